Source: an optimization exercise on an open RTL-to-GDS flow (aim: small area). Production flows keep margins and buffers that such runs may drop. Only simulation tests tie the RTL to the original design; equivalence was not proved. The runs stand in the order in which they began. Some may have run side by side, so a run need not build on the results above it, and the first need not be the original design. Not every run is shown, and edits may drop behaviour that the tests do not exercise. The flow treats the clock pin as an ideal source, which a real chip does not have. Power is estimated from default activity; no workload was simulated.

<file path="flow/config.mk">
export PLATFORM = sky130hd
export DESIGN_NAME = wb_drv_config
export DESIGN_NICKNAME = wb_drv_config
export VERILOG_FILES = /design/flow/design.v
export SDC_FILE = /design/flow/constraint.sdc
export NUM_CORES = 4
export LEC_CHECK = 0
export CAP_MARGIN = 20
export CORE_MARGIN = 2
export CORE_UTILIZATION = 40
export SLEW_MARGIN = 20
</file>
<file path="flow/constraint.sdc">
create_clock -name core_clock -period 10.0 [get_ports {clk}]
set_input_delay 2.0000 -clock core_clock [delete_from_list [all_inputs] [get_ports {clk}]]
set_output_delay 2.0000 -clock core_clock [all_outputs]
set_load 0.01 [all_outputs]
</file>
<file path="flow/design.v">
`default_nettype none
`timescale 1ns/1ns
module wb_drv_config #(
        parameter [31:0]    BASE_ADDRESS        = 32'h0300_0000,
        parameter [31:0]    DELAY_SYNC_ADDRESS  = BASE_ADDRESS,
        parameter [31:0]    DELAY_P_ADDRESS     = BASE_ADDRESS+1,
        parameter [31:0]    DELAY_N_ADDRESS     = BASE_ADDRESS+2,
        parameter [31:0]    DRV_CURRENT         = BASE_ADDRESS+3
    ) (
        input wire      clk,
        input wire      reset,
        input wire          i_wb_cyc,        
        input wire          i_wb_stb,        
        input wire          i_wb_we,         
        input wire [31:0]   i_wb_addr,       
        input wire [31:0]   i_wb_data,       
        output reg          o_wb_ack,        
        output wire          o_wb_stall,      
        output reg [31:0]   o_wb_data,       
        output reg [15:0]   o_del_sync,      
        output reg [15:0]   o_del_sync_inv,  
        output reg [15:0]   o_del_p,         
        output reg [15:0]   o_del_p_inv,     
        output reg [15:0]   o_del_n,         
        output reg [15:0]   o_del_n_inv,     
        output reg [31:0]   o_current       
    );
    assign o_wb_stall = 0;
    always @(posedge clk) begin
        if(reset) begin
            o_del_sync      <=  'hffff_0000;
            o_del_sync_inv  <=  'h0000_ffff;
            o_del_p         <=  'hffff_0000;
            o_del_p_inv     <=  'h0000_ffff;
            o_del_n         <=  'hffff_0000;
            o_del_n_inv     <=  'h0000_ffff;
            o_current      <=  1;
        end else if(i_wb_stb && i_wb_cyc && i_wb_we && !o_wb_stall) begin
            if(i_wb_addr == DELAY_SYNC_ADDRESS) begin
                o_del_sync      <=  i_wb_data[15:0];
                o_del_sync_inv  <=  ~i_wb_data[31:16];
            end
            if(i_wb_addr == DELAY_P_ADDRESS) begin
                o_del_p         <=  i_wb_data[15:0];
                o_del_p_inv     <=  ~i_wb_data[31:16];
            end
            if(i_wb_addr == DELAY_N_ADDRESS) begin
                o_del_n         <=  i_wb_data[15:0];
                o_del_n_inv     <=  ~i_wb_data[31:16];
            end
            if(i_wb_addr == DRV_CURRENT) begin
                o_current      <=  i_wb_data;
            end
        end
    end
    always @(posedge clk) begin
        if(reset) begin
            o_wb_data   <= 0;
        end else if (i_wb_stb && i_wb_cyc && !i_wb_we && !o_wb_stall) begin
            if(i_wb_addr == DELAY_SYNC_ADDRESS) begin
                o_wb_data <= {o_del_sync, o_del_sync_inv};
            end
            if(i_wb_addr == DELAY_P_ADDRESS) begin
                o_wb_data <= {o_del_p, o_del_p_inv};
            end
            if(i_wb_addr == DELAY_N_ADDRESS) begin
                o_wb_data <= {o_del_n, o_del_n_inv};
            end
            if(i_wb_addr == DRV_CURRENT) begin
                o_wb_data <= o_current;
            end
        end
    end
    always @(posedge clk) begin
        if(reset)
            o_wb_ack <= 0;
        else
            o_wb_ack <= (i_wb_stb && !o_wb_stall && (i_wb_addr == DELAY_SYNC_ADDRESS || i_wb_addr == DELAY_P_ADDRESS || i_wb_addr == DELAY_N_ADDRESS || i_wb_addr == DRV_CURRENT));
    end
endmodule
</file>
<file path="flow/run.sh">
#!/bin/bash
# synth_recipe.tcl (not shown) runs the flow's synth.tcl, then flattens the netlist and writes it again
# the make line also repeats each setting of config.mk as NAME=value (left out here)
make -C /OpenROAD-flow-scripts/flow DESIGN_CONFIG=/design/flow/config.mk WORK_HOME=/design/flow/orfs CLKGATE_MAP_FILE= SYNTH_SCRIPT=/design/flow/synth_recipe.tcl finish
</file>
==> flow_summary.json, run 1 <==
{
  "fin_hold_ws_ps": 478.5,
  "maxSlewHeadroom_pct": 41.37,
  "setup_tns_ps": 0,
  "cts_tree": "built",
  "io_pins": 231,
  "port_buffers": 229,
  "viasPerCell": 5.717,
  "total_power_mw": 1.378,
  "min_period_over_period_pct": 49.73,
  "path_max_fanout": 69,
  "routed_wl_um": 26550,
  "worstPathCellList": "clkdlybuf4s50_1, or4b_1, or4_4, or4_2, o31ai_1",
  "n_antenna_cell": 0,
  "clockBufferDepth": 2,
  "drive_gt1_share_pct": 9.862,
  "synth_nets": 822,
  "yosys_warnings": 1,
  "min_path_type": "flop to flop",
  "area_growth_pct": 39.54,
  "post_drt_wl_per_cell_um": 22.65,
  "worstPathArrival_ps": 5310,
  "max_stage_delay_ps": 1060,
  "grt_pass1_wl_um": 39810,
  "syn_area_um2": 7208,
  "hpwl_um": 18040,
  "ys_seq_elements": 161,
  "cts_resized": 0,
  "layout_min_cycle_time_ps": 4973,
  "syn_inst": 753,
  "yosysSeqAreaShare_pct": 44.71,
  "yosysTopAreaCell": "dfxtp_1",
  "vdd_drop_max_mv": 0.1310,
  "slew_viol_final": 0,
  "htreeDepth": 4,
  "antenna_found_initial": 0,
  "cts_inserted_buffers": 17,
  "layout_commonest_cell": "clkdlybuf4s50_1",
  "grt_max_degree": 84,
  "post_cts_buffers": 0,
  "clock.fmax_mhz": 201.1,
  "drc_errors": 0,
  "vias": 6700,
  "yosys-top-cells-area": "dfxtp_1, mux2i_1, nand2_1",
  "start_kind": "input pin",
  "rsz0062_at_grt": "false",
  "overflow": 0,
  "grt_use_total_pct": 26.79,
  "crit_type": "input pin to flop",
  "crit_slowest_cell": "or4_2",
  "drt-initial-drc-count": 490,
  "num-fill-cells": 1597,
  "firstDrtPassIters": 5,
  "avgSynthCellArea_um2": 9.573,
  "utilization_pct": 56.38,
  "end_kind": "flop",
  "synth.distinct_cells": 34,
  "clkTransAtPathRegs_ps": 60,
  "worst_pin_slew_ps": 879.4,
  "start_util_pct": 40.40,
  "cp.required_ps": 10340,
  "clk_latency_ps": 430,
  "synth_top_area_share_pct": 44.71,
  "hold_viol": 0,
  "layout.nets": 999,
  "chipWidth_um": 138.2,
  "die-height_um": 138.2,
  "hold_buffers": 0,
  "powerDensity_nw_per_um2": 137.0,
  "skew_ps": 6.864,
  "layout_common_cells": "clkdlybuf4s50_1, dfxtp_1, mux2i_1",
  "worst-path-buf-inv": 1,
  "core.rowCount": 49,
  "drtAntennaViolNets": 0,
  "crit_family": "simple AND/OR/NAND/NOR gates",
  "grt_pass1_vias": 6415,
  "status": "complete, no violations",
  "dieArea_um2": 19110,
  "coreArea_um2": 17840,
  "finalWeightedCongestion": 0.8525,
  "power.leakage_nw": 4.018,
  "root_buffer": "clkbuf_16",
  "setup_violations": 0,
  "cap_violations": 0,
  "cts_sinks": 161
}
power by group:
group	total, mW	switching [mW]	internal [mW]	leakage, nW
clock network	0.650	0.265	0.386	0.286
logic	0.0862	0.0513	0.0349	2.43
registers	0.641	0.0000000000401	0.641	1.30
cell usage after synthesis:
cell	number
mux2_4	10
buf_6	11
nand4_1	1
or3_1	2
or4_4	2
nor4_1	37
o311ai_0	32
or4_1	4
or2_2	1
nand2_1	80
o21ai_0	32
inv_1	2
o31ai_1	32
nor2b_1	32
nand3b_1	1
nand3_1	1
clkbuf_1	61
nand4b_1	1
mux2_1	4
conb_1	1
nand2b_1	2
clkbuf_2	1
and4_1	2
buf_1	3
buf_4	2
nor2_1	50
a31o_1	2
or4b_1	1
mux2i_1	113
a31oi_1	32
buf_2	6
dfxtp_1	161
a31o_2	29
mux2_2	2
worst paths after layout:
check	start	endpoint	slack, ps	cells after the start
min	o_del_sync[8]	o_del_sync[8]	480	2
max reg2reg	o_current[19]	o_wb_data[19]	8880	4
min reg2reg	o_del_sync[8]	o_del_sync[8]	480	2
max	i_wb_addr[27]	o_wb_data[24]	5030	5
metrics by stage:
step,setup slack (ps),area (um2),instances
after detailed placement,4627,9475,1140
after floorplan,5857,7208,753
final,5027,10060,1172
after global placement,4561,9474,1140
after global routing,4944,10060,1172
after CTS,5056,10060,1172
logic make-up after synthesis:
kind of cell           count (synthesis)  synth area share (%)
AOI/OAI and AO/OA                    159                 15.99
DFF                                  161                 44.71
and+or+nand+nor                      217                 14.69
buffers and inverters                 86                 5.850
muxes                                129                 18.71
other                                  1               0.05202
sequential cells by signal, summed over array words and instances, names as in the netlist:
| register | count |
|---|---|
| o_del_p_inv | 16 |
| o_wb_ack | 1 |
| o_del_sync | 16 |
| o_del_sync_inv | 16 |
| o_del_n | 16 |
| o_del_n_inv | 16 |
| o_wb_data | 32 |
| o_current | 32 |
| o_del_p | 16 |
area by class of cell:
type                       count  area, um2  area share (%)
clock buffer                  22      474.2           4.715
clock inverter                10      108.9           1.082
inverter                       2      8.758         0.08708
multi-input combinational    506       3577           35.56
sequential                   161       3223           32.04
tap                          229      286.5           2.849
timing repair buffer         242       2380           23.66
per-layer routing:
layer  share of wire, %  vias to the layer above  wire [um]  track usage [%]
met5                  0                        -          0                0
met4                2.4                        0        639            9.452
met3                7.1                       41       1877            5.334
met2                 47                      288      12600            44.11
met1                 43                     3248      11430            35.17
li1                   -                     3123          -                -
worst register-to-register path, stage by stage (launching register included):
cell     delay (ps)
dfxtp_1         380
mux2i_1         120
nand2_1         170
o21ai_0         150
o31ai_1         210
==> run 2: changes to the inputs <==
==> flow/design.v (replaced) <==
`default_nettype none
`timescale 1ns/1ns
module wb_drv_config #(
        parameter [31:0]    BASE_ADDRESS        = 32'h0300_0000,
        parameter [31:0]    DELAY_SYNC_ADDRESS  = BASE_ADDRESS,
        parameter [31:0]    DELAY_P_ADDRESS     = BASE_ADDRESS+1,
        parameter [31:0]    DELAY_N_ADDRESS     = BASE_ADDRESS+2,
        parameter [31:0]    DRV_CURRENT         = BASE_ADDRESS+3
    ) (
        input wire      clk,
        input wire      reset,
        input wire          i_wb_cyc,        
        input wire          i_wb_stb,        
        input wire          i_wb_we,         
        input wire [31:0]   i_wb_addr,       
        input wire [31:0]   i_wb_data,       
        output reg          o_wb_ack,        
        output wire         o_wb_stall,      
        output wire [31:0]  o_wb_data,       
        output reg [15:0]   o_del_sync,      
        output reg [15:0]   o_del_sync_inv,  
        output reg [15:0]   o_del_p,         
        output reg [15:0]   o_del_p_inv,     
        output reg [15:0]   o_del_n,         
        output reg [15:0]   o_del_n_inv,     
        output reg [31:0]   o_current       
    );
    assign o_wb_stall = 0;
    wire hit_sync = (i_wb_addr == DELAY_SYNC_ADDRESS);
    wire hit_p    = (i_wb_addr == DELAY_P_ADDRESS);
    wire hit_n    = (i_wb_addr == DELAY_N_ADDRESS);
    wire hit_cur  = (i_wb_addr == DRV_CURRENT);
    wire hit      = hit_sync | hit_p | hit_n | hit_cur;
    wire wr = i_wb_stb & i_wb_cyc & i_wb_we;
    wire w_sync = wr & hit_sync & ~reset;
    wire w_p    = wr & hit_p    & ~reset;
    wire w_n    = wr & hit_n    & ~reset;
    wire w_cur  = wr & hit_cur  & ~reset;
    wire h_sync = ~(reset | (wr & hit_sync));
    wire h_p    = ~(reset | (wr & hit_p));
    wire h_n    = ~(reset | (wr & hit_n));
    wire h_cur  = ~(reset | (wr & hit_cur));
    wire [15:0] d_inv = ~i_wb_data[31:16] | {16{reset}};
    wire        d_c0  = i_wb_data[0] | reset;
    wire [15:0] nx_sync, nx_sync_inv, nx_p, nx_p_inv, nx_n, nx_n_inv;
    wire [31:0] nx_cur;
    wire [31:0] d_cur = {i_wb_data[31:1], d_c0};
    wire [31:0] w_cur_v = {{31{w_cur}}, ~h_cur};
    genvar i;
    generate for (i = 0; i < 16; i = i + 1) begin : g_del
        wb_drv_config_ao22 u_sync     (.a1(o_del_sync[i]),     .a2(h_sync), .b1(i_wb_data[i]), .b2(w_sync),  .x(nx_sync[i]));
        wb_drv_config_ao22 u_sync_inv (.a1(o_del_sync_inv[i]), .a2(h_sync), .b1(d_inv[i]),     .b2(~h_sync), .x(nx_sync_inv[i]));
        wb_drv_config_ao22 u_p        (.a1(o_del_p[i]),        .a2(h_p),    .b1(i_wb_data[i]), .b2(w_p),     .x(nx_p[i]));
        wb_drv_config_ao22 u_p_inv    (.a1(o_del_p_inv[i]),    .a2(h_p),    .b1(d_inv[i]),     .b2(~h_p),    .x(nx_p_inv[i]));
        wb_drv_config_ao22 u_n        (.a1(o_del_n[i]),        .a2(h_n),    .b1(i_wb_data[i]), .b2(w_n),     .x(nx_n[i]));
        wb_drv_config_ao22 u_n_inv    (.a1(o_del_n_inv[i]),    .a2(h_n),    .b1(d_inv[i]),     .b2(~h_n),    .x(nx_n_inv[i]));
    end
    for (i = 0; i < 32; i = i + 1) begin : g_cur
        wb_drv_config_ao22 u_cur      (.a1(o_current[i]),      .a2(h_cur),  .b1(d_cur[i]),     .b2(w_cur_v[i]), .x(nx_cur[i]));
    end endgenerate
    always @(posedge clk) begin
        o_del_sync     <= nx_sync;
        o_del_sync_inv <= nx_sync_inv;
        o_del_p        <= nx_p;
        o_del_p_inv    <= nx_p_inv;
        o_del_n        <= nx_n;
        o_del_n_inv    <= nx_n_inv;
        o_current      <= nx_cur;
    end
    localparam CONSEC = (DELAY_SYNC_ADDRESS[1:0] == 2'd0) &&
                        (DELAY_P_ADDRESS == DELAY_SYNC_ADDRESS + 1) &&
                        (DELAY_N_ADDRESS == DELAY_SYNC_ADDRESS + 2) &&
                        (DRV_CURRENT     == DELAY_SYNC_ADDRESS + 3);
    reg [1:0] rd_sel;
    generate if (CONSEC) begin : g_sel_addr
        always @(posedge clk)
            rd_sel <= i_wb_addr[1:0];
    end else begin : g_sel_hit
        always @(posedge clk)
            rd_sel <= hit_cur ? 2'd3 : hit_n ? 2'd2 : hit_p ? 2'd1 : 2'd0;
    end endgenerate
    wire [3:0] rd_hot = 4'b0001 << rd_sel;
    wire [31:0] rd_sync = {o_del_sync, o_del_sync_inv};
    wire [31:0] rd_p    = {o_del_p, o_del_p_inv};
    wire [31:0] rd_n    = {o_del_n, o_del_n_inv};
    generate for (i = 0; i < 32; i = i + 1) begin : g_rd
        wb_drv_config_ao2222 u_rd (.s(rd_hot), .d({o_current[i], rd_n[i], rd_p[i], rd_sync[i]}), .x(o_wb_data[i]));
    end endgenerate
    always @(posedge clk) begin
        if(reset)
            o_wb_ack <= 0;
        else
            o_wb_ack <= i_wb_stb & hit;
    end
endmodule
module wb_drv_config_ao22 (
        input wire  a1,
        input wire  a2,
        input wire  b1,
        input wire  b2,
        output wire x
    );
    assign x = (a1 & a2) | (b1 & b2);
endmodule
module wb_drv_config_ao2222 (
        input wire [3:0] s,
        input wire [3:0] d,
        output wire      x
    );
    assign x = |(s & d);
endmodule
--- a/flow/config.mk
+++ b/flow/config.mk
@@ -9,3 +9,4 @@
 export CORE_MARGIN = 2
 export CORE_UTILIZATION = 40
 export SLEW_MARGIN = 20
+export SYNTH_HIERARCHICAL = 1
==> run 2 against run 1 <==
  * Still clean on timing, DRC and antenna
  * Die area decreased by 33%
  * Clock-buffer cell count is 4 lower
  * Clock power is 8.9% lower
  * Total power down 4.2%
  * Register-to-register slack gained 420 ps
  * Sequential power is 12% lower
  * Combinational power increased by 93%
  * Worst setup slack gained 240 ps
  * First-iteration DRC count down 29%
  * Cell count is 30% lower
  * Synthesized area fell by 34%
  * Non-clock buffer count fell by 9
  * Largest power group unchanged
==> flow_summary.json, run 2 <==
{
  "setup_tns_ps": 0,
  "cts_resized": 0,
  "yosysSeqAreaShare_pct": 55.38,
  "cap_violations": 0,
  "fin_hold_ws_ps": 512.4,
  "port_buffers": 229,
  "grt_max_degree": 33,
  "drc_errors": 0,
  "clkPwrFrac_pct": 44.9,
  "total_power_mw": 1.319,
  "end_kind": "primary output",
  "layout_common_cells": "clkdlybuf4s50_1, dfxtp_1, a22o_1",
  "clkTransAtPathRegs_ps": 60,
  "syn_area_um2": 4736,
  "routed_wl_um": 17930,
  "vias": 4841,
  "min_period_over_period_pct": 47.31,
  "crit_slowest_cell": "and2_1",
  "powerDensity_nw_per_um2": 167.9,
  "rsz0062_at_grt": "false",
  "cts_tree": "built",
  "status": "complete, no violations",
  "clk_latency_ps": 410,
  "firstDrtPassIters": 6,
  "grt_use_total_pct": 27.44,
  "setup_violations": 0,
  "cts_inserted_buffers": 17,
  "pwr-share-seq_pct": 42.5,
  "yosys_warnings": 7,
  "grt_pass1_vias": 4832,
  "worstPathArrival_ps": 2730,
  "clock.fmax_mhz": 211.4,
  "combPwrFrac_pct": 12.6,
  "worst-path-buf-inv": 2,
  "syn_inst": 414,
  "hpwl_um": 11440,
  "coreArea_um2": 11470,
  "max_stage_delay_ps": 660,
  "worst_pin_slew_ps": 1166,
  "intPower_mw": 0.9839,
  "post_cts_buffers": 0,
  "layout_commonest_cell": "clkdlybuf4s50_1",
  "instances_no_fill": 816,
  "num-fill-cells": 905,
  "core.rowCount": 39,
  "synthTopCellsByCount": "dfxtp_1, a22o_1, a22oi_1",
  "clockBufferDepth": 2,
  "crit_type": "flop to primary output",
  "largest_register": "o_current",
  "finalWeightedCongestion": 0.8030,
  "layout.nets": 729,
  "dp_slack_ps": 5392,
  "min_path_type": "flop to flop",
  "netSwitchingFraction_pct": 25.42,
  "power.leakage_nw": 3.074,
  "die-height_um": 112.8,
  "place_area_um2": 7286,
  "layout_min_cycle_time_ps": 4731,
  "crit_family": "buffers and inverters",
  "root_buffer": "clkbuf_16",
  "yosysTopAreaCell": "dfxtp_1",
  "drt-initial-drc-count": 349,
  "synth_top_area_share_pct": 55.38,
  "io_pins": 231,
  "viasPerCell": 5.933,
  "fin_area_um2": 7855,
  "drive_gt1_share_pct": 7.875,
  "dpl.cell_count": 784,
  "largest_reg_flops": 32,
  "yosys-top-cells-area": "dfxtp_1, a22o_1, a22oi_1",
  "grt_pass1_wl_um": 27390,
  "drtAntennaViolNets": 0,
  "ys_seq_elements": 131,
  "overflow": 0,
  "cts_sinks": 131,
  "start_kind": "flop",
  "switchingPower_mw": 0.3353,
  "post_drt_wl_per_cell_um": 21.97,
  "cp.required_ps": 8000,
  "dominantRegCellSynth": "dfxtp_1",
  "slew_viol_final": 0,
  "synth_nets": 483,
  "utilization_pct": 68.50,
  "worst_slack_ps": 5269,
  "avgSynthCellArea_um2": 11.44,
  "hold_buffers": 0,
  "start_util_pct": 41.30,
  "postSynth.asyncResetShare_pct": 0,
  "dieArea_um2": 12730,
  "maxSlewHeadroom_pct": 22.24,
  "hold_viol": 0,
  "chipWidth_um": 112.8,
  "antenna_found_initial": 0,
  "n_antenna_cell": 0,
  "htreeDepth": 4,
  "path_max_fanout": 19,
  "yosysMostFrequentCell": "dfxtp_1",
  "worstPathCellList": "and2_1, buf_4, a22oi_1, nand2_1, clkdlybuf4s50_1",
  "vdd_drop_max_mv": 0.1252,
  "synth.distinct_cells": 26,
  "skew_ps": 0,
  "synth-edff-count": 0,
  "area_growth_pct": 65.87
}
## run 2: power groups by stage
stage          registers (mW)  clock network (mW)  logic [mW]
5_1_grt                 0.563               0.620       0.175
3_5_place_dp            0.571                   0       0.166
3_3_place_gp            0.571                   0       0.164
2_1_floorplan           0.575                   0      0.0508
6_report                0.561               0.592       0.166
4_1_cts                 0.560               0.595       0.166
## run 2: logic make-up (layout without fill, tap and decap cells)
| logic type | count (synthesis) | count (layout) | share of synthesized area (%) |
|---|---|---|---|
| compound gates | 200 | 200 | 35.09 |
| flops | 131 | 131 | 55.38 |
| simple gates | 75 | 75 | 8.666 |
| buf+inv | 7 | 266 | 0.7925 |
| other cells | 1 | 1 | 0.07918 |
## run 2: worst paths after layout
check / depth (start not counted) / slack, ps / end / startpoint
worst max register to register: 1 / 9300 / o_del_p[11] / o_del_p[11]
worst min-delay path: 1 / 510 / o_del_sync_inv[4] / o_del_sync_inv[4]
worst max-delay path: 5 / 5270 / o_wb_data[11] / rd_sel[1]
worst min register to register: 1 / 510 / o_del_sync_inv[4] / o_del_sync_inv[4]
## run 2: per-module statistics from Yosys, one instance, submodules excluded
module	cells	copies in the design
wb_drv_config	190	1
wb_drv_config_ao2222	3	32
wb_drv_config_ao22	1	128
## run 2: area by class of cell
| type | count | area, um2 | area share [%] |
|---|---|---|---|
| Timing Repair Buffer | 233 | 2322 | 29.56 |
| Sequential cell | 131 | 2623 | 33.39 |
| Clock buffer | 18 | 439.2 | 5.591 |
| Inverter | 1 | 3.754 | 0.04779 |
| Clock inverter | 14 | 130.1 | 1.657 |
| Tap cell | 143 | 178.9 | 2.278 |
| Multi-Input combinational cell | 276 | 2158 | 27.48 |
## run 2: metal layers
metal,global-route usage (%),share of wire [%],vias to the layer above
met3,8.570,10,19
met1,36.63,42,2351
li1,-,-,2186
met2,43.15,46,285
met4,7.724,1.5,0
met5,0,0,-
==> run 3: changes to the inputs <==
==> flow/flow/run.sh (new file) <==
#!/bin/bash
# The standard layout, with the port buffers that buffer_ports inserts made of
# the smallest buffer cell instead of the default clkdlybuf4s50_1.
set -euo pipefail
export BUFFER_PORTS_ARGS="-buffer_cell sky130_fd_sc_hd__buf_1"
bash standard.sh > standard.log 2>&1
==> flow/standard.sh (new file) <==
#!/bin/bash
# synth_recipe.tcl (not shown) runs the flow's synth.tcl, then flattens the netlist and writes it again
# the make line also repeats each setting of config.mk as NAME=value (left out here)
make -C /OpenROAD-flow-scripts/flow DESIGN_CONFIG=/design/flow/config.mk WORK_HOME=/design/flow/orfs CLKGATE_MAP_FILE= SYNTH_SCRIPT=/design/flow/synth_recipe.tcl "${@:-finish}"
removed: flow/run.sh
==> run 3 against run 2 <==
  * Fmax up 8.0%
  * Sequential power hardly changed
  * Still clean on timing, DRC and antenna
  * First-iteration DRC count fell by 17%
  * Flip-flop and latch count did not move
  * Global-route usage fell by 2.3 points
==> flow_summary.json, run 3 <==
{
  "status": "complete, no violations",
  "hold_viol": 0,
  "coreArea_um2": 11470,
  "viasPerCell": 5.767,
  "grt_max_degree": 33,
  "io_pins": 231,
  "chipWidth_um": 112.8,
  "worst-path-stages": 5,
  "power.leakage_nw": 2.526,
  "htreeDepth": 4,
  "synth_top_area_share_pct": 55.38,
  "num-fill-cells": 1044,
  "end_kind": "primary output",
  "setup_violations": 0,
  "skew_ps": 0,
  "largest_reg_flops": 32,
  "root_buffer": "clkbuf_16",
  "hpwl_um": 10550,
  "drc_errors": 0,
  "layout_commonest_cell": "buf_1",
  "cts_inserted_buffers": 17,
  "overflow": 0,
  "firstDrtPassIters": 5,
  "synth-simple-area-share_pct": 8.666,
  "vias": 4706,
  "cts_tree": "built",
  "syn_area_um2": 4736,
  "synth-edff-count": 0,
  "cts_resized": 0,
  "clock.fmax_mhz": 228.4,
  "yosys_warnings": 7,
  "drt-initial-drc-count": 289,
  "powerDensity_nw_per_um2": 201.7,
  "grt_pass1_vias": 4451,
  "maxSlewHeadroom_pct": 26.93,
  "layout_common_cells": "buf_1, dfxtp_1, a22o_1",
  "clk_latency_ps": 400,
  "crit_family": "simple AND/OR/NAND/NOR gates",
  "layout_min_cycle_time_ps": 4379,
  "finalWeightedCongestion": 0.7937,
  "setup_tns_ps": 0,
  "start_kind": "flop",
  "die-height_um": 112.8,
  "worstPathCellList": "and2_1, buf_4, a22oi_1, nand2_1, buf_1",
  "synthTopCellsByCount": "dfxtp_1, a22o_1, a22oi_1",
  "dominantRegCellSynth": "dfxtp_1",
  "yosys-top-cells-area": "dfxtp_1, a22o_1, a22oi_1",
  "place_area_um2": 5854,
  "post_drt_wl_per_cell_um": 20.08,
  "routed_wl_um": 16390,
  "min_path_type": "flop to flop",
  "synthAdderAreaFrac_pct": 0,
  "worst-path-buf-inv": 2,
  "rsz0062_at_grt": "false",
  "vdd_drop_max_mv": 0.1155,
  "synth-compound-area-share_pct": 35.09,
  "max_stage_delay_ps": 700,
  "worstPathArrival_ps": 2380,
  "dieArea_um2": 12730,
  "cp.required_ps": 8000,
  "syn_inst": 414,
  "yosysSeqAreaShare_pct": 55.38,
  "clockBufferDepth": 2,
  "core.rowCount": 39,
  "fin_area_um2": 6460,
  "grt_pass1_wl_um": 25120,
  "ys_seq_elements": 131,
  "grt_use_total_pct": 25.13,
  "worst_pin_slew_ps": 1096,
  "n_antenna_cell": 0,
  "crit_type": "flop to primary output",
  "yosysMostFrequentCell": "dfxtp_1",
  "synth_top_family_by_area": "compound AO/OA/AOI/OAI gates",
  "avgSynthCellArea_um2": 11.44,
  "synth_xor_area_share_pct": 0,
  "postSynth.asyncResetShare_pct": 0,
  "holdPathStages": 1,
  "slew_viol_final": 0,
  "crit_slowest_cell": "and2_1",
  "hold_buffers": 0,
  "yosysTopAreaCell": "dfxtp_1",
  "synthMuxAreaShare_pct": 0,
  "reg2regPathDepth": 1,
  "synth.distinct_cells": 26,
  "drive_gt1_share_pct": 7.578,
  "layout.nets": 729,
  "cts_sinks": 131,
  "antenna_found_initial": 0,
  "synth_nets": 483,
  "port_buffers": 229,
  "drtAntennaViolNets": 0,
  "area_growth_pct": 36.41,
  "post_cts_buffers": 0,
  "cap_violations": 0,
  "path_max_fanout": 17,
  "min_period_over_period_pct": 43.79,
  "clkTransAtPathRegs_ps": 60,
  "largest_register": "o_current",
  "start_util_pct": 41.30
}
## run 3: cell counts after synthesis
No cell type changed its count.
## run 3: worst paths after layout
path | slack (ps) | from | endpoint
setup reg to reg | 9310 | o_del_n[0] | o_del_n[0]
hold / removal | 510 | o_del_sync_inv[11] | o_del_sync_inv[11]
setup / recovery | 5620 | rd_sel[0] | o_wb_data[11]
hold reg to reg | 510 | o_del_sync_inv[11] | o_del_sync_inv[11]
## run 3: cell type report
cell class / instances / area [um2] / area share (%)
repair buffers: 233 / 890.9 / 13.79
flip-flops and latches: 131 / 2623 / 40.60
clock buffers: 23 / 478.0 / 7.399
inverters: 1 / 3.754 / 0.05811
well taps: 143 / 178.9 / 2.770
multi-input cells: 276 / 2158 / 33.41
clock inverters: 9 / 127.6 / 1.976
## run 3: cell families (layout without fill, tap and decap cells)
logic type / count (synthesis) / after routing
AOI/OAI and AO/OA: 200 / 200
other: 1 / 1
buffers and inverters: 7 / 266
and+or+nand+nor: 75 / 75
DFF: 131 / 131
## run 3: stage by stage
stage               total power, mW  cells  util, %  worst slack (ps)  hold slack [ps]
floorplan                    0.6259    414        -              5824            545.9
global placement             0.6841    784    51.05              5880            488.1
detailed placement           0.6854    784    51.05              5776            495.7
CTS                           1.311    816    56.33              5626            508.6
global route                  1.348    816    56.33              5516            533.7
finish                        1.303    816    56.33              5621            512.7
## run 3: report_power, final
group / total, mW / internal (mW) / switching, mW
sequential: 0.561 / 0.542 / 0.0183
combinational: 0.115 / 0.0419 / 0.0734
clock: 0.627 / 0.411 / 0.217
total: 1.30 / 0.995 / 0.308
## run 3: layer usage
layer	vias to the layer above	part of all wire (%)	GRT usage [%]	wire length, um
met4	0	0.62	7.480	102
met1	2254	46	35.60	7593
met3	11	8.1	5.945	1324
met5	-	0	0	0
met2	246	45	38.28	7367
li1	2195	-	-	-
## run 3: Yosys stat by module (local to each module, per instance)
module                cells  cell area [um2]
wb_drv_config_ao2222      3            18.77
wb_drv_config_ao22        1            8.758
wb_drv_config           190             3014
==> run 4: changes to the inputs <==
--- a/flow/design.v
+++ b/flow/design.v
@@ -107,5 +107,22 @@
         input wire [3:0] d,
         output wire      x
     );
-    assign x = |(s & d);
+    wire n012, n3;
+    wb_drv_config_aoi222 u_aoi (.s(s[2:0]), .d(d[2:0]), .y(n012));
+    wb_drv_config_nand2  u_n3  (.a(s[3]), .b(d[3]), .y(n3));
+    wb_drv_config_nand2  u_x   (.a(n012), .b(n3), .y(x));
 endmodule
+module wb_drv_config_nand2 (
+        input wire  a,
+        input wire  b,
+        output wire y
+    );
+    assign y = ~(a & b);
+endmodule
+module wb_drv_config_aoi222 (
+        input wire [2:0] s,
+        input wire [2:0] d,
+        output wire      y
+    );
+    assign y = ~|(s & d);
+endmodule
==> flow/flow/run.sh (replaced) <==
#!/bin/bash
# The standard layout, with two changes that only pick smaller cells:
# - the port buffers that buffer_ports inserts are the smallest buffer cell
#   instead of the default clkdlybuf4s50_1;
# - clock tree synthesis builds the tree from small clock buffers and adds no
#   dummy loads.
set -euo pipefail
export BUFFER_PORTS_ARGS="-buffer_cell sky130_fd_sc_hd__buf_1"
export CTS_ARGS="-sink_clustering_enable -repair_clock_nets -buf_list {sky130_fd_sc_hd__clkbuf_2 sky130_fd_sc_hd__clkbuf_4} -dont_use_dummy_load"
bash standard.sh > standard.log 2>&1
==> run 4 against run 3 <==
  * Cell area fell by 7.0%
  * Still clean on timing, DRC and antenna
  * Fmax fell by 1.7%
  * Die area fell by 0.81%
  * Non-clock buffer count up 1
  * Core utilization decreased by 3.7 points
  * Critical path type unchanged
==> flow_summary.json, run 4 <==
{
  "finalWeightedCongestion": 0.7928,
  "grt_pass1_vias": 4481,
  "dieArea_um2": 12620,
  "vias": 4771,
  "viasPerCell": 5.949,
  "crit_type": "flop to primary output",
  "avgSynthCellArea_um2": 11.34,
  "antenna_found_initial": 0,
  "num-fill-cells": 1105,
  "htreeDepth": 4,
  "post_cts_buffers": 0,
  "slew_viol_final": 0,
  "hold_buffers": 0,
  "largest_reg_flops": 32,
  "layout_commonest_cell": "buf_1",
  "drtAntennaViolNets": 0,
  "min_period_over_period_pct": 44.53,
  "synth.distinct_cells": 26,
  "min_path_type": "flop to flop",
  "yosys_warnings": 7,
  "rsz0062_at_grt": "false",
  "layout_min_cycle_time_ps": 4453,
  "yosys-top-cells-area": "dfxtp_1, a22o_1, a222oi_1",
  "drt-initial-drc-count": 530,
  "hpwl_um": 10710,
  "power.leakage_nw": 2.346,
  "routed_wl_um": 16780,
  "crit_slowest_cell": "nor2b_4",
  "port_buffers": 229,
  "maxSlewHeadroom_pct": 28.55,
  "cp.required_ps": 8000,
  "yosysMostFrequentCell": "dfxtp_1",
  "yosysSeqAreaShare_pct": 55.85,
  "layout_common_cells": "buf_1, dfxtp_1, a22o_1",
  "netSwitchingFraction_pct": 27.27,
  "clkPwrFrac_pct": 25.9,
  "worst_pin_slew_ps": 1069,
  "cap_violations": 0,
  "io_pins": 231,
  "post_drt_wl_per_cell_um": 20.93,
  "combPwrFrac_pct": 13.0,
  "utilization_pct": 52.63,
  "vdd_drop_max_mv": 0.07229,
  "yosysTopAreaCell": "dfxtp_1",
  "max_stage_delay_ps": 920,
  "worstPathArrival_ps": 2450,
  "synthTopCellsByCount": "dfxtp_1, a22o_1, nand2_1",
  "syn_inst": 414,
  "setup_violations": 0,
  "intPower_mw": 0.6637,
  "chipWidth_um": 112.4,
  "layout.nets": 730,
  "status": "complete, no violations",
  "dominantRegCellSynth": "dfxtp_1",
  "coreArea_um2": 11420,
  "multi_input_area_um2": 2118,
  "die-height_um": 112.4,
  "worstPathCellList": "nor2b_4, a222oi_1, nand2_1, buf_1",
  "path_max_fanout": 32,
  "synth-edff-count": 0,
  "clkTransAtPathRegs_ps": 100,
  "end_kind": "primary output",
  "grt_use_total_pct": 26.02,
  "pwr-share-seq_pct": 61.2,
  "switchingPower_mw": 0.2488,
  "largest_register": "o_current",
  "grt_use_met1_pct": 35.22,
  "gr-max-usage-layer": "met2",
  "ys_seq_elements": 131,
  "synth_top_area_share_pct": 55.85,
  "synth_nets": 483,
  "clockBufferDepth": 2,
  "core.rowCount": 39,
  "cts_inserted_buffers": 17,
  "start_util_pct": 41.12,
  "skew_ps": 0,
  "cts_tree": "built",
  "firstDrtPassIters": 8,
  "area_growth_pct": 27.98,
  "root_buffer": "clkbuf_4",
  "grtUsageMet3_pct": 6.102,
  "powerDensity_nw_per_um2": 151.9,
  "cts_sinks": 131,
  "use_met2_pct": 40.20,
  "overflow": 0,
  "start_kind": "flop",
  "setup_tns_ps": 0,
  "hold_viol": 0,
  "cts_resized": 0,
  "drive_gt1_share_pct": 6.070,
  "regArea_um2": 2623,
  "total_power_mw": 0.9126,
  "drc_errors": 0,
  "clock.fmax_mhz": 224.6,
  "grt_pass1_wl_um": 25340,
  "syn_area_um2": 4696,
  "clk_latency_ps": 510,
  "grt_max_degree": 33,
  "n_antenna_cell": 0,
  "postSynth.asyncResetShare_pct": 0
}
==> run 4: logic make-up (layout without fill, tap and decap cells) <==
| logic type | after synthesis | in the layout | share of synthesized area [%] |
|---|---|---|---|
| AOI/OAI and AO/OA | 168 | 168 | 31.97 |
| buffers and inverters | 7 | 252 | 0.7992 |
| DFF | 131 | 131 | 55.85 |
| other | 1 | 1 | 0.07986 |
| and+or+nand+nor | 107 | 107 | 11.30 |
==> run 4: worst max-delay path, delay by kind of cell (launching register included) <==
| kind | cells | cell delay, ps |
|---|---|---|
| DFF | 1 | 460 |
| and+or+nand+nor | 2 | 1050 |
| AOI/OAI and AO/OA | 1 | 240 |
| buffers and inverters | 1 | 190 |
==> run 4: per-layer routing <==
metal	wire [um]	up-vias
met1	7432	2282
met5	0	-
met3	1432	26
met2	7633	280
li1	-	2183
met4	284	0
==> run 4: Yosys stat by module (local to each module, per instance), a selection <==
module | copies in the design | flops+latches
wb_drv_config | 1 | 131
wb_drv_config_ao22 | 128 | 0
wb_drv_config_aoi222 | 32 | 0
wb_drv_config_nand2 | 64 | 0
==> run 4: area by class of cell <==
type | count | area share [%]
flip-flops and latches | 131 | 43.64
multi-input cells | 276 | 35.25
repair buffers | 234 | 15.95
well taps | 143 | 2.977
clock buffers | 17 | 2.124
inverters | 1 | 0.06246
==> run 4: final timing paths <==
path	start	end	slack, ps	cells past startpoint
max	rd_sel[1]	o_wb_data[20]	5550	4
min	o_del_sync[12]	o_del_sync[12]	520	1
max reg2reg	o_current[19]	o_current[19]	9300	1
min reg2reg	o_del_sync[12]	o_del_sync[12]	520	1
==> run 4: power by group through the flow <==
stage | combinational, mW | clock (mW) | sequential (mW)
finish | 0.118 | 0.236 | 0.558
global route | 0.127 | 0.266 | 0.561
CTS | 0.115 | 0.244 | 0.558
detailed placement | 0.115 | 0 | 0.570
global placement | 0.112 | 0 | 0.569
floorplan | 0.0507 | 0 | 0.575
==> run 4: per-stage QoR <==
step           std cells  area, um2  setup slack (ps)  hold WS, ps
4_1_cts              800       5954              5536        517.8
6_report             802       6010              5547        516.5
2_1_floorplan        414       4696              5824        544.5
3_3_place_gp         782       5799              5687        486.4
5_1_grt              802       6010              5360        536.0
3_5_place_dp         783       5827              5617        496.1
==> run 5: changes to the inputs <==
==> flow/design.v (replaced) <==
`default_nettype none
`timescale 1ns/1ns
module wb_drv_config #(
        parameter [31:0]    BASE_ADDRESS        = 32'h0300_0000,
        parameter [31:0]    DELAY_SYNC_ADDRESS  = BASE_ADDRESS,
        parameter [31:0]    DELAY_P_ADDRESS     = BASE_ADDRESS+1,
        parameter [31:0]    DELAY_N_ADDRESS     = BASE_ADDRESS+2,
        parameter [31:0]    DRV_CURRENT         = BASE_ADDRESS+3
    ) (
        input wire      clk,
        input wire      reset,
        input wire          i_wb_cyc,        
        input wire          i_wb_stb,        
        input wire          i_wb_we,         
        input wire [31:0]   i_wb_addr,       
        input wire [31:0]   i_wb_data,       
        output reg          o_wb_ack,        
        output wire         o_wb_stall,      
        output wire [31:0]  o_wb_data,       
        output reg [15:0]   o_del_sync,      
        output reg [15:0]   o_del_sync_inv,  
        output reg [15:0]   o_del_p,         
        output reg [15:0]   o_del_p_inv,     
        output reg [15:0]   o_del_n,         
        output reg [15:0]   o_del_n_inv,     
        output reg [31:0]   o_current       
    );
    assign o_wb_stall = 0;
    localparam CONSEC = (DELAY_SYNC_ADDRESS[1:0] == 2'd0) &&
                        (DELAY_P_ADDRESS == DELAY_SYNC_ADDRESS + 1) &&
                        (DELAY_N_ADDRESS == DELAY_SYNC_ADDRESS + 2) &&
                        (DRV_CURRENT     == DELAY_SYNC_ADDRESS + 3);
    wire [3:0] w, h, l;
    wire       ack_d;        
    wire [3:0] rd_hot;       
    wire [15:0] d_inv;       
    wire        d_c0;        
    genvar i;
    generate if (CONSEC) begin : g_fast
        localparam [31:0] B = DELAY_SYNC_ADDRESS;
        wire [7:0] ne;
        for (i = 0; i < 7; i = i + 1) begin : g_ne
            wb_drv_config_ne4 #(.K(B[2+4*i +: 4])) u_ne (.x(i_wb_addr[2+4*i +: 4]), .y(ne[i]));
        end
        wb_drv_config_ne2 #(.K(B[31:30])) u_ne_hi (.x(i_wb_addr[31:30]), .y(ne[7]));
        wire y0, y1, hit;
        wb_drv_config_or4  u_y0  (.a(ne[0]), .b(ne[1]), .c(ne[2]), .d(ne[3]), .y(y0));
        wb_drv_config_or4  u_y1  (.a(ne[4]), .b(ne[5]), .c(ne[6]), .d(ne[7]), .y(y1));
        wb_drv_config_nor2 u_hit (.a(y0), .b(y1), .y(hit));
        wire rstn, wr_ok, wa;
        wb_drv_config_inv   u_rstn  (.a(reset), .y(rstn));
        wb_drv_config_and3b u_ack   (.a_n(reset), .b(hit), .c(i_wb_stb), .y(ack_d));
        wb_drv_config_and4b u_wr    (.a_n(reset), .b(i_wb_stb), .c(i_wb_cyc), .d(i_wb_we), .y(wr_ok));
        wb_drv_config_and2  u_wa    (.a(hit), .b(wr_ok), .y(wa));
        wire a1 = i_wb_addr[1];
        wire a0 = i_wb_addr[0];
        wire a1n, a0n;
        wb_drv_config_inv   u_a1n (.a(a1), .y(a1n));
        wb_drv_config_inv   u_a0n (.a(a0), .y(a0n));
        wb_drv_config_and3  u_w0 (.a(a1n), .b(a0n), .c(wa), .y(w[0]));
        wb_drv_config_and3  u_w1 (.a(a1n), .b(a0),  .c(wa), .y(w[1]));
        wb_drv_config_and3  u_w2 (.a(a1),  .b(a0n), .c(wa), .y(w[2]));
        wb_drv_config_and3  u_w3 (.a(a1),  .b(a0),  .c(wa), .y(w[3]));
        for (i = 0; i < 4; i = i + 1) begin : g_hl
            wb_drv_config_nor2 u_h (.a(w[i]), .b(reset), .y(h[i]));
            wb_drv_config_inv  u_l (.a(h[i]), .y(l[i]));
        end
        for (i = 0; i < 16; i = i + 1) begin : g_dinv
            wb_drv_config_nand2 u_d (.a(i_wb_data[16+i]), .b(rstn), .y(d_inv[i]));
        end
        wb_drv_config_or2 u_d_c0 (.a(i_wb_data[0]), .b(reset), .y(d_c0));
        reg [1:0] rd_sel;
        always @(posedge clk)
            rd_sel <= i_wb_addr[1:0];
        wire r1n, r0n;
        wb_drv_config_inv  u_r1n (.a(rd_sel[1]), .y(r1n));
        wb_drv_config_inv  u_r0n (.a(rd_sel[0]), .y(r0n));
        wb_drv_config_nor2 u_s0 (.a(rd_sel[1]), .b(rd_sel[0]), .y(rd_hot[0]));
        wb_drv_config_nor2 u_s1 (.a(rd_sel[1]), .b(r0n), .y(rd_hot[1]));
        wb_drv_config_nor2 u_s2 (.a(r1n), .b(rd_sel[0]), .y(rd_hot[2]));
        wb_drv_config_nor2 u_s3 (.a(r1n), .b(r0n), .y(rd_hot[3]));
    end else begin : g_any
        wire [3:0] hit_k = {i_wb_addr == DRV_CURRENT, i_wb_addr == DELAY_N_ADDRESS,
                            i_wb_addr == DELAY_P_ADDRESS, i_wb_addr == DELAY_SYNC_ADDRESS};
        wire wr = i_wb_stb & i_wb_cyc & i_wb_we;
        assign w = hit_k & {4{wr & ~reset}};
        assign h = ~((hit_k & {4{wr}}) | {4{reset}});
        assign l = ~h;
        assign ack_d = i_wb_stb & (|hit_k) & ~reset;
        assign d_inv = ~i_wb_data[31:16] | {16{reset}};
        assign d_c0 = i_wb_data[0] | reset;
        reg [3:0] rd_q;
        always @(posedge clk)
            rd_q <= hit_k[3] ? 4'b1000 : hit_k[2] ? 4'b0100 : hit_k[1] ? 4'b0010 : 4'b0001;
        assign rd_hot = rd_q;
    end endgenerate
    wire [15:0] nx_sync, nx_sync_inv, nx_p, nx_p_inv, nx_n, nx_n_inv;
    wire [31:0] nx_cur;
    wire [31:0] d_cur = {i_wb_data[31:1], d_c0};
    wire [31:0] w_cur = {{31{w[3]}}, l[3]};
    generate for (i = 0; i < 16; i = i + 1) begin : g_del
        wb_drv_config_ao22 u_sync     (.a1(o_del_sync[i]),     .a2(h[0]), .b1(i_wb_data[i]), .b2(w[0]), .x(nx_sync[i]));
        wb_drv_config_ao22 u_sync_inv (.a1(o_del_sync_inv[i]), .a2(h[0]), .b1(d_inv[i]),     .b2(l[0]), .x(nx_sync_inv[i]));
        wb_drv_config_ao22 u_p        (.a1(o_del_p[i]),        .a2(h[1]), .b1(i_wb_data[i]), .b2(w[1]), .x(nx_p[i]));
        wb_drv_config_ao22 u_p_inv    (.a1(o_del_p_inv[i]),    .a2(h[1]), .b1(d_inv[i]),     .b2(l[1]), .x(nx_p_inv[i]));
        wb_drv_config_ao22 u_n        (.a1(o_del_n[i]),        .a2(h[2]), .b1(i_wb_data[i]), .b2(w[2]), .x(nx_n[i]));
        wb_drv_config_ao22 u_n_inv    (.a1(o_del_n_inv[i]),    .a2(h[2]), .b1(d_inv[i]),     .b2(l[2]), .x(nx_n_inv[i]));
    end
    for (i = 0; i < 32; i = i + 1) begin : g_cur
        wb_drv_config_ao22 u_cur      (.a1(o_current[i]),      .a2(h[3]), .b1(d_cur[i]),     .b2(w_cur[i]), .x(nx_cur[i]));
    end endgenerate
    always @(posedge clk) begin
        o_del_sync     <= nx_sync;
        o_del_sync_inv <= nx_sync_inv;
        o_del_p        <= nx_p;
        o_del_p_inv    <= nx_p_inv;
        o_del_n        <= nx_n;
        o_del_n_inv    <= nx_n_inv;
        o_current      <= nx_cur;
    end
    wire [31:0] rd_sync = {o_del_sync, o_del_sync_inv};
    wire [31:0] rd_p    = {o_del_p, o_del_p_inv};
    wire [31:0] rd_n    = {o_del_n, o_del_n_inv};
    generate for (i = 0; i < 32; i = i + 1) begin : g_rd
        wire n012, n3;
        wb_drv_config_aoi222 u_aoi (.s(rd_hot[2:0]), .d({rd_n[i], rd_p[i], rd_sync[i]}), .y(n012));
        wb_drv_config_nand2  u_n3  (.a(rd_hot[3]), .b(o_current[i]), .y(n3));
        wb_drv_config_nand2  u_x   (.a(n012), .b(n3), .y(o_wb_data[i]));
    end endgenerate
    always @(posedge clk)
        o_wb_ack <= ack_d;
endmodule
module wb_drv_config_ao22 (input wire a1, input wire a2, input wire b1, input wire b2, output wire x);
    assign x = (a1 & a2) | (b1 & b2);
endmodule
module wb_drv_config_aoi222 (input wire [2:0] s, input wire [2:0] d, output wire y);
    assign y = ~|(s & d);
endmodule
module wb_drv_config_ne4 #(parameter [3:0] K = 4'd0) (input wire [3:0] x, output wire y);
    assign y = (x != K);
endmodule
module wb_drv_config_ne2 #(parameter [1:0] K = 2'd0) (input wire [1:0] x, output wire y);
    assign y = (x != K);
endmodule
module wb_drv_config_inv (input wire a, output wire y);
    assign y = ~a;
endmodule
module wb_drv_config_nand2 (input wire a, input wire b, output wire y);
    assign y = ~(a & b);
endmodule
module wb_drv_config_nor2 (input wire a, input wire b, output wire y);
    assign y = ~(a | b);
endmodule
module wb_drv_config_and2 (input wire a, input wire b, output wire y);
    assign y = a & b;
endmodule
module wb_drv_config_or2 (input wire a, input wire b, output wire y);
    assign y = a | b;
endmodule
module wb_drv_config_and3 (input wire a, input wire b, input wire c, output wire y);
    assign y = a & b & c;
endmodule
module wb_drv_config_and3b (input wire a_n, input wire b, input wire c, output wire y);
    assign y = ~a_n & b & c;
endmodule
module wb_drv_config_or4 (input wire a, input wire b, input wire c, input wire d, output wire y);
    assign y = a | b | c | d;
endmodule
module wb_drv_config_and4b (input wire a_n, input wire b, input wire c, input wire d, output wire y);
    assign y = ~a_n & b & c & d;
endmodule
==> flow/flow/run.sh (replaced) <==
#!/bin/bash
# The standard layout, with changes that only pick smaller cells:
# - the port buffers that buffer_ports inserts are the smallest buffer cell
#   instead of the default clkdlybuf4s50_1;
# - clock tree synthesis builds the tree from clkbuf_4 and adds no dummy
#   loads; afterwards any clock buffer whose flip-flops see a clock slew over
#   100 ps (placement estimate) is upsized (flow/clkfix.tcl).
set -euo pipefail
export BUFFER_PORTS_ARGS="-buffer_cell sky130_fd_sc_hd__buf_1"
export CTS_ARGS="-sink_clustering_enable -repair_clock_nets -buf_list {sky130_fd_sc_hd__clkbuf_4} -dont_use_dummy_load"
bash standard.sh cts > standard_cts.log 2>&1
export RES_DIR="$PWD/orfs/results/$FLOW_PLATFORM/wb_drv_config/base"
export CLK_SLEW_TARGET=0.100
openroad -no_init -exit flow/clkfix.tcl > clkfix.log 2>&1
bash standard.sh > standard_finish.log 2>&1
==> flow/flow/clkfix.tcl (new file) <==
# After clock tree synthesis: upsize the clock buffers that drive flip-flop
# clock pins with a slew over a target, then legalize the placement again.
set res $::env(RES_DIR)
read_liberty $::env(FLOW_HOME)/platforms/$::env(FLOW_PLATFORM)/lib/sky130_fd_sc_hd__tt_025C_1v80.lib
read_db $res/4_cts.odb
read_sdc $res/4_cts.sdc
source $::env(FLOW_HOME)/platforms/$::env(FLOW_PLATFORM)/setRC.tcl

set next_size [dict create \
  sky130_fd_sc_hd__clkbuf_1 sky130_fd_sc_hd__clkbuf_2 \
  sky130_fd_sc_hd__clkbuf_2 sky130_fd_sc_hd__clkbuf_4 \
  sky130_fd_sc_hd__clkbuf_4 sky130_fd_sc_hd__clkbuf_8 \
  sky130_fd_sc_hd__clkbuf_8 sky130_fd_sc_hd__clkbuf_16]

set target $::env(CLK_SLEW_TARGET)
for {set it 0} {$it < 4} {incr it} {
  estimate_parasitics -placement
  set bad {}
  foreach p [get_pins -hierarchical */CLK] {
    if {[get_property $p slew_max] > $target} {
      set net [get_nets -of_objects $p]
      foreach d [get_pins -of_objects $net -filter "direction==output"] {
        set name [get_full_name [get_cells -of_objects $d]]
        if {[lsearch $bad $name] < 0} { lappend bad $name }
      }
    }
  }
  puts "pass $it: [llength $bad] clock drivers over $target ns"
  if {[llength $bad] == 0} break
  foreach name $bad {
    set c [get_cells $name]
    set m [get_property $c ref_name]
    if {[dict exists $next_size $m]} {
      puts "upsize $name $m -> [dict get $next_size $m]"
      replace_cell $c [dict get $next_size $m]
    }
  }
}

detailed_placement
check_placement -verbose
estimate_parasitics -placement
set mx 0
foreach p [get_pins -hierarchical */CLK] {
  set s [get_property $p slew_max]
  if {$s > $mx} { set mx $s }
}
puts "largest flip-flop clock-pin slew after the fix: $mx ns"
write_db $res/4_cts.odb
==> run 5 against run 4 <==
  * Fmax shrank 16%
  * Sequential share of layout area up 1.4 points
  * Clock power grew 5%
  * Synthesized cell count down 1.2%
  * Core utilization is 0.94 points lower
  * Synthesized area is 2.5% lower
  * First-iteration DRC count decreased by 24%
  * Register-to-register slack about the same
  * Cell area decreased by 3.0%
  * Routed wire length fell by 1.6%
  * Global-route usage is 0.22 points lower
  * Combinational power decreased by 7%
==> flow_summary.json, run 5 <==
{
  "yosys-top-cells-area": "dfxtp_1, a22o_1, a222oi_1",
  "start_kind": "input pin",
  "hold_start": "o_current[8]",
  "cts_tree": "built",
  "fin_area_um2": 5827,
  "hold_viol": 0,
  "intPower_mw": 0.6709,
  "r2r-start": "o_del_n_inv[15]",
  "root_buffer": "clkbuf_4",
  "yosysMostFrequentCell": "dfxtp_1",
  "r2r_setup_slack_ps": 9300,
  "cts_sinks": 131,
  "dieArea_um2": 12310,
  "antenna_found_initial": 0,
  "drtAntennaViolNets": 0,
  "ys_seq_elements": 131,
  "reg2reg_to": "o_del_n_inv[15]",
  "netSwitchingFraction_pct": 26.87,
  "power.leakage_nw": 2.337,
  "synth.distinct_cells": 15,
  "drc_errors": 0,
  "slew_viol_final": 0,
  "cts_resized": 0,
  "hpwl_um": 10760,
  "rsz0062_at_grt": "false",
  "place_area_um2": 5680,
  "clk_latency_ps": 500,
  "syn_inst": 409,
  "clkPwrFrac_pct": 26.9,
  "dpl.cell_count": 783,
  "synthTopCellsByCount": "dfxtp_1, a22o_1, nand2_1",
  "port_buffers": 229,
  "n_antenna_cell": 0,
  "io_pins": 231,
  "yosys_warnings": 7,
  "firstDrtPassIters": 6,
  "utilization_pct": 51.69,
  "clkTransAtPathRegs_ps": 90,
  "yosysTopAreaCell": "dfxtp_1",
  "drive_gt1_share_pct": 4.262,
  "htreeDepth": 4,
  "grt_use_total_pct": 25.80,
  "synth_top_area_share_pct": 57.30,
  "synth_nets": 478,
  "crit_type": "input pin to flop",
  "setup_tns_ps": 0,
  "yosysSeqAreaShare_pct": 57.30,
  "layout_min_cycle_time_ps": 5317,
  "maxSlewHeadroom_pct": 26.45,
  "core.rowCount": 39,
  "end_kind": "flop",
  "grt_pass1_wl_um": 24830,
  "largest_register": "o_current",
  "switchingPower_mw": 0.2466,
  "postSynth.asyncResetShare_pct": 0,
  "instances_no_fill": 800,
  "synth-edff-count": 0,
  "status": "complete, no violations",
  "largest_reg_flops": 32,
  "grt_max_degree": 34,
  "cp.required_ps": 10420,
  "grt_pass1_vias": 4428,
  "fin_hold_ws_ps": 518.5,
  "min_period_over_period_pct": 53.17,
  "powerDensity_nw_per_um2": 157.4,
  "start_util_pct": 40.60,
  "area_growth_pct": 27.31,
  "reg2regPathDepth": 1,
  "total_power_mw": 0.9174,
  "worst_pin_slew_ps": 1103,
  "worstPathArrival_ps": 5740,
  "worst_slack_ps": 4683,
  "post_drt_wl_per_cell_um": 20.65,
  "syn_area_um2": 4577,
  "pwr-share-seq_pct": 61.1,
  "overflow": 0,
  "cap_violations": 0,
  "coreArea_um2": 11270,
  "cts_inserted_buffers": 17,
  "setup_violations": 0,
  "layout_common_cells": "buf_1, dfxtp_1, a22o_1",
  "dp_slack_ps": 4265,
  "clock.fmax_mhz": 188.1,
  "post_cts_buffers": 0,
  "die-height_um": 111.0,
  "layout_commonest_cell": "buf_1",
  "combPwrFrac_pct": 12.0,
  "routed_wl_um": 16520,
  "chipWidth_um": 111.0,
  "min_to": "o_current[8]",
  "path_max_fanout": 33,
  "dominantRegCellSynth": "dfxtp_1",
  "layout.nets": 728,
  "skew_ps": 0,
  "avgSynthCellArea_um2": 11.19,
  "clockBufferDepth": 2,
  "viasPerCell": 5.873,
  "hold_buffers": 0,
  "drt-initial-drc-count": 404,
  "min_path_type": "flop to flop",
  "vdd_drop_max_mv": 0.05946,
  "holdPathStages": 1,
  "finalWeightedCongestion": 0.8252,
  "vias": 4698
}
## run 5: cell count changes after synthesis, sizes merged, moves of 3 or more
cell	change
and3	+4
nand2b	-16
clkbuf	-4
a31o	-4
nand2	+15
a31oi	-4
or4	+8
nor4	-6
inv	+8
nor2	+4
and4b	-3
## run 5: Yosys stat by module (local to each module, per instance), excerpt
module / cells inside / flip-flops and latches / copies in the design / cell area (um2)
wb_drv_config_aoi222: 1 / 0 / 32 / 10.01
wb_drv_config: 133 / 131 / 1 / 2634
wb_drv_config_inv: 1 / 0 / 9 / 3.754
wb_drv_config_and4b: 1 / 0 / 1 / 10.01
wb_drv_config_nor2: 1 / 0 / 9 / 3.754
wb_drv_config_and2: 1 / 0 / 1 / 6.256
wb_drv_config_and3b: 1 / 0 / 1 / 8.758
wb_drv_config_and3: 1 / 0 / 4 / 6.256
wb_drv_config_or4: 1 / 0 / 2 / 7.507
wb_drv_config_ao22: 1 / 0 / 128 / 8.758
wb_drv_config_nand2: 1 / 0 / 80 / 3.754
wb_drv_config_or2: 1 / 0 / 1 / 6.256
## run 5: cells by family (layout without fill, tap and decap cells)
family / after synthesis / in the layout / share of synthesized area (%)
buffers and inverters: 10 / 258 / 0.9021
other: 1 / 1 / 0.08193
and+or+nand+nor: 107 / 107 / 10.22
DFF: 131 / 131 / 57.30
AOI/OAI and AO/OA: 160 / 160 / 31.49
## run 5: worst max path at each step
stage | cells after the start | endpoint | start
final | 9 | o_del_n_inv[3] | i_wb_addr[14]
after global routing | 9 | o_del_n_inv[2] | i_wb_addr[14]
after CTS | 9 | o_del_n_inv[14] | i_wb_addr[14]
after detailed placement | 9 | o_del_n_inv[1] | i_wb_addr[14]
after global placement | 9 | o_del_n_inv[0] | i_wb_addr[14]
after floorplan | 7 | o_current[0] | i_wb_addr[19]
## run 5: metal layers
layer,share of wire (%),track usage (%),up-vias
li1,-,-,2134
met1,43,33.61,2254
met2,47,41.55,282
met3,8.3,6.506,28
met4,2.0,9.500,0
met5,0,0,-
## run 5: cell type report
type | instances | area (um2)
clock buffers | 17 | 146.4
fillers | 1081 | 5445
well taps | 143 | 178.9
inverters | 9 | 33.78
multi-input cells | 268 | 1963
flip-flops and latches | 131 | 2623
repair buffers | 232 | 882.1
## run 5: power groups by stage
stage | logic (mW) | clock network [mW] | registers [mW]
2_1_floorplan | 0.0476 | 0 | 0.575
3_3_place_gp | 0.108 | 0 | 0.572
3_5_place_dp | 0.109 | 0 | 0.572
4_1_cts | 0.109 | 0.239 | 0.560
5_1_grt | 0.118 | 0.273 | 0.563
6_report | 0.110 | 0.247 | 0.561
## run 5: worst max-delay path, cell delays in order
cell	delay (ps)
buf_1	90
or4_1	580
or4_1	490
nor2_1	120
and2_1	180
and3_1	910
nor2_4	400
inv_1	720
a22o_1	220
==> run 6: changes to the inputs <==
--- a/flow/design.v
+++ b/flow/design.v
@@ -55,15 +55,17 @@
         wire a1 = i_wb_addr[1];
         wire a0 = i_wb_addr[0];
         wire a1n, a0n;
+        wire [3:0] wn;
         wb_drv_config_inv   u_a1n (.a(a1), .y(a1n));
         wb_drv_config_inv   u_a0n (.a(a0), .y(a0n));
-        wb_drv_config_and3  u_w0 (.a(a1n), .b(a0n), .c(wa), .y(w[0]));
-        wb_drv_config_and3  u_w1 (.a(a1n), .b(a0),  .c(wa), .y(w[1]));
-        wb_drv_config_and3  u_w2 (.a(a1),  .b(a0n), .c(wa), .y(w[2]));
-        wb_drv_config_and3  u_w3 (.a(a1),  .b(a0),  .c(wa), .y(w[3]));
+        wb_drv_config_nand3 u_w0 (.a(a1n), .b(a0n), .c(wa), .y(wn[0]));
+        wb_drv_config_nand3 u_w1 (.a(a1n), .b(a0),  .c(wa), .y(wn[1]));
+        wb_drv_config_nand3 u_w2 (.a(a1),  .b(a0n), .c(wa), .y(wn[2]));
+        wb_drv_config_nand3 u_w3 (.a(a1),  .b(a0),  .c(wa), .y(wn[3]));
         for (i = 0; i < 4; i = i + 1) begin : g_hl
-            wb_drv_config_nor2 u_h (.a(w[i]), .b(reset), .y(h[i]));
-            wb_drv_config_inv  u_l (.a(h[i]), .y(l[i]));
+            wb_drv_config_inv   u_w (.a(wn[i]), .y(w[i]));
+            wb_drv_config_nand2 u_l (.a(wn[i]), .b(rstn), .y(l[i]));
+            wb_drv_config_inv   u_h (.a(l[i]), .y(h[i]));
         end
         for (i = 0; i < 16; i = i + 1) begin : g_dinv
             wb_drv_config_nand2 u_d (.a(i_wb_data[16+i]), .b(rstn), .y(d_inv[i]));
@@ -73,12 +75,16 @@
         always @(posedge clk)
             rd_sel <= i_wb_addr[1:0];
         wire r1n, r0n;
-        wb_drv_config_inv  u_r1n (.a(rd_sel[1]), .y(r1n));
-        wb_drv_config_inv  u_r0n (.a(rd_sel[0]), .y(r0n));
-        wb_drv_config_nor2 u_s0 (.a(rd_sel[1]), .b(rd_sel[0]), .y(rd_hot[0]));
-        wb_drv_config_nor2 u_s1 (.a(rd_sel[1]), .b(r0n), .y(rd_hot[1]));
-        wb_drv_config_nor2 u_s2 (.a(r1n), .b(rd_sel[0]), .y(rd_hot[2]));
-        wb_drv_config_nor2 u_s3 (.a(r1n), .b(r0n), .y(rd_hot[3]));
+        wire [3:0] sn;
+        wb_drv_config_inv   u_r1n (.a(rd_sel[1]), .y(r1n));
+        wb_drv_config_inv   u_r0n (.a(rd_sel[0]), .y(r0n));
+        wb_drv_config_nand2 u_s0 (.a(r1n), .b(r0n), .y(sn[0]));
+        wb_drv_config_nand2 u_s1 (.a(r1n), .b(rd_sel[0]), .y(sn[1]));
+        wb_drv_config_nand2 u_s2 (.a(rd_sel[1]), .b(r0n), .y(sn[2]));
+        wb_drv_config_nand2 u_s3 (.a(rd_sel[1]), .b(rd_sel[0]), .y(sn[3]));
+        for (i = 0; i < 4; i = i + 1) begin : g_s
+            wb_drv_config_inv u_s (.a(sn[i]), .y(rd_hot[i]));
+        end
     end else begin : g_any
         wire [3:0] hit_k = {i_wb_addr == DRV_CURRENT, i_wb_addr == DELAY_N_ADDRESS,
                             i_wb_addr == DELAY_P_ADDRESS, i_wb_addr == DELAY_SYNC_ADDRESS};
@@ -157,8 +163,8 @@
 module wb_drv_config_or2 (input wire a, input wire b, output wire y);
     assign y = a | b;
 endmodule
-module wb_drv_config_and3 (input wire a, input wire b, input wire c, output wire y);
-    assign y = a & b & c;
+module wb_drv_config_nand3 (input wire a, input wire b, input wire c, output wire y);
+    assign y = ~(a & b & c);
 endmodule
 module wb_drv_config_and3b (input wire a_n, input wire b, input wire c, output wire y);
     assign y = ~a_n & b & c;
==> run 6 against run 5 <==
  * Still clean
  * Hold slack lost 3.2 ps
  * Core utilization fell by 0.19 points
  * Critical path depth grew 1
  * Total power increased by 0.69%
  * Cell count increased by 1.3%
  * Fmax up 12%
  * Largest power group unchanged
==> flow_summary.json, run 6 <==
{
  "status": "complete, no violations",
  "min_path_type": "flop to flop",
  "dominantRegCellSynth": "dfxtp_1",
  "fin_area_um2": 5831,
  "overflow": 0,
  "hold_buffers": 0,
  "layout_min_cycle_time_ps": 4758,
  "timing.critical_path.mode_cell": "or4_1",
  "syn_area_um2": 4602,
  "worstPathCellList": "buf_1, or4_1, or4_1, nor2_1, and2_1, nand3_1, nand2_1, inv_1, buf_4, a22o_1",
  "layout_commonest_cell": "buf_1",
  "grt_max_degree": 33,
  "firstDrtPassIters": 6,
  "clockBufferDepth": 2,
  "worstPathArrival_ps": 5150,
  "setup_violations": 0,
  "vdd_drop_max_mv": 0.06450,
  "yosysTopAreaCell": "dfxtp_1",
  "start_util_pct": 40.65,
  "synth_top_area_share_pct": 56.99,
  "post_cts_buffers": 0,
  "area_growth_pct": 26.70,
  "setup_tns_ps": 0,
  "rsz0062_at_grt": "false",
  "synth-edff-count": 0,
  "synth_nets": 486,
  "min_period_over_period_pct": 47.58,
  "yosysSeqAreaShare_pct": 56.99,
  "syn_inst": 417,
  "hpwl_um": 10900,
  "post_drt_wl_per_cell_um": 20.57,
  "cts_tree": "built",
  "avgSynthCellArea_um2": 11.04,
  "grt_pass1_wl_um": 24810,
  "maxSlewHeadroom_pct": 41.65,
  "slew_viol_final": 0,
  "grt_use_total_pct": 25.86,
  "grt_pass1_vias": 4540,
  "dieArea_um2": 12380,
  "drc_errors": 0,
  "coreArea_um2": 11320,
  "clkTransAtPathRegs_ps": 70,
  "total_power_mw": 0.9237,
  "htreeDepth": 4,
  "cts_inserted_buffers": 17,
  "end_kind": "flop",
  "fin_hold_ws_ps": 515.3,
  "root_buffer": "clkbuf_4",
  "skew_ps": 0,
  "finalWeightedCongestion": 0.7931,
  "place_area_um2": 5663,
  "cts_resized": 0,
  "io_pins": 231,
  "start_kind": "input pin",
  "layout_common_cells": "buf_1, dfxtp_1, a22o_1",
  "n_antenna_cell": 0,
  "drive_gt1_share_pct": 3.898,
  "largest_reg_flops": 32,
  "routed_wl_um": 16660,
  "yosysMostFrequentCell": "dfxtp_1",
  "worst_pin_slew_ps": 874.2,
  "largest_register": "o_current",
  "layout.nets": 738,
  "drtAntennaViolNets": 0,
  "max_stage_delay_ps": 580,
  "hold_viol": 0,
  "viasPerCell": 5.878,
  "port_buffers": 229,
  "crit_type": "input pin to flop",
  "yosys-top-cells-area": "dfxtp_1, a22o_1, nand2_1",
  "drt-initial-drc-count": 415,
  "power.leakage_nw": 2.397,
  "synth.distinct_cells": 15,
  "die-height_um": 111.3,
  "ys_seq_elements": 131,
  "cap_violations": 0,
  "dpl.cell_count": 792,
  "worst_slack_ps": 5242,
  "powerDensity_nw_per_um2": 158.4,
  "antenna_found_initial": 0,
  "yosys_warnings": 7,
  "dp_slack_ps": 4640,
  "core.rowCount": 39,
  "utilization_pct": 51.50,
  "synthTopCellsByCount": "dfxtp_1, a22o_1, nand2_1",
  "clk_latency_ps": 500,
  "vias": 4761,
  "clock.fmax_mhz": 210.2,
  "chipWidth_um": 111.3,
  "path_max_fanout": 20,
  "cts_sinks": 131,
  "cp.required_ps": 10400,
  "postSynth.asyncResetShare_pct": 0,
  "instances_no_fill": 810,
  "crit_slowest_cell": "nand2_1"
}
[run 6: per-module statistics from Yosys, one instance, submodules excluded, a selection]
module / cell area [um2] / flip-flops and latches
wb_drv_config: 2634 / 131
wb_drv_config_and4b: 10.01 / 0
wb_drv_config_aoi222: 10.01 / 0
wb_drv_config_ao22: 8.758 / 0
wb_drv_config_and3b: 8.758 / 0
wb_drv_config_or4: 7.507 / 0
wb_drv_config_and2: 6.256 / 0
wb_drv_config_or2: 6.256 / 0
wb_drv_config_nand3: 5.005 / 0
wb_drv_config_nand2: 3.754 / 0
wb_drv_config_nor2: 3.754 / 0
[run 6: report_power, final]
part	internal (mW)	switching (mW)	leakage, nW
Combinational	0.0397	0.0700	1.23
Sequential	0.541	0.0183	1.07
Clock	0.0941	0.161	0.0886
[run 6: metal layers]
layer  vias up  track usage [%]  part of all wire, %
met5         -                0                    0
met4         0            9.547                  1.7
met3        21            5.577                  8.5
met2       283            42.32                   47
met1      2293            33.67                   43
li1       2164                -                    -
[run 6: cells by family (layout without fill, tap and decap cells)]
| logic type | count (synthesis) | count (layout) | synth area share [%] |
|---|---|---|---|
| AO/OA/AOI/OAI | 160 | 160 | 31.32 |
| buffers and inverters | 18 | 268 | 1.550 |
| flip-flops | 131 | 131 | 56.99 |
| other | 1 | 1 | 0.08149 |
| AND/OR/NAND/NOR | 107 | 107 | 10.06 |
[run 6: final timing paths]
path	startpoint	end	slack (ps)	cells after the start
worst max-delay path	i_wb_addr[19]	o_del_sync_inv[1]	5240	10
worst min-delay path	o_del_n_inv[5]	o_del_n_inv[5]	520	1
worst min register to register	o_del_n_inv[5]	o_del_n_inv[5]	520	1
worst max register to register	o_del_p_inv[0]	o_del_p_inv[0]	9280	1
[run 6: layout make-up]
type,instances,area [um2]
well taps,143,178.9
inverters,17,63.81
repair buffers,234,904.6
flip-flops and latches,131,2623
fillers,1108,5490
clock buffers,17,152.6
multi-input cells,268,1908
[run 6: worst max-delay path: cells and delay by family]
kind / cells / cell delay (ps)
buf+inv: 3 / 870
compound gates: 1 / 240
simple gates: 6 / 2040
==> run 7: changes to the inputs <==
--- a/flow/config.mk
+++ b/flow/config.mk
@@ -7,6 +7,6 @@
 export LEC_CHECK = 0
 export CAP_MARGIN = 20
 export CORE_MARGIN = 2
-export CORE_UTILIZATION = 40
+export CORE_UTILIZATION = 75
 export SLEW_MARGIN = 20
 export SYNTH_HIERARCHICAL = 1
==> run 7 against run 6 <==
  * The flow now stops in global placement (3_3_place_gp)
  * Synthesized area is the same
  * Synthesized cell count unchanged
==> flow_summary.json, run 7 <==
{
  "status": "did not finish",
  "failing_step": "global placement (3_3_place_gp)",
  "first-error": "[ERROR GPL-0301] Utilization 103.413 % exceeds 100%.",
  "synth_nets": 486,
  "yosysMostFrequentCell": "dfxtp_1",
  "avgSynthCellArea_um2": 11.04,
  "syn_inst": 417,
  "postSynth.asyncResetShare_pct": 0,
  "yosysSeqAreaShare_pct": 56.99,
  "yosys-top-cells-area": "dfxtp_1, a22o_1, nand2_1",
  "io_pins": 231,
  "synth.distinct_cells": 15,
  "yosys_warnings": 7,
  "port_buffers": 229,
  "yosysTopAreaCell": "dfxtp_1",
  "core.rowCount": 28,
  "synthTopCellsByCount": "dfxtp_1, a22o_1, nand2_1",
  "start_util_pct": 77.73,
  "synth_top_area_share_pct": 56.99,
  "chipWidth_um": 82.33,
  "die-height_um": 82.33,
  "dominantRegCellSynth": "dfxtp_1",
  "syn_area_um2": 4602,
  "synth-edff-count": 0,
  "ys_seq_elements": 131
}
[run 7: cell counts after synthesis]
Identical to the previous run, type by type.
[run 7: cell families after synthesis]
kind of cell           count (synthesis)  synth area share, %
DFF                                  131                56.99
buffers and inverters                 18                1.550
and+or+nand+nor                      107                10.06
AOI/OAI and AO/OA                    160                31.32
other                                  1              0.08149
[run 7: Yosys stat by module (local to each module, per instance), excerpt]
module	flops+latches	copies in the design	cell area, um2	cells
wb_drv_config_or2	0	1	6.256	1
wb_drv_config_and3b	0	1	8.758	1
wb_drv_config_aoi222	0	32	10.01	1
wb_drv_config_ao22	0	128	8.758	1
wb_drv_config_and2	0	1	6.256	1
wb_drv_config_nand2	0	88	3.754	1
wb_drv_config_nor2	0	1	3.754	1
==> run 8: changes to the inputs <==
--- a/flow/design.v
+++ b/flow/design.v
@@ -30,9 +30,10 @@
                         (DELAY_P_ADDRESS == DELAY_SYNC_ADDRESS + 1) &&
                         (DELAY_N_ADDRESS == DELAY_SYNC_ADDRESS + 2) &&
                         (DRV_CURRENT     == DELAY_SYNC_ADDRESS + 3);
-    wire [3:0] w, h, l;
+    wire [3:0] w, h, hh, l;     
     wire       ack_d;        
     wire [3:0] rd_hot;       
+    wire [3:0] rd_hot_hi;    
     wire [15:0] d_inv;       
     wire        d_c0;        
     genvar i;
@@ -66,6 +67,7 @@
             wb_drv_config_inv   u_w (.a(wn[i]), .y(w[i]));
             wb_drv_config_nand2 u_l (.a(wn[i]), .b(rstn), .y(l[i]));
             wb_drv_config_inv   u_h (.a(l[i]), .y(h[i]));
+            wb_drv_config_inv   u_hh (.a(l[i]), .y(hh[i]));
         end
         for (i = 0; i < 16; i = i + 1) begin : g_dinv
             wb_drv_config_nand2 u_d (.a(i_wb_data[16+i]), .b(rstn), .y(d_inv[i]));
@@ -83,7 +85,8 @@
         wb_drv_config_nand2 u_s2 (.a(rd_sel[1]), .b(r0n), .y(sn[2]));
         wb_drv_config_nand2 u_s3 (.a(rd_sel[1]), .b(rd_sel[0]), .y(sn[3]));
         for (i = 0; i < 4; i = i + 1) begin : g_s
-            wb_drv_config_inv u_s (.a(sn[i]), .y(rd_hot[i]));
+            wb_drv_config_inv u_s  (.a(sn[i]), .y(rd_hot[i]));
+            wb_drv_config_inv u_sh (.a(sn[i]), .y(rd_hot_hi[i]));
         end
     end else begin : g_any
         wire [3:0] hit_k = {i_wb_addr == DRV_CURRENT, i_wb_addr == DELAY_N_ADDRESS,
@@ -92,6 +95,7 @@
         assign w = hit_k & {4{wr & ~reset}};
         assign h = ~((hit_k & {4{wr}}) | {4{reset}});
         assign l = ~h;
+        assign hh = h;
         assign ack_d = i_wb_stb & (|hit_k) & ~reset;
         assign d_inv = ~i_wb_data[31:16] | {16{reset}};
         assign d_c0 = i_wb_data[0] | reset;
@@ -99,6 +103,7 @@
         always @(posedge clk)
             rd_q <= hit_k[3] ? 4'b1000 : hit_k[2] ? 4'b0100 : hit_k[1] ? 4'b0010 : 4'b0001;
         assign rd_hot = rd_q;
+        assign rd_hot_hi = rd_q;
     end endgenerate
     wire [15:0] nx_sync, nx_sync_inv, nx_p, nx_p_inv, nx_n, nx_n_inv;
     wire [31:0] nx_cur;
@@ -106,14 +111,14 @@
     wire [31:0] w_cur = {{31{w[3]}}, l[3]};
     generate for (i = 0; i < 16; i = i + 1) begin : g_del
         wb_drv_config_ao22 u_sync     (.a1(o_del_sync[i]),     .a2(h[0]), .b1(i_wb_data[i]), .b2(w[0]), .x(nx_sync[i]));
-        wb_drv_config_ao22 u_sync_inv (.a1(o_del_sync_inv[i]), .a2(h[0]), .b1(d_inv[i]),     .b2(l[0]), .x(nx_sync_inv[i]));
+        wb_drv_config_ao22 u_sync_inv (.a1(o_del_sync_inv[i]), .a2(hh[0]), .b1(d_inv[i]),     .b2(l[0]), .x(nx_sync_inv[i]));
         wb_drv_config_ao22 u_p        (.a1(o_del_p[i]),        .a2(h[1]), .b1(i_wb_data[i]), .b2(w[1]), .x(nx_p[i]));
-        wb_drv_config_ao22 u_p_inv    (.a1(o_del_p_inv[i]),    .a2(h[1]), .b1(d_inv[i]),     .b2(l[1]), .x(nx_p_inv[i]));
+        wb_drv_config_ao22 u_p_inv    (.a1(o_del_p_inv[i]),    .a2(hh[1]), .b1(d_inv[i]),     .b2(l[1]), .x(nx_p_inv[i]));
         wb_drv_config_ao22 u_n        (.a1(o_del_n[i]),        .a2(h[2]), .b1(i_wb_data[i]), .b2(w[2]), .x(nx_n[i]));
-        wb_drv_config_ao22 u_n_inv    (.a1(o_del_n_inv[i]),    .a2(h[2]), .b1(d_inv[i]),     .b2(l[2]), .x(nx_n_inv[i]));
+        wb_drv_config_ao22 u_n_inv    (.a1(o_del_n_inv[i]),    .a2(hh[2]), .b1(d_inv[i]),     .b2(l[2]), .x(nx_n_inv[i]));
     end
     for (i = 0; i < 32; i = i + 1) begin : g_cur
-        wb_drv_config_ao22 u_cur      (.a1(o_current[i]),      .a2(h[3]), .b1(d_cur[i]),     .b2(w_cur[i]), .x(nx_cur[i]));
+        wb_drv_config_ao22 u_cur      (.a1(o_current[i]),      .a2(i < 16 ? h[3] : hh[3]), .b1(d_cur[i]),     .b2(w_cur[i]), .x(nx_cur[i]));
     end endgenerate
     always @(posedge clk) begin
         o_del_sync     <= nx_sync;
@@ -129,8 +134,9 @@
     wire [31:0] rd_n    = {o_del_n, o_del_n_inv};
     generate for (i = 0; i < 32; i = i + 1) begin : g_rd
         wire n012, n3;
-        wb_drv_config_aoi222 u_aoi (.s(rd_hot[2:0]), .d({rd_n[i], rd_p[i], rd_sync[i]}), .y(n012));
-        wb_drv_config_nand2  u_n3  (.a(rd_hot[3]), .b(o_current[i]), .y(n3));
+        wire [3:0] sel = (i < 16) ? rd_hot : rd_hot_hi;
+        wb_drv_config_aoi222 u_aoi (.s(sel[2:0]), .d({rd_n[i], rd_p[i], rd_sync[i]}), .y(n012));
+        wb_drv_config_nand2  u_n3  (.a(sel[3]), .b(o_current[i]), .y(n3));
         wb_drv_config_nand2  u_x   (.a(n012), .b(n3), .y(o_wb_data[i]));
     end endgenerate
     always @(posedge clk)
--- a/flow/config.mk
+++ b/flow/config.mk
@@ -7,6 +7,6 @@
 export LEC_CHECK = 0
 export CAP_MARGIN = 20
 export CORE_MARGIN = 2
-export CORE_UTILIZATION = 75
+export CORE_UTILIZATION = 60
 export SLEW_MARGIN = 20
 export SYNTH_HIERARCHICAL = 1
==> run 8 against run 7 <==
  * The run now finishes clean
  * Synthesized area rose by 0.65%
  * Synthesized cell count rose by 1.9%
==> flow_summary.json, run 8 <==
{
  "status": "complete, no violations",
  "r2r_setup_slack_ps": 9270,
  "core.rowCount": 32,
  "firstDrtPassIters": 8,
  "regArea_um2": 2623,
  "yosys_warnings": 7,
  "hold_buffers": 0,
  "layout_common_cells": "buf_1, dfxtp_1, a22o_1",
  "post_drt_wl_per_cell_um": 19.89,
  "power.leakage_nw": 2.429,
  "utilization_pct": 75.77,
  "port_buffers": 229,
  "worstPathArrival_ps": 5020,
  "finalWeightedCongestion": 0.8215,
  "largest_reg_flops": 32,
  "worst_pin_slew_ps": 1058,
  "layout_min_cycle_time_ps": 4648,
  "synth_nets": 494,
  "syn_inst": 425,
  "syn_area_um2": 4632,
  "die-height_um": 91.86,
  "cts_inserted_buffers": 17,
  "synth.distinct_cells": 15,
  "max_stage_delay_ps": 590,
  "yosysTopAreaCell": "dfxtp_1",
  "layout_commonest_cell": "buf_1",
  "start_kind": "input pin",
  "drt-initial-drc-count": 447,
  "synth_top_area_share_pct": 56.62,
  "skew_ps": 0,
  "vdd_drop_max_mv": 0.09971,
  "maxSlewHeadroom_pct": 29.37,
  "ys_seq_elements": 131,
  "hpwl_um": 10790,
  "yosys-top-cells-area": "dfxtp_1, a22o_1, nand2_1",
  "cap_violations": 0,
  "synthTopCellsByCount": "dfxtp_1, a22o_1, nand2_1",
  "largest_register": "o_current",
  "crit_type": "input pin to flop",
  "dieArea_um2": 8438,
  "rsz0062_at_grt": "false",
  "layout.nets": 741,
  "grt_pass1_vias": 4390,
  "setup_tns_ps": 0,
  "cts_resized": 0,
  "cp.required_ps": 10370,
  "hold_viol": 0,
  "htreeDepth": 4,
  "drive_gt1_share_pct": 2.537,
  "avgSynthCellArea_um2": 10.90,
  "chipWidth_um": 91.86,
  "routed_wl_um": 15360,
  "drc_errors": 0,
  "grt_pass1_wl_um": 23380,
  "synth-edff-count": 0,
  "clk_latency_ps": 490,
  "grt_max_degree": 32,
  "clkTransAtPathRegs_ps": 70,
  "timing.critical_path.mode_cell": "or4_1",
  "cts_tree": "built",
  "path_max_fanout": 18,
  "crit_slowest_cell": "nand2_1",
  "worstPathCellList": "buf_1, or4_1, or4_1, nor2_1, and2_1, nand3_1, nand2_1, inv_1, a22o_1",
  "antenna_found_initial": 0,
  "dominantRegCellSynth": "dfxtp_1",
  "grt_use_total_pct": 35.84,
  "min_period_over_period_pct": 46.48,
  "place_area_um2": 5612,
  "viasPerCell": 6.259,
  "yosysMostFrequentCell": "dfxtp_1",
  "dpl.cell_count": 755,
  "postSynth.asyncResetShare_pct": 0,
  "fin_area_um2": 5764,
  "root_buffer": "clkbuf_4",
  "cts_sinks": 131,
  "area_growth_pct": 24.45,
  "overflow": 0,
  "slew_viol_final": 0,
  "io_pins": 231,
  "start_util_pct": 60.89,
  "yosysSeqAreaShare_pct": 56.62,
  "multi_input_area_um2": 1908,
  "coreArea_um2": 7607,
  "instances_no_fill": 772,
  "n_antenna_cell": 0,
  "clockBufferDepth": 2,
  "clock.fmax_mhz": 215.2,
  "post_cts_buffers": 0,
  "num-fill-cells": 599,
  "min_path_type": "flop to flop",
  "drtAntennaViolNets": 0,
  "end_kind": "flop",
  "setup_violations": 0,
  "vias": 4832,
  "powerDensity_nw_per_um2": 158.3
}
-- run 8: routing by layer --
metal	track usage (%)	vias to the layer above	part of all wire, %
met1	49.07	2295	40
met2	57.05	346	48
met5	0	-	0
met4	11.07	0	1.2
li1	-	2171	-
met3	7.888	20	11
-- run 8: worst paths after layout --
check                                         from                 end  depth (start not counted)
worst min register to register  o_del_sync_inv[10]  o_del_sync_inv[10]                          1
worst min-delay path            o_del_sync_inv[10]  o_del_sync_inv[10]                          1
worst max register to register        o_current[7]        o_current[7]                          1
worst max-delay path                 i_wb_addr[19]      o_del_p_inv[6]                          9
-- run 8: worst max-delay path: cells and delay by family --
kind / cells / cell delay (ps)
compound gates: 1 / 340
buf+inv: 2 / 590
simple gates: 6 / 2070
-- run 8: power by group --
group / internal, mW / switching (mW)
sequential: 0.541 / 0.0169
combinational: 0.0383 / 0.0675
clock: 0.0943 / 0.154
total: 0.674 / 0.239
-- run 8: per-stage QoR --
| stage | power (mW) | setup WS, ps | hold slack [ps] |
|---|---|---|---|
| final | 0.9123 | 5352 | 513.9 |
| after global routing | 0.9471 | 5258 | 531.1 |
| after CTS | 0.8939 | 5409 | 510.9 |
| after detailed placement | 0.6734 | 4914 | 494.7 |
| after global placement | 0.6704 | 4902 | 486.8 |
| after floorplan | 0.6232 | 5651 | 544.5 |
-- run 8: per-module statistics from Yosys, one instance, submodules excluded, excerpt --
module	times used	cell area, um2	flip-flops and latches	cells
wb_drv_config_and4b	1	10.01	0	1
wb_drv_config_and2	1	6.256	0	1
wb_drv_config_ao22	128	8.758	0	1
wb_drv_config_aoi222	32	10.01	0	1
wb_drv_config_nand2	88	3.754	0	1
wb_drv_config_and3b	1	8.758	0	1
wb_drv_config_or4	2	7.507	0	1
wb_drv_config_or2	1	6.256	0	1
wb_drv_config_nand3	4	5.005	0	1
wb_drv_config	1	2634	131	133
wb_drv_config_nor2	1	3.754	0	1
wb_drv_config_inv	25	3.754	0	1
-- run 8: final cells by class --
class                   instances  area share (%)
repair buffers                229           14.91
well taps                     102           2.214
flip-flops and latches        131           45.50
inverters                      25           1.628
clock buffers                  17           2.648
multi-input cells             268           33.10
-- run 8: kinds of logic (layout without fill, tap and decap cells) --
group	count (synthesis)	after routing	synth area share, %
AOI/OAI and AO/OA	160	160	31.12
DFF	131	131	56.62
and+or+nand+nor	107	107	9.995
buffers and inverters	26	271	2.188
other	1	1	0.08096
==> run 9: changes to the inputs <==
==> flow/design.v: back to that of run 6 <==
==> run 9 against run 8 <==
  * Still clean
  * Sequential power about the same
  * Synthesized area down 0.65%
  * Register-to-register slack better by 20 ps
  * Via count down 0.60%
  * Clock power about the same
  * Fmax down 2.7%
  * First-iteration DRC count up 20%
  * Hold slack worse by 4.2 ps
  * Critical path type unchanged
  * Largest power group unchanged
==> flow_summary.json, run 9 <==
{
  "layout_min_cycle_time_ps": 4778,
  "r2r-start": "o_current[14]",
  "grt_use_met1_pct": 45.87,
  "synth_nets": 486,
  "chipWidth_um": 91.58,
  "largest_register": "o_current",
  "finalWeightedCongestion": 0.8569,
  "clockBufferDepth": 2,
  "skew_ps": 0,
  "largest_reg_flops": 32,
  "root_buffer": "clkbuf_4",
  "min_to": "o_current[3]",
  "layout_common_cells": "buf_1, dfxtp_1, a22o_1",
  "yosysSeqAreaShare_pct": 56.99,
  "setup_violations": 0,
  "gr-max-usage-layer": "met2",
  "syn_inst": 417,
  "overflow": 0,
  "die-height_um": 91.58,
  "cts_inserted_buffers": 17,
  "crit_slowest_cell": "inv_1",
  "hold_buffers": 0,
  "slew_viol_final": 0,
  "start_util_pct": 62.78,
  "post_drt_wl_per_cell_um": 19.98,
  "htreeDepth": 4,
  "grtUsageMet3_pct": 9.793,
  "dieArea_um2": 8386,
  "drive_gt1_share_pct": 3.469,
  "n_antenna_cell": 0,
  "syn_area_um2": 4602,
  "rsz0062_at_grt": "false",
  "setup_tns_ps": 0,
  "r2r_setup_slack_ps": 9290,
  "clk_latency_ps": 500,
  "synth-edff-count": 0,
  "start_kind": "input pin",
  "drtAntennaViolNets": 0,
  "dp_slack_ps": 4587,
  "layout_commonest_cell": "buf_1",
  "grt_pass1_vias": 4413,
  "yosysMostFrequentCell": "dfxtp_1",
  "firstDrtPassIters": 8,
  "synth_top_area_share_pct": 56.99,
  "grt_use_total_pct": 35.84,
  "min_period_over_period_pct": 47.78,
  "antenna_found_initial": 0,
  "place_area_um2": 5605,
  "cts_sinks": 131,
  "post_cts_buffers": 0,
  "hpwl_um": 9811,
  "clkTransAtPathRegs_ps": 70,
  "area_growth_pct": 24.99,
  "core.rowCount": 31,
  "maxSlewHeadroom_pct": 28.47,
  "status": "complete, no violations",
  "synthTopCellsByCount": "dfxtp_1, a22o_1, nand2_1",
  "clock.fmax_mhz": 209.3,
  "cts_tree": "built",
  "max_stage_delay_ps": 690,
  "holdPathStages": 1,
  "worst_slack_ps": 5222,
  "hold_viol": 0,
  "path_max_fanout": 32,
  "layout.nets": 734,
  "power.leakage_nw": 2.367,
  "reg2reg_to": "o_current[14]",
  "drc_errors": 0,
  "dominantRegCellSynth": "dfxtp_1",
  "ys_seq_elements": 131,
  "vias": 4803,
  "cts_resized": 0,
  "yosys-top-cells-area": "dfxtp_1, a22o_1, nand2_1",
  "vdd_drop_max_mv": 0.08620,
  "hold_start": "o_current[3]",
  "drt-initial-drc-count": 535,
  "min_path_type": "flop to flop",
  "use_met2_pct": 57.84,
  "worstPathArrival_ps": 5160,
  "cp.required_ps": 10380,
  "grt_pass1_wl_um": 23390,
  "cap_violations": 0,
  "end_kind": "flop",
  "crit_type": "input pin to flop",
  "postSynth.asyncResetShare_pct": 0,
  "reg2regPathDepth": 1,
  "avgSynthCellArea_um2": 11.04,
  "powerDensity_nw_per_um2": 158.8,
  "routed_wl_um": 15220,
  "fin_hold_ws_ps": 509.7,
  "yosys_warnings": 7,
  "worstPathCellList": "buf_1, or4_1, or4_1, nor2_1, and2_1, nand3_1, nand2_1, inv_1, a22o_1",
  "grt_max_degree": 33,
  "coreArea_um2": 7331,
  "fin_area_um2": 5752,
  "timing.critical_path.mode_cell": "or4_1",
  "io_pins": 231,
  "yosysTopAreaCell": "dfxtp_1",
  "synth.distinct_cells": 15,
  "port_buffers": 229,
  "worst_pin_slew_ps": 1066,
  "viasPerCell": 6.303,
  "utilization_pct": 78.46
}
## run 9: changes by cell type in the layout (fill, tap and decap cells not counted), sizes merged
cell,change
inv,-10
clkinv,+2
buf,+1
## run 9: report_power, final
group          switching [mW]  total, mW  leakage, nW  internal [mW]
Sequential             0.0182      0.559         1.07          0.541
Clock                   0.156      0.246       0.0860         0.0901
Combinational          0.0688      0.108         1.21         0.0393
## run 9: how the worst max path moves through the flow
stage                        from              to  slack (ps)  cells after the start
floorplan           i_wb_addr[19]  o_del_n_inv[0]        5500                      8
global placement     i_wb_addr[7]     o_del_p[13]        4630                      9
detailed placement   i_wb_addr[7]     o_del_p[15]        4590                      9
CTS                  i_wb_addr[7]     o_del_p[15]        5110                      9
global route        i_wb_addr[19]      o_del_n[3]        5070                      9
finish               i_wb_addr[7]      o_del_n[3]        5220                      9
## run 9: metrics by stage
stage               cells  power, mW
CTS                   762     0.8966
global placement      744     0.6726
detailed placement    745     0.6761
finish                762     0.9132
floorplan             417     0.6226
global route          762     0.9462
## run 9: area by class of cell
class                   count  area, um2
clock buffers              17      146.4
well taps                  99      123.9
flip-flops and latches    131       2623
inverters                  17      63.81
multi-input cells         268       1908
fillers                   531       1579
repair buffers            230      887.1
## run 9: cell families after synthesis
| family | Yosys count | share of synthesized area [%] |
|---|---|---|
| other cells | 1 | 0.08149 |
| buf+inv | 18 | 1.550 |
| compound gates | 160 | 31.32 |
| flops | 131 | 56.99 |
| simple gates | 107 | 10.06 |
## run 9: modules after synthesis, one instance, submodules excluded, excerpt
| module | flip-flops and latches | cells inside |
|---|---|---|
| wb_drv_config_and3b | 0 | 1 |
| wb_drv_config_nand3 | 0 | 1 |
| wb_drv_config | 131 | 133 |
| wb_drv_config_aoi222 | 0 | 1 |
| wb_drv_config_inv | 0 | 1 |
| wb_drv_config_nand2 | 0 | 1 |
| wb_drv_config_and2 | 0 | 1 |
| wb_drv_config_nor2 | 0 | 1 |
| wb_drv_config_and4b | 0 | 1 |
## run 9: worst max-delay path, delay by kind of cell
family / cells / cell delay (ps)
simple gates: 6 / 2020
buf+inv: 2 / 760
compound gates: 1 / 390
## run 9: routing by layer
layer	vias to the layer above	part of all wire (%)
met5	-	0
met4	0	2.4
met3	32	12
met2	384	47
met1	2230	38
li1	2157	-
==> run 10: changes to the inputs <==
==> flow/flow/run.sh (replaced) <==
#!/bin/bash
# The standard layout, with changes that only pick other cells:
# - inverters with a fanout of 8 or more become inv_2 before placement
#   (same area as inv_1, more drive; flow/prep.tcl);
# - the port buffers that buffer_ports inserts are the smallest buffer cell
#   instead of the default clkdlybuf4s50_1;
# - clock tree synthesis builds the tree from clkbuf_4 and adds no dummy
#   loads; afterwards any clock buffer whose flip-flops see a clock slew over
#   100 ps (placement estimate) is upsized (flow/clkfix.tcl).
set -euo pipefail
export RES_DIR="$PWD/orfs/results/$FLOW_PLATFORM/wb_drv_config/base"
export BUFFER_PORTS_ARGS="-buffer_cell sky130_fd_sc_hd__buf_1"
export CTS_ARGS="-sink_clustering_enable -repair_clock_nets -buf_list {sky130_fd_sc_hd__clkbuf_4} -dont_use_dummy_load"
bash standard.sh floorplan > standard_floorplan.log 2>&1
openroad -no_init -exit flow/prep.tcl > prep.log 2>&1
bash standard.sh cts > standard_cts.log 2>&1
export CLK_SLEW_TARGET=0.100
openroad -no_init -exit flow/clkfix.tcl > clkfix.log 2>&1
bash standard.sh > standard_finish.log 2>&1
==> flow/flow/prep.tcl (new file) <==
# Before placement: inverters that drive many loads use the inv_2 variant,
# which has the same area as inv_1 and twice its drive.
set res $::env(RES_DIR)
read_liberty $::env(FLOW_HOME)/platforms/$::env(FLOW_PLATFORM)/lib/sky130_fd_sc_hd__tt_025C_1v80.lib
read_db $res/2_floorplan.odb
set n 0
foreach inst [get_cells *] {
  if {[get_property $inst ref_name] ne "sky130_fd_sc_hd__inv_1"} continue
  set out [get_pins -of_objects $inst -filter "direction==output"]
  set fo [llength [get_pins -of_objects [get_nets -of_objects $out] -filter "direction==input"]]
  if {$fo >= 8} {
    replace_cell $inst sky130_fd_sc_hd__inv_2
    puts "inv_2 for [get_full_name $inst] (fanout $fo)"
    incr n
  }
}
puts "$n inverters changed to inv_2"
write_db $res/2_floorplan.odb
==> run 10 against run 9 <==
  * Synthesized cell count unchanged
  * Die area unchanged
  * Combinational power about the same
  * Sequential share of layout area increased by 0.22 points
  * Core utilization decreased by 0.38 points
  * Critical path type unchanged
  * Hold slack improved by 3.5 ps
  * Highest routed layer unchanged
==> flow_summary.json, run 10 <==
{
  "viasPerCell": 6.321,
  "avgSynthCellArea_um2": 11.04,
  "antenna_found_initial": 0,
  "total_power_mw": 0.9095,
  "coreArea_um2": 7331,
  "area_growth_pct": 24.39,
  "vdd_drop_max_mv": 0.08193,
  "dominantRegCellSynth": "dfxtp_1",
  "die-height_um": 91.58,
  "yosys-top-cells-area": "dfxtp_1, a22o_1, nand2_1",
  "cts_tree": "built",
  "r2r-start": "o_current[19]",
  "instances_no_fill": 761,
  "start_kind": "input pin",
  "syn_area_um2": 4602,
  "port_buffers": 229,
  "min_to": "o_del_sync[8]",
  "root_buffer": "clkbuf_4",
  "status": "complete, no violations",
  "dpl.cell_count": 744,
  "hpwl_um": 9670,
  "chipWidth_um": 91.58,
  "synth_top_family_by_area": "compound AO/OA/AOI/OAI gates",
  "powerDensity_nw_per_um2": 158.9,
  "syn_inst": 417,
  "clk_latency_ps": 480,
  "htreeDepth": 4,
  "post_cts_buffers": 0,
  "finalWeightedCongestion": 0.8036,
  "synth_top_area_share_pct": 56.99,
  "largest_reg_flops": 32,
  "synth_nets": 486,
  "synthTopCellsByCount": "dfxtp_1, a22o_1, nand2_1",
  "setup_tns_ps": 0,
  "grt_use_total_pct": 35.00,
  "worst_pin_slew_ps": 794.5,
  "maxSlewHeadroom_pct": 46.90,
  "yosys_warnings": 7,
  "drt-initial-drc-count": 521,
  "skew_ps": 0,
  "setup_violations": 0,
  "grt_max_degree": 33,
  "vias": 4810,
  "holdPathStages": 1,
  "layout.nets": 733,
  "layout_commonest_cell": "buf_1",
  "synth-compound-area-share_pct": 31.32,
  "cap_violations": 0,
  "yosysTopAreaCell": "dfxtp_1",
  "path_max_fanout": 32,
  "layout_min_cycle_time_ps": 4705,
  "synth-edff-count": 0,
  "core.rowCount": 31,
  "clockBufferDepth": 2,
  "crit_type": "input pin to flop",
  "cts_resized": 0,
  "synthAdderAreaFrac_pct": 0,
  "dieArea_um2": 8386,
  "hold_viol": 0,
  "cts_sinks": 131,
  "postSynth.asyncResetShare_pct": 0,
  "drc_errors": 0,
  "power.leakage_nw": 2.351,
  "utilization_pct": 78.09,
  "reg2reg_to": "o_current[19]",
  "end_kind": "flop",
  "overflow": 0,
  "io_pins": 231,
  "fin_hold_ws_ps": 513.2,
  "worstPathArrival_ps": 5070,
  "layout_common_cells": "buf_1, dfxtp_1, a22o_1",
  "cp.required_ps": 10370,
  "clock.fmax_mhz": 212.5,
  "timing.critical_path.mode_cell": "or4_1",
  "drtAntennaViolNets": 0,
  "slew_viol_final": 0,
  "firstDrtPassIters": 6,
  "clkTransAtPathRegs_ps": 70,
  "largest_register": "o_current",
  "synth-simple-area-share_pct": 10.06,
  "yosysSeqAreaShare_pct": 56.99,
  "crit_family": "simple AND/OR/NAND/NOR gates",
  "drive_gt1_share_pct": 4.532,
  "cts_inserted_buffers": 17,
  "hold_buffers": 0,
  "yosysMostFrequentCell": "dfxtp_1",
  "r2r_setup_slack_ps": 9280,
  "hold_start": "o_del_sync[8]",
  "min_path_type": "flop to flop",
  "routed_wl_um": 14940,
  "rsz0062_at_grt": "false",
  "grt_pass1_vias": 4470,
  "worst-path-buf-inv": 2,
  "worstPathCellList": "buf_1, or4_1, or4_1, nor2_1, and2_1, nand3_1, nand2_1, inv_2, a22o_1",
  "ys_seq_elements": 131,
  "synth.distinct_cells": 15,
  "grt_pass1_wl_um": 23180,
  "n_antenna_cell": 0,
  "crit_slowest_cell": "nand2_1",
  "min_period_over_period_pct": 47.05,
  "max_stage_delay_ps": 620,
  "post_drt_wl_per_cell_um": 19.63,
  "synth_xor_area_share_pct": 0,
  "start_util_pct": 62.78,
  "synthMuxAreaShare_pct": 0,
  "reg2regPathDepth": 1
}
==> run 10: cell types whose count changed in the layout (fill, tap and decap cells not counted), sizes merged <==
cell / previous run / this run
buf: 230 / 229
inv: 15 / 17
clkinv: 2 / 0
==> run 10: final cells by class <==
class | instances | area, um2
inverters | 17 | 63.81
flip-flops and latches | 131 | 2623
well taps | 99 | 123.9
repair buffers | 229 | 859.6
multi-input cells | 268 | 1908
fillers | 572 | 1607
clock buffers | 17 | 146.4
==> run 10: worst max path at each step <==
stage | start | end | slack (ps) | depth (start not counted)
2_1_floorplan | i_wb_addr[19] | o_del_n_inv[0] | 5500 | 8
3_3_place_gp | i_wb_addr[19] | o_del_sync_inv[11] | 4980 | 9
3_5_place_dp | i_wb_addr[7] | o_del_sync[3] | 4870 | 9
4_1_cts | i_wb_addr[7] | o_del_sync_inv[3] | 5380 | 9
5_1_grt | i_wb_addr[7] | o_del_sync[12] | 5240 | 9
6_report | i_wb_addr[7] | o_del_sync_inv[7] | 5290 | 9
==> run 10: cell families (layout without fill, tap and decap cells) <==
family	after synthesis	after routing
compound gates	160	160
flops	131	131
simple gates	107	107
buf+inv	18	263
other cells	1	1
==> run 10: metrics by stage <==
step / setup WS, ps / cell area (um2)
2_1_floorplan: 5497 / 4602
3_3_place_gp: 4980 / 5578
3_5_place_dp: 4865 / 5578
4_1_cts: 5381 / 5705
5_1_grt: 5238 / 5724
6_report: 5295 / 5724
==> run 10: power breakdown <==
part           switching [mW]  internal (mW)
Combinational          0.0684         0.0383
Sequential             0.0178          0.541
Clock                   0.154         0.0903
Total                   0.240          0.670
==> run 10: Yosys stat by module, one instance, submodules excluded, a selection <==
module | cells inside | cell area (um2) | copies in the design
wb_drv_config | 133 | 2634 | 1
wb_drv_config_and2 | 1 | 6.256 | 1
wb_drv_config_nor2 | 1 | 3.754 | 1
wb_drv_config_or4 | 1 | 7.507 | 2
wb_drv_config_or2 | 1 | 6.256 | 1
wb_drv_config_ao22 | 1 | 8.758 | 128
wb_drv_config_nand2 | 1 | 3.754 | 88
wb_drv_config_and4b | 1 | 10.01 | 1
wb_drv_config_inv | 1 | 3.754 | 17
wb_drv_config_and3b | 1 | 8.758 | 1
wb_drv_config_nand3 | 1 | 5.005 | 4
==> run 10: layer usage <==
| metal | wire, um | GRT usage [%] | vias up | part of all wire (%) |
|---|---|---|---|---|
| met5 | 0 | 0 | - | 0 |
| met4 | 303 | 12.50 | 0 | 2.0 |
| met3 | 1594 | 6.805 | 28 | 11 |
| met2 | 7394 | 59.56 | 340 | 50 |
| met1 | 5644 | 44.15 | 2298 | 38 |
| li1 | - | - | 2144 | - |
==> run 11: changes to the inputs <==
--- a/flow/config.mk
+++ b/flow/config.mk
@@ -7,6 +7,6 @@
 export LEC_CHECK = 0
 export CAP_MARGIN = 20
 export CORE_MARGIN = 2
-export CORE_UTILIZATION = 60
+export CORE_UTILIZATION = 65
 export SLEW_MARGIN = 20
 export SYNTH_HIERARCHICAL = 1
==> run 11 against run 10 <==
  * First-iteration DRC count is 24% higher
  * Largest power group unchanged
  * Worst setup slack better by 10 ps
  * Critical path type unchanged
  * Combinational power barely moved
  * Still clean on timing, DRC and antenna
  * Critical path depth did not move
==> flow_summary.json, run 11 <==
{
  "worst_pin_slew_ps": 846.4,
  "ys_seq_elements": 131,
  "dominantRegCellSynth": "dfxtp_1",
  "chipWidth_um": 88.14,
  "layout_common_cells": "buf_1, dfxtp_1, a22o_1",
  "synth-simple-area-share_pct": 10.06,
  "grt_pass1_wl_um": 22100,
  "r2r_setup_slack_ps": 9280,
  "netSwitchingFraction_pct": 26.47,
  "clk_latency_ps": 500,
  "firstDrtPassIters": 7,
  "avgSynthCellArea_um2": 11.04,
  "hold_viol": 0,
  "worstSetupEndpoint": "o_del_p_inv[7]",
  "pwr-share-seq_pct": 61.1,
  "io_pins": 231,
  "maxSlewHeadroom_pct": 43.44,
  "end_kind": "flop",
  "crit_type": "input pin to flop",
  "worst-path-buf-inv": 2,
  "layout.nets": 733,
  "path_max_fanout": 32,
  "die-height_um": 88.14,
  "layout_commonest_cell": "buf_1",
  "routed_wl_um": 15320,
  "synth_nets": 486,
  "core.rowCount": 30,
  "synthAdderAreaFrac_pct": 0,
  "yosysTopAreaCell": "dfxtp_1",
  "yosys_warnings": 7,
  "area_growth_pct": 24.44,
  "antenna_found_initial": 0,
  "cts_inserted_buffers": 17,
  "crit_slowest_cell": "nand2_1",
  "skew_ps": 0,
  "syn_inst": 417,
  "setup_violations": 0,
  "intPower_mw": 0.6737,
  "fin_area_um2": 5727,
  "grt_use_total_pct": 37.84,
  "worstPathCellList": "buf_1, or4_1, or4_1, nor2_1, and2_1, nand3_1, nand2_1, inv_2, a22o_1",
  "combPwrFrac_pct": 11.8,
  "timing.critical_path.mode_cell": "or4_1",
  "coreArea_um2": 6832,
  "instances_no_fill": 758,
  "cap_violations": 0,
  "vias": 4960,
  "start_util_pct": 67.36,
  "min_period_over_period_pct": 46.95,
  "largest_register": "o_current",
  "synthTopCellsByCount": "dfxtp_1, a22o_1, nand2_1",
  "hpwl_um": 9835,
  "yosysSeqAreaShare_pct": 56.99,
  "synth_xor_area_share_pct": 0,
  "post_drt_wl_per_cell_um": 20.21,
  "hold_buffers": 0,
  "power.leakage_nw": 2.354,
  "start_kind": "input pin",
  "yosysMostFrequentCell": "dfxtp_1",
  "post_cts_buffers": 0,
  "overflow": 0,
  "cts_tree": "built",
  "grt_pass1_vias": 4401,
  "reg2regPathDepth": 1,
  "r2r-start": "o_del_n_inv[5]",
  "synth.distinct_cells": 15,
  "num-fill-cells": 452,
  "clockBufferDepth": 2,
  "synth_top_family_by_area": "compound AO/OA/AOI/OAI gates",
  "yosys-top-cells-area": "dfxtp_1, a22o_1, nand2_1",
  "syn_area_um2": 4602,
  "worstPathArrival_ps": 5070,
  "dpl.cell_count": 741,
  "synthMuxAreaShare_pct": 0,
  "max_stage_delay_ps": 660,
  "port_buffers": 229,
  "rsz0062_at_grt": "false",
  "cts_resized": 0,
  "place_area_um2": 5574,
  "setup_tns_ps": 0,
  "largest_reg_flops": 32,
  "slew_viol_final": 0,
  "drc_errors": 0,
  "powerDensity_nw_per_um2": 160.0,
  "layout_min_cycle_time_ps": 4695,
  "clkTransAtPathRegs_ps": 70,
  "n_antenna_cell": 0,
  "switchingPower_mw": 0.2426,
  "clock.fmax_mhz": 213.0,
  "crit_family": "simple AND/OR/NAND/NOR gates",
  "dieArea_um2": 7769,
  "cts_sinks": 131,
  "htreeDepth": 4,
  "status": "complete, no violations",
  "clkPwrFrac_pct": 27.1,
  "synth-edff-count": 0,
  "cp.required_ps": 10380,
  "synth_top_area_share_pct": 56.99,
  "viasPerCell": 6.544,
  "drive_gt1_share_pct": 4.532,
  "postSynth.asyncResetShare_pct": 0,
  "min_path_type": "flop to flop",
  "grt_max_degree": 33,
  "setup.worst_path.start": "i_wb_addr[7]",
  "vdd_drop_max_mv": 0.09971,
  "worst-path-stages": 9,
  "drtAntennaViolNets": 0,
  "root_buffer": "clkbuf_4",
  "synth-compound-area-share_pct": 31.32,
  "reg2reg_to": "o_del_n_inv[5]",
  "drt-initial-drc-count": 645,
  "finalWeightedCongestion": 0.8320
}
## run 11: cell type report
| type | count | area, um2 | share of cell area, % |
|---|---|---|---|
| multi-input cells | 268 | 1908 | 33.32 |
| inverters | 17 | 63.81 | 1.114 |
| flip-flops and latches | 131 | 2623 | 45.79 |
| repair buffers | 229 | 859.6 | 15.01 |
| well taps | 96 | 120.1 | 2.097 |
| clock buffers | 17 | 152.6 | 2.665 |
## run 11: how the worst min path moves through the flow
stage	from	to	slack (ps)	depth (start not counted)
4_1_cts	o_del_sync_inv[9]	o_del_sync_inv[9]	510	1
6_report	o_current[1]	o_current[1]	510	1
3_5_place_dp	o_current[17]	o_current[17]	500	1
3_3_place_gp	o_current[4]	o_current[4]	490	1
2_1_floorplan	o_del_sync[0]	o_del_sync[0]	540	1
5_1_grt	o_current[17]	o_current[17]	530	1
## run 11: routing by layer
layer	share of wire (%)	track usage, %	wire length [um]
met2	49	61.91	7529
met4	2.7	16.12	410
met1	36	47.45	5530
met5	0	0	0
met3	12	10.18	1849
## run 11: power groups by stage
| stage | Clock, mW | Sequential [mW] | Combinational, mW |
|---|---|---|---|
| floorplan | 0 | 0.575 | 0.0477 |
| global placement | 0 | 0.570 | 0.103 |
| detailed placement | 0 | 0.570 | 0.106 |
| CTS | 0.230 | 0.558 | 0.106 |
| global route | 0.273 | 0.561 | 0.115 |
| finish | 0.248 | 0.559 | 0.108 |
## run 11: kinds of logic after synthesis
kind of cell,after synthesis
flops,131
compound gates,160
buf+inv,18
other cells,1
simple gates,107
## run 11: modules after synthesis, one instance, submodules excluded, a selection
module / cells / cell area, um2 / copies in the design
wb_drv_config: 133 / 2634 / 1
wb_drv_config_and2: 1 / 6.256 / 1
wb_drv_config_and3b: 1 / 8.758 / 1
wb_drv_config_and4b: 1 / 10.01 / 1
wb_drv_config_ao22: 1 / 8.758 / 128
wb_drv_config_aoi222: 1 / 10.01 / 32
wb_drv_config_inv: 1 / 3.754 / 17
wb_drv_config_nand2: 1 / 3.754 / 88
wb_drv_config_nand3: 1 / 5.005 / 4
wb_drv_config_nor2: 1 / 3.754 / 1
wb_drv_config_or2: 1 / 6.256 / 1
wb_drv_config_or4: 1 / 7.507 / 2
## run 11: metrics by stage
stage	hold slack (ps)	total power, mW	setup WS, ps	utilization [%]
floorplan	544.5	0.6226	5497	-
global placement	488.2	0.6727	4960	81.59
detailed placement	495.2	0.6760	4908	81.59
CTS	513.1	0.8945	5427	83.46
global route	526.3	0.9491	5219	83.83
finish	512.4	0.9163	5305	83.83
==> run 12: changes to the inputs <==
--- a/flow/config.mk
+++ b/flow/config.mk
@@ -7,6 +7,8 @@
 export LEC_CHECK = 0
 export CAP_MARGIN = 20
 export CORE_MARGIN = 2
-export CORE_UTILIZATION = 65
+export CORE_UTILIZATION = 60
+export GPL_ROUTABILITY_DRIVEN = 0
+export GPL_TIMING_DRIVEN = 0
 export SLEW_MARGIN = 20
 export SYNTH_HIERARCHICAL = 1
==> run 12 against run 11 <==
  * Still clean
  * Clock-buffer cell count did not move
  * Total power fell by 0.70%
  * Worst setup slack improved by 18 ps
  * Global-route usage fell by 2.0 points
  * Synthesized area did not move
  * First-iteration DRC count fell by 9.8%
  * Via count fell by 1.5%
  * Clock skew did not move
==> flow_summary.json, run 12 <==
{
  "synthTopCellsByCount": "dfxtp_1, a22o_1, nand2_1",
  "root_buffer": "clkbuf_4",
  "cts_tree": "built",
  "slew_viol_final": 0,
  "antenna_found_initial": 0,
  "cts_sinks": 131,
  "syn_inst": 417,
  "yosys-top-cells-area": "dfxtp_1, a22o_1, nand2_1",
  "hold_viol": 0,
  "grt_max_degree": 33,
  "synth_top_area_share_pct": 56.99,
  "yosysSeqAreaShare_pct": 56.99,
  "synth-edff-count": 0,
  "worst-path-buf-inv": 2,
  "end_kind": "flop",
  "synth.distinct_cells": 15,
  "path_max_fanout": 32,
  "area_growth_pct": 24.55,
  "syn_area_um2": 4602,
  "worstPathArrival_ps": 5050,
  "yosys_warnings": 7,
  "dieArea_um2": 8386,
  "drive_gt1_share_pct": 4.676,
  "powerDensity_nw_per_um2": 158.7,
  "cp.required_ps": 10370,
  "layout.nets": 734,
  "postSynth.asyncResetShare_pct": 0,
  "yosysTopAreaCell": "dfxtp_1",
  "layout_min_cycle_time_ps": 4677,
  "clk_latency_ps": 500,
  "setup_violations": 0,
  "crit_slowest_cell": "nand2_1",
  "htreeDepth": 4,
  "grt_pass1_vias": 4598,
  "min_period_over_period_pct": 46.77,
  "cts_resized": 0,
  "io_pins": 231,
  "timing.critical_path.mode_cell": "or4_1",
  "chipWidth_um": 91.58,
  "layout_commonest_cell": "buf_1",
  "n_antenna_cell": 0,
  "crit_type": "input pin to flop",
  "maxSlewHeadroom_pct": 48.10,
  "clockBufferDepth": 2,
  "ys_seq_elements": 131,
  "max_stage_delay_ps": 610,
  "crit_family": "simple AND/OR/NAND/NOR gates",
  "synth_nets": 486,
  "firstDrtPassIters": 9,
  "coreArea_um2": 7331,
  "avgSynthCellArea_um2": 11.04,
  "clkTransAtPathRegs_ps": 70,
  "drc_errors": 0,
  "status": "complete, no violations",
  "largest_reg_flops": 32,
  "hpwl_um": 9829,
  "dominantRegCellSynth": "dfxtp_1",
  "start_kind": "input pin",
  "cts_inserted_buffers": 17,
  "skew_ps": 0,
  "drtAntennaViolNets": 0,
  "die-height_um": 91.58,
  "grt_pass1_wl_um": 23450,
  "port_buffers": 229,
  "drt-initial-drc-count": 582,
  "vias": 4884,
  "hold_buffers": 0,
  "post_drt_wl_per_cell_um": 20.34,
  "fin_hold_ws_ps": 513.1,
  "post_cts_buffers": 0,
  "viasPerCell": 6.409,
  "power.leakage_nw": 2.356,
  "min_path_type": "flop to flop",
  "worstPathCellList": "buf_1, or4_1, or4_1, nor2_1, and2_1, nand3_1, nand2_1, inv_2, a22o_1",
  "rsz0062_at_grt": "false",
  "largest_register": "o_current",
  "core.rowCount": 31,
  "yosysMostFrequentCell": "dfxtp_1",
  "cap_violations": 0,
  "layout_common_cells": "buf_1, dfxtp_1, a22o_1",
  "routed_wl_um": 15500,
  "start_util_pct": 62.78,
  "vdd_drop_max_mv": 0.08193,
  "clock.fmax_mhz": 213.8,
  "setup_tns_ps": 0,
  "overflow": 0,
  "grt_use_total_pct": 35.89,
  "worst_pin_slew_ps": 776.6
}
==> run 12: cell count changes in the layout (fill, tap and decap cells not counted) <==
cell / delta
clkbuf_8: -1
clkbuf_4: +1
buf_4: +1
==> run 12: metrics by stage <==
step | worst slack (ps) | utilization (%) | std cells | power [mW] | area, um2
final | 5323 | 78.19 | 762 | 0.9099 | 5732
after global routing | 5252 | 78.19 | 762 | 0.9467 | 5732
after CTS | 5420 | 77.93 | 762 | 0.8953 | 5713
after detailed placement | 4911 | 76.19 | 745 | 0.6767 | 5585
after global placement | 4947 | 76.19 | 745 | 0.6732 | 5585
after floorplan | 5497 | - | 417 | 0.6226 | 4602
==> run 12: layout make-up <==
type	instances	area, um2
Multi-Input combinational cell	268	1908
Inverter	17	63.81
Tap cell	99	123.9
Clock buffer	17	146.4
Timing Repair Buffer	229	859.6
Sequential cell	131	2623
Buffer	1	7.507
Fill cell	549	1599
==> run 12: path summary, 6_finish.rpt <==
| check | start | end | slack, ps | cells after the start |
|---|---|---|---|---|
| max | i_wb_addr[3] | o_del_n[14] | 5320 | 9 |
| min reg2reg | o_del_p[8] | o_del_p[8] | 510 | 1 |
| max reg2reg | o_del_p_inv[12] | o_del_p_inv[12] | 9290 | 1 |
| min | o_del_p[8] | o_del_p[8] | 510 | 1 |
==> run 12: where the power goes <==
part / leakage [nW] / switching, mW / internal (mW)
clock network: 0.0860 / 0.152 / 0.0902
registers: 1.07 / 0.0182 / 0.541
logic: 1.20 / 0.0700 / 0.0385
==> run 12: kinds of logic (layout without fill, tap and decap cells) <==
group / Yosys count / in the layout / synth area share, %
other cells: 1 / 1 / 0.08149
compound gates: 160 / 160 / 31.32
simple gates: 107 / 107 / 10.06
buf+inv: 18 / 264 / 1.550
flops: 131 / 131 / 56.99
==> run 12: metal layers <==
layer | vias to the layer above | wire length [um] | global-route usage (%)
li1 | 2150 | - | -
met1 | 2312 | 5705 | 42.87
met2 | 375 | 7644 | 61.03
met3 | 47 | 1667 | 8.880
met4 | 0 | 483 | 15.66
met5 | - | 0 | 0
==> run 12: modules after synthesis, one instance, submodules excluded, excerpt <==
module	area, um2	copies in the design
wb_drv_config_and3b	8.758	1
wb_drv_config_ao22	8.758	128
wb_drv_config_nand2	3.754	88
wb_drv_config_and4b	10.01	1
wb_drv_config_aoi222	10.01	32
wb_drv_config_or4	7.507	2
wb_drv_config_nand3	5.005	4
==> run 13: changes to the inputs <==
--- a/flow/config.mk
+++ b/flow/config.mk
@@ -7,8 +7,6 @@
 export LEC_CHECK = 0
 export CAP_MARGIN = 20
 export CORE_MARGIN = 2
-export CORE_UTILIZATION = 60
-export GPL_ROUTABILITY_DRIVEN = 0
-export GPL_TIMING_DRIVEN = 0
+export CORE_UTILIZATION = 50
 export SLEW_MARGIN = 20
 export SYNTH_HIERARCHICAL = 1
==> run 13 against run 12 <==
  * Critical endpoint is now o_del_sync_inv[3]
  * Global-route usage decreased by 5.9 points
  * Fmax rose by 0.43%
  * Critical path type unchanged
  * Clock skew is the same
  * Cell area is 0.13% higher
  * Via count down 3.9%
  * Worst setup slack better by 20 ps
  * Core utilization fell by 15 points
  * Still clean on timing, DRC and antenna
  * Clock power increased by 2%
==> flow_summary.json, run 13 <==
{
  "area_growth_pct": 24.71,
  "grt_pass1_wl_um": 23080,
  "coreArea_um2": 9065,
  "cts_sinks": 131,
  "synth_top_area_share_pct": 56.99,
  "cp.required_ps": 10370,
  "reg2reg_to": "o_del_sync_inv[5]",
  "htreeDepth": 4,
  "cts_tree": "built",
  "firstDrtPassIters": 8,
  "slew_viol_final": 0,
  "layout_commonest_cell": "buf_1",
  "num-fill-cells": 821,
  "grtUsageMet3_pct": 7.730,
  "dieArea_um2": 9987,
  "io_pins": 231,
  "hold_buffers": 0,
  "yosys_warnings": 7,
  "crit_type": "input pin to flop",
  "clockBufferDepth": 2,
  "clock.fmax_mhz": 214.7,
  "clkTransAtPathRegs_ps": 80,
  "min_path_type": "flop to flop",
  "dominantRegCellSynth": "dfxtp_1",
  "setup_tns_ps": 0,
  "antenna_found_initial": 0,
  "fin_area_um2": 5739,
  "overflow": 0,
  "chipWidth_um": 99.94,
  "cts_inserted_buffers": 17,
  "end_kind": "flop",
  "core.rowCount": 35,
  "avgSynthCellArea_um2": 11.04,
  "use_met2_pct": 49.22,
  "cap_violations": 0,
  "reg2regPathDepth": 1,
  "hold_viol": 0,
  "largest_reg_flops": 32,
  "worstPathArrival_ps": 5020,
  "drive_gt1_share_pct": 4.532,
  "largest_register": "o_current",
  "power.leakage_nw": 2.351,
  "routed_wl_um": 15210,
  "grt_use_total_pct": 29.94,
  "grt_max_degree": 33,
  "postSynth.asyncResetShare_pct": 0,
  "setup.worst_path.start": "i_wb_addr[19]",
  "hpwl_um": 9701,
  "yosysMostFrequentCell": "dfxtp_1",
  "place_area_um2": 5593,
  "powerDensity_nw_per_um2": 158.9,
  "viasPerCell": 6.074,
  "start_util_pct": 50.77,
  "yosys-top-cells-area": "dfxtp_1, a22o_1, nand2_1",
  "synth-edff-count": 0,
  "yosysSeqAreaShare_pct": 56.99,
  "gr-max-usage-layer": "met2",
  "yosysTopAreaCell": "dfxtp_1",
  "grt_use_met1_pct": 39.39,
  "r2r-start": "o_del_sync_inv[5]",
  "cts_resized": 0,
  "rsz0062_at_grt": "false",
  "status": "complete, no violations",
  "ys_seq_elements": 131,
  "root_buffer": "clkbuf_4",
  "syn_area_um2": 4602,
  "worst_pin_slew_ps": 839.2,
  "port_buffers": 229,
  "layout_common_cells": "buf_1, dfxtp_1, a22o_1",
  "min_period_over_period_pct": 46.57,
  "syn_inst": 417,
  "vdd_drop_max_mv": 0.07151,
  "drc_errors": 0,
  "drtAntennaViolNets": 0,
  "layout.nets": 733,
  "instances_no_fill": 773,
  "skew_ps": 0,
  "synth_nets": 486,
  "clk_latency_ps": 500,
  "maxSlewHeadroom_pct": 43.92,
  "vias": 4695,
  "post_drt_wl_per_cell_um": 19.67,
  "synth.distinct_cells": 15,
  "utilization_pct": 63.31,
  "grt_pass1_vias": 4322,
  "n_antenna_cell": 0,
  "path_max_fanout": 32,
  "start_kind": "input pin",
  "synthTopCellsByCount": "dfxtp_1, a22o_1, nand2_1",
  "dpl.cell_count": 756,
  "setup_violations": 0,
  "finalWeightedCongestion": 0.8006,
  "drt-initial-drc-count": 342,
  "worstSetupEndpoint": "o_del_sync_inv[3]",
  "post_cts_buffers": 0,
  "die-height_um": 99.94,
  "layout_min_cycle_time_ps": 4657,
  "r2r_setup_slack_ps": 9300
}
run 13: changes by cell type in the layout (fill, tap and decap cells not counted), sizes merged:
cell	before	now
buf	230	229
run 13: per-module statistics from Yosys, one instance, submodules excluded, a selection:
module,times used,cells inside
wb_drv_config,1,133
wb_drv_config_and2,1,1
wb_drv_config_and3b,1,1
wb_drv_config_and4b,1,1
wb_drv_config_ao22,128,1
wb_drv_config_aoi222,32,1
wb_drv_config_inv,17,1
wb_drv_config_nand2,88,1
wb_drv_config_nand3,4,1
wb_drv_config_nor2,1,1
wb_drv_config_or2,1,1
wb_drv_config_or4,2,1
run 13: cell families after synthesis:
family                 share of synthesized area [%]
buffers and inverters                          1.550
DFF                                            56.99
AOI/OAI and AO/OA                              31.32
and+or+nand+nor                                10.06
other                                        0.08149
run 13: worst min path at each step:
stage | startpoint | endpoint | slack (ps) | cells past startpoint
CTS | o_del_sync_inv[0] | o_del_sync_inv[0] | 520 | 1
floorplan | o_del_sync[0] | o_del_sync[0] | 540 | 1
global route | o_del_sync_inv[13] | o_del_sync_inv[13] | 530 | 1
global placement | o_del_n[1] | o_del_n[1] | 490 | 1
detailed placement | o_del_sync_inv[13] | o_del_sync_inv[13] | 490 | 1
finish | o_current[28] | o_current[28] | 510 | 1
run 13: stage by stage:
stage / hold WS (ps) / total power, mW / worst slack, ps
2_1_floorplan: 544.5 / 0.6226 / 5497
3_3_place_gp: 488.4 / 0.6746 / 4879
3_5_place_dp: 494.3 / 0.6762 / 4838
4_1_cts: 517.4 / 0.9022 / 5363
5_1_grt: 525.9 / 0.9521 / 5212
6_report: 511.2 / 0.9118 / 5343
run 13: cell type report:
type | instances | area (um2) | area share, %
multi-input combinational | 268 | 1908 | 33.25
inverter | 17 | 63.81 | 1.112
clock buffer | 17 | 146.4 | 2.551
sequential | 131 | 2623 | 45.69
timing repair buffer | 229 | 859.6 | 14.98
tap | 111 | 138.9 | 2.420
run 13: report_power, final:
part           total (mW)  switching (mW)  leakage, nW  internal (mW)
logic               0.107          0.0685         1.19         0.0382
registers           0.559          0.0179         1.07          0.541
clock network       0.246           0.156       0.0860         0.0903
run 13: worst max-delay path, stage by stage:
cell	delay (ps)
buf_1	70
or4_1	500
or4_1	500
nor2_1	130
and2_1	190
nand3_1	120
nand2_1	640
inv_2	520
a22o_1	330
run 13: metal layers:
layer	vias to the layer above	wire (um)
li1	2152	-
met1	2253	6401
met4	0	104
met3	8	1416
met2	282	7286
met5	-	0

[static timing again, ports no longer ideal]
Ports are ideal in the flow. The routed layouts listed here were re-timed in OpenROAD.
Step 1: set_driving_cell puts a clkbuf_16 on clk and a buf_2 on each other input, an assumption about the parent block.
Step 2 moves the port delays by t, midway between the first and last clock arrival at a register: inputs arrive t later, outputs are due t later. That takes back most of the time a late clock gives input paths.
a / b / c = ideal ports / drivers / drivers and shift; a / b = the first two.
run	t (ns)	setup WS [ns]	worst setup path after step 2	latest minus earliest clock arrival (ns)	pins driven straight from the clock port
run 1	0.468	5.027 / 5.045 / 4.577	input to register	0.009 / 0.009	1
run 2	0.445	5.269 / 5.227 / 5.373	input to register	0.010 / 0.010	1
run 3	0.437	5.621 / 5.581 / 5.754	input to register	0.007 / 0.008	1
run 4	0.542	5.547 / 5.515 / 5.644	input to register	0.037 / 0.037	1
run 5	0.520	4.683 / 4.692 / 4.172	input to register	0.032 / 0.032	1
run 6	0.552	5.242 / 5.254 / 4.702	input to register	0.032 / 0.032	1
run 8	0.523	5.352 / 5.363 / 4.840	input to register	0.030 / 0.030	1
run 9	0.534	5.222 / 5.230 / 4.696	input to register	0.028 / 0.029	1
run 10	0.518	5.295 / 5.306 / 4.788	input to register	0.023 / 0.023	1
run 11	0.525	5.305 / 5.314 / 4.789	input to register	0.035 / 0.034	1
run 12	0.518	5.323 / 5.333 / 4.815	input to register	0.031 / 0.031	1
run 13	0.526	5.343 / 5.356 / 4.831	input to register	0.032 / 0.033	1
After both steps setup and hold are still met in every run listed. The setup slack of run 6, which loses most, moves by +0.012 ns with the drivers and by -0.540 ns with both steps.
